Context: an optimization exercise on an open-source flow, tuned for small area and a short achievable clock period. The choices shown serve that exercise and are no tape-out recipe. Where RTL was checked, it was by simulation tests only, not by an equivalence proof against the original. The runs stand in the order in which they began. Some may have run side by side, so a run need not build on the results above it, and the first need not be the original design. Some runs may be left out. An edit can pass the tests and still lose a function that they never use. For run 1, only the layout was checked, not whether the RTL still works. No activity file was given, so power comes from the tool's default toggle rates.

==> design/flow/run.sh <==
#!/bin/bash
# synth_recipe.tcl (not shown) runs the flow's synth.tcl, then flattens the netlist and writes it again
# the make line also repeats each setting of config.mk as NAME=value (left out here)
make -C /OpenROAD-flow-scripts/flow DESIGN_CONFIG=/design/flow/config.mk WORK_HOME=/design/flow/orfs CLKGATE_MAP_FILE= SYNTH_SCRIPT=/design/flow/synth_recipe.tcl finish
==> design/flow/design.v <==
module mul(
    input         mul_clk,
    input         resetn,
    input         mul_signed,
    input  [31:0] x,
    input  [31:0] y,
    input         de_to_ex_valid,
    input         ex_allowin,
    output [63:0] result
);
    wire [16:0] booth_c;                              
    wire [63:0] booth_part_prod [16:0];               
    wire [16:0] part_prod [63:0];                     
    wire [63:0] x_mul = {{32{x[31]&mul_signed}}, x}; 
    wire [33:0] y_mul = {{ 2{y[31]&mul_signed}}, y};
    genvar j;
    generate
    for(j = 0; j < 17; j = j + 1) begin : booth
        if(j == 0) begin
          booth_2b booth_0(
                            .Y({y_mul[1:0], 1'b0}), 
                            .X(x_mul             ),
                            .P(booth_part_prod[0]), 
                            .C(booth_c[0]        )
                          );
        end else begin
          booth_2b booth(
                            .Y(y_mul[2*j+1:2*j-1]), 
                            .X(x_mul<<(2*j)      ), 
                            .P(booth_part_prod[j]), 
                            .C(booth_c[j]        )
                        );
        end
    end
    endgenerate
    genvar k;
    generate
    for(k = 0; k < 64; k = k + 1)
        begin: switch
            assign part_prod[k] = {
                                        booth_part_prod[16][k],
                                        booth_part_prod[15][k], 
                                        booth_part_prod[14][k], 
                                        booth_part_prod[13][k], 
                                        booth_part_prod[12][k], 
                                        booth_part_prod[11][k], 
                                        booth_part_prod[10][k], 
                                        booth_part_prod[ 9][k], 
                                        booth_part_prod[ 8][k], 
                                        booth_part_prod[ 7][k], 
                                        booth_part_prod[ 6][k], 
                                        booth_part_prod[ 5][k], 
                                        booth_part_prod[ 4][k], 
                                        booth_part_prod[ 3][k], 
                                        booth_part_prod[ 2][k], 
                                        booth_part_prod[ 1][k], 
                                        booth_part_prod[ 0][k]
                                  };
        end
    endgenerate
    reg  [16:0] booth_c_r;               
    reg  [16:0] part_prod_r[63:0];       
    wire [13:0] c[63:0];                 
    wire [63:0] add_src1, add_src2;      
    always @(posedge mul_clk)
    begin
        if(de_to_ex_valid & ex_allowin) begin
                booth_c_r <= booth_c;
        end
    end
    genvar m;
    generate
        for(m = 0; m < 64; m = m + 1) begin : part_prod_trans
            always @(posedge mul_clk)
            begin
                if(de_to_ex_valid & ex_allowin) begin
                    part_prod_r[m] <= part_prod[m];
                end
            end
        end
    endgenerate
    assign c[0] = booth_c_r[13:0];
    assign add_src2[0] = booth_c_r[14];
    genvar i;
    generate
    for(i = 0; i < 64; i = i + 1) 
    begin: wallace
        if(i < 63) begin
            wallace_16 wallace(
                                    .cin    (c[i]          ), 
                                    .data_in(part_prod_r[i]), 
                                    .cout   (c[i+1]        ), 
                                    .C      (add_src2[i+1] ), 
                                    .S      (add_src1[i]   )
                               );
        end else begin
            wallace_16 wallace_63(
                                    .cin    (c[63]          ),
                                    .data_in(part_prod_r[63]), 
                                    .S      (add_src1[63]   )
                                 );
        end
    end
    endgenerate
    assign result = add_src1 + add_src2 + booth_c_r[15] + booth_c_r[16];
endmodule
module booth_2b(
    input [2:0] Y,
    input [63:0] X,
    output [63:0] P,
    output C
);
    assign P = Y==3'b001 ? X      :
               Y==3'b010 ? X      :
               Y==3'b011 ? X<<1   :
               Y==3'b100 ? ~(X<<1):
               Y==3'b101 ? ~X     :
               Y==3'b110 ? ~X     :
                           68'd0;
    assign C = Y==3'b100 || Y==3'b101 || Y==3'b110;
endmodule
module wallace_16(
    input  [13:0] cin,
    input  [16:0] data_in,
    output [13:0] cout,
    output        C,
    output        S
);
    wire B1_2, A1_2, C1_3, B1_3, A1_3, A2_0, C2_1, B2_1, A2_1, B3_1, A3_1, A4_0, B4_0, A5_0;
    function [1:0] Add_1;
        input A, B, CIN;
        begin
          Add_1 = A + B + CIN;
        end
    endfunction
    assign {cout[ 0], B1_2} = Add_1(data_in[ 4], data_in[ 3], data_in[ 2]),
           {cout[ 1], A1_2} = Add_1(data_in[ 7], data_in[ 6], data_in[ 5]),
           {cout[ 2], C1_3} = Add_1(data_in[10], data_in[ 9], data_in[ 8]),
           {cout[ 3], B1_3} = Add_1(data_in[13], data_in[12], data_in[11]),
           {cout[ 4], A1_3} = Add_1(data_in[16], data_in[15], data_in[14]),
           {cout[ 5], A2_0} = Add_1(    cin[ 2],     cin[ 1],     cin[ 0]),
           {cout[ 6], C2_1} = Add_1(data_in[ 0],     cin[ 4],     cin[ 3]),
           {cout[ 7], B2_1} = Add_1(       A1_2,        B1_2, data_in[ 1]),
           {cout[ 8], A2_1} = Add_1(       A1_3,        B1_3,        C1_3),
           {cout[ 9], B3_1} = Add_1(       A2_0,     cin[ 6],     cin[ 5]),
           {cout[10], A3_1} = Add_1(       A2_1,        B2_1,        C2_1),
           {cout[11], B4_0} = Add_1(    cin[ 9],     cin[ 8],     cin[ 7]),
           {cout[12], A4_0} = Add_1(       A3_1,        B3_1,     cin[10]),
           {cout[13], A5_0} = Add_1(       A4_0,        B4_0,     cin[11]),
           {C       , S   } = Add_1(       A5_0,     cin[13],     cin[12]);
endmodule
==> design/flow/config.mk <==
export PLATFORM = sky130hd
export DESIGN_NAME = mul
export DESIGN_NICKNAME = mul
export VERILOG_FILES = /design/flow/design.v
export SDC_FILE = /design/flow/constraint.sdc
export NUM_CORES = 4
export LEC_CHECK = 0
export CAP_MARGIN = 20
export CORE_MARGIN = 2
export CORE_UTILIZATION = 40
export SLEW_MARGIN = 20
==> design/flow/constraint.sdc <==
create_clock -name core_clock -period 12.0 [get_ports {mul_clk}]
set_input_delay 2.4000 -clock core_clock [delete_from_list [all_inputs] [get_ports {mul_clk}]]
set_output_delay 2.4000 -clock core_clock [all_outputs]
set_load 0.01 [all_outputs]
==> results of run 1 <==
## metrics by stage
step                hold WS (ns)  utilization  worst slack [ns]  cells  cell area, um^2
floorplan                   2.61            -              1.69   4959            55300
global placement            2.93        0.423             0.747   6567            58100
CTS                         2.26        0.439            0.0923   6685            60300
finish                      2.33        0.439             0.411   6693            60300
global route                2.32        0.439            0.0531   6686            60300
detailed placement          2.93        0.423             0.837   6568            58100
## logic make-up after synthesis
| kind of cell | synth area share |
|---|---|
| AND/OR/NAND/NOR | 0.0366 |
| buffers and inverters | 0.0786 |
| multiplexers | 0.00256 |
| XOR/XNOR | 0.0919 |
| flip-flops | 0.331 |
| AO/OA/AOI/OAI | 0.149 |
| other | 0.0000679 |
| adder cells (fa/ha/maj) | 0.310 |
## final cells by class
class,count,area (um^2),share of cell area
multi-input combinational,3198,32900,0.545
sequential,609,18300,0.303
inverter,723,2720,0.0450
tap,1794,2240,0.0372
timing repair buffer,245,2010,0.0334
clock buffer,88,1930,0.0319
clock inverter,29,216,0.00359
antenna,7,17.5,0.000290
## worst max-delay path, cell delays in order, from the launching register on
cell	delay, ns
sky130_fd_sc_hd__edfxtp_1	0.55
sky130_fd_sc_hd__fa_1	0.73
sky130_fd_sc_hd__buf_4	0.29
sky130_fd_sc_hd__inv_1	0.06
sky130_fd_sc_hd__buf_4	0.19
sky130_fd_sc_hd__fa_1	0.51
sky130_fd_sc_hd__fa_1	0.59
sky130_fd_sc_hd__fa_1	0.45
sky130_fd_sc_hd__fa_1	0.51
sky130_fd_sc_hd__inv_1	0.05
sky130_fd_sc_hd__fa_1	0.45
sky130_fd_sc_hd__ha_1	0.32
sky130_fd_sc_hd__ha_1	0.46
sky130_fd_sc_hd__and3_1	0.27
sky130_fd_sc_hd__nand3_1	0.46
sky130_fd_sc_hd__a2111oi_2	0.46
sky130_fd_sc_hd__o31ai_2	0.13
sky130_fd_sc_hd__buf_4	0.21
sky130_fd_sc_hd__a21o_1	0.28
sky130_fd_sc_hd__or3_4	0.39
sky130_fd_sc_hd__a21oi_4	0.17
sky130_fd_sc_hd__o22ai_1	0.11
sky130_fd_sc_hd__xnor2_1	0.29
sky130_fd_sc_hd__clkdlybuf4s50_1	0.61
## sequential cells by signal (all words and copies together), names as in the netlist
register / count
part_prod_r: 592
booth_c_r: 17
## placed cells by master (no fill, tap or decap), drive strengths merged, types with 13 or more instances in the layout
master           n
o22a            13
o21bai          14
nor3            23
xor2           509
edfxtp         609
o21ai          518
nor2            95
a21o            42
ha             139
o31ai           18
clkdlybuf4s50   84
nand2          106
a21oi          125
buf            161
nand3           44
fa             770
clkbuf          88
inv            723
mux2i           13
clkinv          25
nor2b           22
and2            64
a221o           19
xnor2           71
a22oi          447
nand4           16
## timing repair
action | in CTS | in global routing
setup endpoints to repair | 0 | 2
gates resized for setup | 0 | 4
buffers inserted | 0 | 0
hold endpoints to repair | 0 | 0
## layer usage
layer / wire length (um) / global-route usage
met1: 72700 / 0.349
met2: 81000 / 0.395
met3: 17000 / 0.0538
met4: 6430 / 0.0900
met5: 81 / 0.00137
## path summary, 6_finish.rpt
path                                         start                           to
hold / removal                                y[7]  part_prod_r[6][3]$_DFFE_PP_
setup / recovery  part_prod_r[0][16]$_SDFFCE_PP0P_                   result[58]
==> flow_summary.ini, run 1 <==
[min_path]
whs_path_depth = 2
timing.hold.worst.class = input pin to flop

[grt]
first_global_vias = 39400
globalRoute.totalOverflow = 0
grtUsageTotal = 0.253
antenna_found_initial = 13
first_pass_grt_wire_length_um = 264000
pin_count_of_the_biggest_net_entering_global_routing = 164

[timing]
max_slew_margin = 0.179
grt_setup_unrepaired = no
final_hold_viol_count = 0
setup_viol = 0
max_clock_freq_mhz = 86.3
fin_tns_setup_ns = 0
timing_worst_slew_pin_value_ns = 1.23
post_route_minimum_period_ns = 11.59
min_period_over_period = 0.966
slew_viol_final = 0

[die]
coreArea_um2 = 137000
initial_utilization = 0.402
io_pins = 133
dieArea_um2 = 141000
chipWidth_um = 376
num_rows = 136
dieHeight_um = 376

[synth]
ys_seq_elements = 609
yosysTopAreaCellShare = 0.331
yosys-top-cells-count = sky130_fd_sc_hd__fa_1 (770), sky130_fd_sc_hd__inv_1 (722), sky130_fd_sc_hd__edfxtp_1 (609)
synth.cell_area_um2 = 55300
synth_edf_count = 609
ys_warn_count = 4
synth.top_cells.by_area = sky130_fd_sc_hd__edfxtp_1 (33%), sky130_fd_sc_hd__fa_1 (28%), sky130_fd_sc_hd__xor2_1 (8.1%)
postSynthAreaPerCell_um2 = 11.1
synth_async_sr_flop_share = 0
syn-instance-count = 4958
synthDistinctLibCells = 78
synth.yosys.seq_area_share = 0.331
yosys.area.top_type = sky130_fd_sc_hd__edfxtp_1
dominantRegCellSynth = sky130_fd_sc_hd__edfxtp_1
synthMostInstantiatedCell = sky130_fd_sc_hd__fa_1

[setup_path]
cp_data_required_time_ns = 9.60
worst-endpoint-arrival_ns = 9.19
worstSetupStartpointType = flop
cp_capture_type = output port
timing_worst_setup_path_type = flop to output port
critPathMaxFanout = 8

[clocking]
clock_sinks = 609
clock_slew_at_the_register_clock_pins_of_the_worst_setup_and_hold_paths_ns = 0.06
numCtsBuffers = 72
clock_tree.buffer_depth = 3
cts.htree.levels = 3
cts.root.buffer_cell = sky130_fd_sc_hd__clkbuf_16
cts-hold-fix-buffers = 0
tritoncts = built

[place]
dp.final_hpwl_um = 124000
quantity_of_i_o_buffers_inserted_on_ports = 131
gp_congestion = 1.02

[drt]
via_per_inst = 5.76
drt_pre_antenna_iters = 6
routed_wire_length_per_instance_um = 26.5
wirelength_um = 177000
vias_post_dr = 38600
drt_first_iter_violations = 4448
remaining_drc_errors = 0
route.antenna.remaining_nets = 0

[job]
maxCapViolations = 0

[outcome]
run_status = no timing/DRC/antenna violations

[cells_and_area]
layout.nets = 5827
final_layout_size_suffix_gt1_frac = 0.0670
areaGrowthSynthToFinish_pct = 9.17
fillers = 12700
Power of run 1 is left out: the tool's default activity adds up to more than one toggle a clock period on the data nets, which glitch-free logic cannot reach.
--- run 2: outline of the changes from run 1 ---
design/flow/design.v: 151 -> 2545 lines; modules unchanged: 0
  mul: edited, 106 -> 2545 lines, shown in part
  removed: booth_2b, wallace_16
==> module mul, changes in run 2, first 41 of 2631 lines <==
@@ -9,98 +9,2537 @@
     output [63:0] result
 );
-    wire [16:0] booth_c;                              
-    wire [63:0] booth_part_prod [16:0];               
-    wire [16:0] part_prod [63:0];                     
-    wire [63:0] x_mul = {{32{x[31]&mul_signed}}, x}; 
-    wire [33:0] y_mul = {{ 2{y[31]&mul_signed}}, y};
-    genvar j;
-    generate
-    for(j = 0; j < 17; j = j + 1) begin : booth
-        if(j == 0) begin
-          booth_2b booth_0(
-                            .Y({y_mul[1:0], 1'b0}), 
-                            .X(x_mul             ),
-                            .P(booth_part_prod[0]), 
-                            .C(booth_c[0]        )
-                          );
-        end else begin
-          booth_2b booth(
-                            .Y(y_mul[2*j+1:2*j-1]), 
-                            .X(x_mul<<(2*j)      ), 
-                            .P(booth_part_prod[j]), 
-                            .C(booth_c[j]        )
-                        );
+    wire en = de_to_ex_valid & ex_allowin;
+    wire n0 = mul_signed & x[31];
+    wire n1 = mul_signed & y[31];
+    wire n2 = y[1] & ~y[0];
+    wire n3 = (y[0] & x[0]) ^ y[1];
+    wire n4 = ((y[0] & x[1]) | (n2 & x[0])) ^ y[1];
+    wire n5 = ((y[0] & x[2]) | (n2 & x[1])) ^ y[1];
+    wire n6 = ((y[0] & x[3]) | (n2 & x[2])) ^ y[1];
+    wire n7 = ((y[0] & x[4]) | (n2 & x[3])) ^ y[1];
+    wire n8 = ((y[0] & x[5]) | (n2 & x[4])) ^ y[1];
+    wire n9 = ((y[0] & x[6]) | (n2 & x[5])) ^ y[1];
+    wire n10 = ((y[0] & x[7]) | (n2 & x[6])) ^ y[1];
+    wire n11 = ((y[0] & x[8]) | (n2 & x[7])) ^ y[1];
+    wire n12 = ((y[0] & x[9]) | (n2 & x[8])) ^ y[1];
+    wire n13 = ((y[0] & x[10]) | (n2 & x[9])) ^ y[1];
+    wire n14 = ((y[0] & x[11]) | (n2 & x[10])) ^ y[1];
==> run 2 against run 1 <==
  * Still clean on timing, DRC and antenna
  * Cell count is 11% lower
  * Global-route usage grew 4.4 points
  * Maximum frequency is 43% higher
  * Utilization down 2.1 points
  * Flip-flop and latch count is 463 lower
  * Die area down 30%
  * Clock-buffer cell count decreased by 71
  * Synthesized area is 30% lower
  * Critical path depth down 12
  * Highest routed layer unchanged
==> flow_summary.ini, run 2 <==
[outcome]
run_status = no timing/DRC/antenna violations

[clocking]
cts-hold-fix-buffers = 0
clock_tree.buffer_depth = 2
cts.root.buffer_cell = sky130_fd_sc_hd__clkbuf_16
tritoncts = built
post_cts_resized = 0
cts.htree.levels = 4
numCtsBuffers = 17
cts_post_setup_buffers_inserted = 0
clock_sinks = 146
clock_slew_at_the_register_clock_pins_of_the_worst_setup_and_hold_paths_ns = 0.07

[drt]
vias_post_dr = 37800
remaining_drc_errors = 0
routed_wire_length_per_instance_um = 25.1
via_per_inst = 6.35
drt_pre_antenna_iters = 9
route.antenna.remaining_nets = 0
wirelength_um = 149000
drt_first_iter_violations = 5047

[die]
dieHeight_um = 314
initial_utilization = 0.404
chipWidth_um = 314
coreArea_um2 = 95200
io_pins = 133
dieArea_um2 = 98500
num_rows = 113

[synth]
synthDistinctLibCells = 73
synth.top_cells.by_area = sky130_fd_sc_hd__fa_1 (25%), sky130_fd_sc_hd__edfxtp_1 (11%), sky130_fd_sc_hd__a21oi_1 (6.5%)
syn-instance-count = 5106
yosys-top-cells-count = sky130_fd_sc_hd__clkbuf_1 (543), sky130_fd_sc_hd__inv_1 (511), sky130_fd_sc_hd__nand2_1 (506)
postSynthAreaPerCell_um2 = 7.52
synthMostInstantiatedCell = sky130_fd_sc_hd__clkbuf_1
yosysTopAreaCellShare = 0.246
ys_seq_elements = 146
yosys.area.top_type = sky130_fd_sc_hd__fa_1
synth.cell_area_um2 = 38400
synth_edf_count = 146
ys_warn_count = 1
synth.yosys.seq_area_share = 0.114
dominantRegCellSynth = sky130_fd_sc_hd__edfxtp_1
synth_async_sr_flop_share = 0

[place]
quantity_of_i_o_buffers_inserted_on_ports = 131
dp.final_hpwl_um = 98300
dp.cells = 5912
instance_area_after_placement_um2 = 39200
gp_congestion = 0.911
pre_cts_ws_ns = 3.99

[timing]
post_route_minimum_period_ns = 8.11
min_period_over_period = 0.676
timing_worst_slew_pin_value_ns = 1.23
max_clock_freq_mhz = 123
grt_setup_unrepaired = no
slew_viol_final = 0
setup_viol = 0
fin_tns_setup_ns = 0
max_slew_margin = 0.180
final_hold_viol_count = 0
fin_ws_ns = 3.89

[setup_path]
cp_capture_type = output port
worstSetupStartpointType = flop
cp_cell_sequence = fa_1 -> ha_1 -> nand3_1 -> nor3b_4 -> nand4_1 -> o2bb2ai_2 -> nor2_1 -> o21ai_2 -> a21oi_2 -> o311ai_1 -> clkdlybuf4s50_1
critPathMaxFanout = 11
cp_data_required_time_ns = 9.60
timing_worst_setup_path_type = flop to output port
worst-endpoint-arrival_ns = 5.71
worst_path_largest_cell_delay_ns = 0.69
cp_num_buf_inv = 1
critPathSlowestCell = sky130_fd_sc_hd__o2bb2ai_2
path_delay_family = compound AO/OA/AOI/OAI gates

[min_path]
timing.hold.worst_endpoint = r140$_DFFE_PP_
whs_path_depth = 2
min-delay-start = y[1]
timing.hold.worst.class = input pin to flop

[grt]
antenna_found_initial = 5
first_global_vias = 34300
grtUsageTotal = 0.297
globalRoute.totalOverflow = 0
pin_count_of_the_biggest_net_entering_global_routing = 128
first_pass_grt_wire_length_um = 223000

[job]
maxCapViolations = 0

[cells_and_area]
area_of_all_placed_cells_without_fillers_um2 = 39800
mostFrequentLayoutCell = sky130_fd_sc_hd__inv_1
layout.nets = 5323
final_layout_size_suffix_gt1_frac = 0.0534
antenna_cells = 0
areaGrowthSynthToFinish_pct = 3.64
stdcell_count = 5944
fillers = 9608
layout_common_cells = sky130_fd_sc_hd__inv_1 (511), sky130_fd_sc_hd__nand2_1 (505), sky130_fd_sc_hd__a21oi_1 (500), sky130_fd_sc_hd__fa_1 (472), sky130_fd_sc_hd__nor2_1 (431)

[pwr]
worst_ir_drop_vdd_mv = 0.196
cellPowerDensity_nw_per_um2 = 237
fin_total_pwr_mw = 9.43
p_leak_nw = 15.5
[run 2: cell count changes in the layout (fill, tap and decap cells not counted), moves of 161 or more]
cell and change:
sky130_fd_sc_hd__nand2_1 +407, sky130_fd_sc_hd__inv_1 -210, sky130_fd_sc_hd__nor2_1 +347, sky130_fd_sc_hd__a22oi_1 -224, sky130_fd_sc_hd__xor2_1 -435, sky130_fd_sc_hd__fa_1 -298, sky130_fd_sc_hd__a21oi_1 +377, sky130_fd_sc_hd__edfxtp_1 -463
sky130_fd_sc_hd__o21ai_0 -161, sky130_fd_sc_hd__o22ai_1 +195
[run 2: logic make-up (layout without fill, tap and decap cells)]
logic type	count (synthesis)	in the layout	synth area share
buffers and inverters	1229	802	0.126
adder cells (fa/ha/maj)	712	712	0.316
flip-flops	146	146	0.114
XOR/XNOR	110	110	0.0251
AND/OR/NAND/NOR	1160	1160	0.127
multiplexers	1	1	0.000261
AO/OA/AOI/OAI	1748	1748	0.291
[run 2: worst max path at each step]
stage | start | endpoint | slack, ns | cells after the start
final | r3$_DFFE_PP_ | result[63] | 3.89 | 11
after global routing | r3$_DFFE_PP_ | result[57] | 3.68 | 11
after CTS | r3$_DFFE_PP_ | result[57] | 3.42 | 11
after detailed placement | y[24] | r93$_DFFE_PP_ | 3.99 | 15
after global placement | r3$_DFFE_PP_ | result[61] | 4.05 | 11
after floorplan | y[1] | r89$_DFFE_PP_ | 5.32 | 13
[run 2: cell type report]
type | count | area [um^2] | share of cell area
Clock buffer | 17 | 425 | 0.0107
Clock inverter | 15 | 226 | 0.00569
Inverter | 514 | 1930 | 0.0485
Multi-Input combinational cell | 3731 | 29300 | 0.735
Sequential cell | 146 | 4380 | 0.110
Tap cell | 1265 | 1580 | 0.0397
Timing Repair Buffer | 256 | 2010 | 0.0505
[run 2: layer usage]
layer | vias to the layer above | part of all wire | track usage
met3 | 379 | 0.13 | 0.0763
li1 | 16600 | - | -
met5 | - | 0.00032 | 0
met2 | 2528 | 0.42 | 0.431
met4 | 8 | 0.041 | 0.115
met1 | 18200 | 0.41 | 0.421
[run 2: power breakdown]
part	internal [mW]	total, mW	switching (mW)
combinational	3.29	7.48	4.19
clock	0.354	0.622	0.268
sequential	1.19	1.32	0.124
[run 2: through the flow]
stage                util  hold slack, ns
floorplan               -            2.73
global placement    0.412            3.03
detailed placement  0.412            3.04
CTS                 0.418            2.49
global route        0.418            2.57
finish              0.418            2.55
==> inputs of run 3 (changes only) <==
--- a/design/flow/config.mk
+++ b/design/flow/config.mk
@@ -6,4 +6,5 @@
 export NUM_CORES = 4
 export LEC_CHECK = 0
+export ABC_AREA = 1
 export CAP_MARGIN = 20
 export CORE_MARGIN = 2
==> run 3 against run 2 <==
  * Wire length is 35% lower
  * Utilization increased by 1.6 points
  * Flip-flop and latch count is the same
  * First-iteration DRC count is 50% lower
  * Via count fell by 36%
  * Synthesized cell count is 34% lower
  * Critical path depth grew 4
  * Maximum frequency rose by 4.4%
  * Die area is 22% lower
  * Global-route usage down 4.3 points
  * Worst hold slack better by 0.060 ns
  * Critical path type is now input pin to flop
==> flow_summary.ini, run 3 <==
[synth]
yosysTopAreaCellShare = 0.315
dominantRegCellSynth = sky130_fd_sc_hd__edfxtp_1
synth.cell_area_um2 = 30000
synthDistinctLibCells = 34
yosys.area.top_type = sky130_fd_sc_hd__fa_1
ys_seq_elements = 146
syn-instance-count = 3368
synth_edf_count = 146
ys_warn_count = 1
synth.yosys.seq_area_share = 0.146
yosys-top-cells-count = sky130_fd_sc_hd__inv_1 (638), sky130_fd_sc_hd__xor2_1 (547), sky130_fd_sc_hd__o22ai_1 (512)
synthMostInstantiatedCell = sky130_fd_sc_hd__inv_1
synth_async_sr_flop_share = 0
postSynthAreaPerCell_um2 = 8.91
synth.top_cells.by_area = sky130_fd_sc_hd__fa_1 (31%), sky130_fd_sc_hd__xor2_1 (16%), sky130_fd_sc_hd__edfxtp_1 (15%)

[setup_path]
critical_path.most_common_cell = sky130_fd_sc_hd__fa_1
critPathMaxFanout = 20
worst_path_largest_cell_delay_ns = 0.72
worst-endpoint-arrival_ns = 8.00
cp_data_required_time_ns = 12.23
cp_cell_sequence = clkdlybuf4s50_1 -> buf_4 -> clkinv_1 -> buf_4 -> nor2_2 -> buf_4 -> inv_1 -> nor2_1 -> fa_1 -> inv_1 -> fa_1 -> fa_1 -> fa_1 -> inv_1 -> fa_1
worstSetupStartpointType = input pin
timing_worst_setup_path_type = input pin to flop
cp_capture_type = flop
critPathSlowestCell = sky130_fd_sc_hd__clkinv_1

[outcome]
run_status = no timing/DRC/antenna violations

[drt]
drt_first_iter_violations = 2519
dr_wl_met2_um = 42800
wirelength_um = 96500
drt_pre_antenna_iters = 6
vias_post_dr = 24100
routed_wire_length_per_instance_um = 22.7
via_per_inst = 5.66
route.met3.wl_um = 10200
remaining_drc_errors = 0
topRoutingLayerUsed = met4
routedLengthMet1_um = 38900
route.antenna.remaining_nets = 0

[place]
gp_congestion = 0.938
dp.final_hpwl_um = 66700
quantity_of_i_o_buffers_inserted_on_ports = 131

[grt]
globalRoute.totalOverflow = 0
grtUsageTotal = 0.254
pin_count_of_the_biggest_net_entering_global_routing = 81
first_pass_grt_wire_length_um = 149000
first_global_vias = 24900
antenna_found_initial = 0

[min_path]
timing.hold.worst.class = input pin to flop
whs_path_depth = 3
min-delay-start = y[1]
timing.hold.worst_endpoint = r140$_DFFE_PP_

[die]
chipWidth_um = 278
num_rows = 100
initial_utilization = 0.404
dieArea_um2 = 77200
dieHeight_um = 278
io_pins = 133
coreArea_um2 = 74300

[timing]
max_slew_margin = 0.267
max_clock_freq_mhz = 129
post_route_minimum_period_ns = 7.77
slew_viol_final = 0
timing_worst_slew_pin_value_ns = 1.10
grt_setup_unrepaired = no
hold-worst-slack_ns = 2.61
fin_tns_setup_ns = 0
setup_viol = 0
final_hold_viol_count = 0
min_period_over_period = 0.647

[clocking]
clock_tree.buffer_depth = 2
cts.htree.levels = 4
cts.root.buffer_cell = sky130_fd_sc_hd__clkbuf_16
clock_slew_at_the_register_clock_pins_of_the_worst_setup_and_hold_paths_ns = 0.07
post_cts_resized = 0
tritoncts = built
clock_sinks = 146
cts-hold-fix-buffers = 0
cts_post_setup_buffers_inserted = 0
numCtsBuffers = 17

[cells_and_area]
fillers = 7335
layout_common_cells = sky130_fd_sc_hd__inv_1 (635), sky130_fd_sc_hd__xor2_1 (547), sky130_fd_sc_hd__o22ai_1 (512), sky130_fd_sc_hd__fa_1 (472), sky130_fd_sc_hd__nand2_1 (274)
final_core_util = 0.435
multiInputGateArea_um2 = 21700
mostFrequentLayoutCell = sky130_fd_sc_hd__inv_1
final_layout_size_suffix_gt1_frac = 0.0505
antenna_cells = 0
areaGrowthSynthToFinish_pct = 7.63
layout.nets = 3930
area_taken_by_flip_flops_and_latches_um2 = 4380

[job]
maxCapViolations = 0
-- run 3: cell count changes after synthesis, sizes merged, moves of 94 or more --
cell and delta:
clkbuf -407, maj3 -124, o22ai +314, o21ai -336, a221oi -140, a22oi -223, nor2 -345, nor2b -94
nand2 -219, xor2 +488, a211oi -112, inv +133, a21oi -435
-- run 3: cell type report --
class                   count  share of cell area
inverters                 649              0.0756
flip-flops and latches    146               0.136
clock buffers              19              0.0134
clock inverters            13             0.00496
repair buffers            217              0.0607
multi-input cells        2242               0.672
well taps                 969              0.0375
-- run 3: stage by stage --
step / setup slack (ns) / instances / cell area (um^2)
6_report: 4.23 / 4255 / 32300
5_1_grt: 4.12 / 4255 / 32300
4_1_cts: 4.35 / 4254 / 32300
3_5_place_dp: 3.81 / 4222 / 31700
3_3_place_gp: 3.88 / 4222 / 31700
2_1_floorplan: 5.65 / 3368 / 30000
-- run 3: cell families after synthesis --
| family | share of synthesized area |
|---|---|
| AO/OA/AOI/OAI | 0.129 |
| XOR/XNOR | 0.162 |
| adder cells (fa/ha/maj) | 0.363 |
| buffers and inverters | 0.135 |
| flip-flops | 0.146 |
| AND/OR/NAND/NOR | 0.0649 |
-- run 3: worst max path at each step --
stage	startpoint	to	cells after the start
CTS	y[3]	r11$_DFFE_PP_	14
global route	y[3]	r23$_DFFE_PP_	14
floorplan	y[3]	r89$_DFFE_PP_	14
detailed placement	y[3]	r23$_DFFE_PP_	14
global placement	y[31]	r69$_DFFE_PP_	15
finish	y[31]	r69$_DFFE_PP_	15
-- run 3: per-layer routing --
metal	vias up	global-route usage
li1	10500	-
met1	11900	0.339
met2	1388	0.392
met3	314	0.0584
met4	0	0.119
met5	-	0
-- run 3: worst max-delay path, delay by kind of cell --
| family | cells | cell delay [ns] |
|---|---|---|
| adder cells (fa/ha/maj) | 5 | 2.29 |
| AND/OR/NAND/NOR | 2 | 0.40 |
| buffers and inverters | 8 | 2.88 |
Power of run 3 is not shown: the default activity estimate is doubtful for this run.
==> inputs of run 4 (changes only) <==
==> design/flow/flow/run.sh (new file) <==
#!/bin/bash
# The standard ORFS layout, with extra make settings:
#  - SYNTH_ARGS=-noabc: no abc -fast before full-adder extraction, so the
#    carry-save tree maps onto full-adder cells without polarity inverters
#  - ABC_AREA=1: area-oriented technology mapping
#  - SETUP_SLACK_MARGIN: repair timing towards a shorter period than the clock
#  - port buffers of a fixed, stronger type
set -euo pipefail
MARGIN=${MARGIN:-6}
bash standard.sh finish \
  SYNTH_ARGS=-noabc \
  ABC_AREA=1 \
  SETUP_SLACK_MARGIN=$MARGIN \
  "BUFFER_PORTS_ARGS=-buffer_cell sky130_fd_sc_hd__buf_4" > make_finish.log 2>&1
==> design/flow/standard.sh (new file) <==
#!/bin/bash
# synth_recipe.tcl (not shown) runs the flow's synth.tcl, then flattens the netlist and writes it again
# the make line also repeats each setting of config.mk as NAME=value (left out here)
make -C /OpenROAD-flow-scripts/flow DESIGN_CONFIG=/design/flow/config.mk WORK_HOME=/design/flow/orfs CLKGATE_MAP_FILE= SYNTH_SCRIPT=/design/flow/synth_recipe.tcl "${@:-finish}"
--- a/design/flow/config.mk
+++ b/design/flow/config.mk
@@ -6,5 +6,4 @@
 export NUM_CORES = 4
 export LEC_CHECK = 0
-export ABC_AREA = 1
 export CAP_MARGIN = 20
 export CORE_MARGIN = 2
removed: design/flow/run.sh
==> run 4 against run 3 <==
  * Maximum frequency rose by 29%
  * Worst hold slack got worse by 0.17 ns
  * Synthesized cell count fell by 12%
  * Clock-buffer cell count fell by 1
  * Critical path depth fell by 5
  * Utilization rose by 1.7 points
  * Setup slack improved by 1.8 ns
  * Non-clock buffer count rose by 37
==> flow_summary.ini, run 4 <==
[timing]
setup_viol = 0
final_hold_viol_count = 0
min_period_over_period = 0.501
grt_setup_unrepaired = yes
fin_tns_setup_ns = 0
max_slew_margin = 0.408
slew_viol_final = 0
fin_ws_ns = 5.99
max_clock_freq_mhz = 166
post_route_minimum_period_ns = 6.01
timing_worst_slew_pin_value_ns = 0.885

[die]
dieArea_um2 = 73400
dieHeight_um = 271
io_pins = 133
num_rows = 97
initial_utilization = 0.406
coreArea_um2 = 70300
chipWidth_um = 271

[clocking]
clock_slew_at_the_register_clock_pins_of_the_worst_setup_and_hold_paths_ns = 0.08
clock_sinks = 146
cts.htree.levels = 4
cts-hold-fix-buffers = 0
numCtsBuffers = 17
cts.root.buffer_cell = sky130_fd_sc_hd__clkbuf_16
tritoncts = built
clock_tree.buffer_depth = 2

[drt]
drt_pre_antenna_iters = 7
via_per_inst = 6.21
drt_first_iter_violations = 2810
vias_post_dr = 24000
wirelength_um = 100000
route.antenna.remaining_nets = 0
routed_wire_length_per_instance_um = 25.9
remaining_drc_errors = 0

[place]
quantity_of_i_o_buffers_inserted_on_ports = 131
gp_congestion = 0.912
dp.final_hpwl_um = 63900
pre_cts_ws_ns = 4.38

[setup_path]
critPathMaxFanout = 16
path_delay_family = adder cells
cp_num_buf_inv = 3
worst_path_largest_cell_delay_ns = 0.65
cp_capture_type = flop
worstSetupStartpointType = input pin
critPathSlowestCell = sky130_fd_sc_hd__o21ai_4
critical_path.most_common_cell = sky130_fd_sc_hd__fa_1
timing_worst_setup_path_type = input pin to flop
cp_data_required_time_ns = 12.20
worst-endpoint-arrival_ns = 6.21
cp_cell_sequence = buf_4 -> clkinvlp_4 -> buf_4 -> o21ai_4 -> o22ai_1 -> xor2_1 -> fa_1 -> fa_1 -> fa_1 -> fa_1

[min_path]
timing.hold.worst.class = input pin to flop

[synth]
synth.top_cells.by_area = sky130_fd_sc_hd__fa_1 (33%), sky130_fd_sc_hd__xor2_1 (17%), sky130_fd_sc_hd__edfxtp_1 (15%)
synth.cell_area_um2 = 28500
ys_warn_count = 1
yosysTopAreaCellShare = 0.332
postSynthAreaPerCell_um2 = 9.60
synth_async_sr_flop_share = 0
synthDistinctLibCells = 34
syn-instance-count = 2970
synthMostInstantiatedCell = sky130_fd_sc_hd__xor2_1
yosys.area.top_type = sky130_fd_sc_hd__fa_1
synth.yosys.seq_area_share = 0.154
synth_edf_count = 146
dominantRegCellSynth = sky130_fd_sc_hd__edfxtp_1
ys_seq_elements = 146
yosys-top-cells-count = sky130_fd_sc_hd__xor2_1 (544), sky130_fd_sc_hd__o22ai_1 (511), sky130_fd_sc_hd__fa_1 (472)

[grt]
first_global_vias = 25200
first_pass_grt_wire_length_um = 151000
pin_count_of_the_biggest_net_entering_global_routing = 82
globalRoute.totalOverflow = 0
antenna_found_initial = 2
grtUsageTotal = 0.270

[cells_and_area]
areaGrowthSynthToFinish_pct = 11.4
layout_common_cells = sky130_fd_sc_hd__xor2_1 (544), sky130_fd_sc_hd__o22ai_1 (510), sky130_fd_sc_hd__fa_1 (470), sky130_fd_sc_hd__nand2_1 (264), sky130_fd_sc_hd__inv_1 (219)
final_layout_size_suffix_gt1_frac = 0.130
mostFrequentLayoutCell = sky130_fd_sc_hd__xor2_1
layout.nets = 3578

[job]
maxCapViolations = 0

[outcome]
run_status = no timing/DRC/antenna violations
## run 4: stage by stage
step	cells	hold slack, ns	cell area, um^2	util
global placement	3776	2.82	29700	0.423
floorplan	2970	2.61	28600	-
finish	3873	2.43	31700	0.452
detailed placement	3776	2.81	29700	0.423
global route	3872	2.44	31700	0.452
CTS	3854	2.41	31200	0.444
## run 4: path summary, 6_finish.rpt
kind              startpoint              to  slack, ns  cells past startpoint
setup / recovery       y[25]   r41$_DFFE_PP_       5.99                     10
hold / removal          y[1]  r140$_DFFE_PP_       2.43                      2
## run 4: repair_timing
item | CTS | global route
setup buffers | 41 | 14
gates resized for setup | 96 | 78
gates cloned | 6 | 4
pin swaps | 14 | 7
setup endpoints to repair | 155 | 87
## run 4: cells by family (layout without fill, tap and decap cells)
group,after synthesis,count (layout),synth area share
AO/OA/AOI/OAI,629,634,0.135
other,0,1,0
XOR/XNOR,550,550,0.169
adder cells (fa/ha/maj),589,589,0.383
flip-flops,146,146,0.154
AND/OR/NAND/NOR,484,486,0.0716
buffers and inverters,572,527,0.0874
## run 4: final cells by class
type / instances / area (um^2)
Fill cell: 6514 / 38500
Sequential cell: 146 / 4380
Clock buffer: 18 / 429
Tap cell: 940 / 1180
Antenna cell: 1 / 2.50
Multi-Input combinational cell: 2259 / 22100
Clock inverter: 13 / 135
Inverter: 242 / 967
Timing Repair Buffer: 254 / 2560
## run 4: per-layer routing
metal | vias up | part of all wire | global-route usage
met1 | 11900 | 0.37 | 0.337
met2 | 1799 | 0.44 | 0.406
met4 | 4 | 0.055 | 0.137
met5 | - | 0.00044 | 0
met3 | 405 | 0.14 | 0.104
li1 | 9885 | - | -
Power of run 4 is not shown: the default activity estimate is doubtful for this run.
==> inputs of run 5 (changes only) <==
--- a/design/flow/design.v
+++ b/design/flow/design.v
@@ -11,5 +11,4 @@
     wire en = de_to_ex_valid & ex_allowin;
     wire n0 = mul_signed & x[31];
-    wire n1 = mul_signed & y[31];
     wire n2 = y[1] & ~y[0];
     wire n3 = (y[0] & x[0]) ^ y[1];
@@ -849,6 +848,6 @@
     wire n837 = n479 ^ n513 ^ n547;
     wire n838 = (n479 & n513) | (n479 & n547) | (n513 & n547);
-    wire n839 = n667 ^ n659 ^ n668;
-    wire n840 = (n667 & n659) | (n667 & n668) | (n659 & n668);
+    wire n839 = n659 ^ n667 ^ n668;
+    wire n840 = (n659 & n667) | (n659 & n668) | (n667 & n668);
     wire n841 = n676 ^ n661 ^ n663;
     wire n842 = (n676 & n661) | (n676 & n663) | (n661 & n663);
@@ -857,6 +856,6 @@
     wire n845 = n446 ^ n480 ^ n514;
     wire n846 = (n446 & n480) | (n446 & n514) | (n480 & n514);
-    wire n847 = n548 ^ n677 ^ n669;
-    wire n848 = (n548 & n677) | (n548 & n669) | (n677 & n669);
+    wire n847 = n548 ^ n669 ^ n677;
+    wire n848 = (n548 & n669) | (n548 & n677) | (n669 & n677);
     wire n849 = n671 ^ n673 ^ n675;
     wire n850 = (n671 & n673) | (n671 & n675) | (n673 & n675);
@@ -875,6 +874,6 @@
     wire n863 = n482 ^ n516 ^ n550;
     wire n864 = (n482 & n516) | (n482 & n550) | (n516 & n550);
-    wire n865 = n693 ^ n687 ^ n689;
-    wire n866 = (n693 & n687) | (n693 & n689) | (n687 & n689);
+    wire n865 = n687 ^ n693 ^ n689;
+    wire n866 = (n687 & n693) | (n687 & n689) | (n693 & n689);
     wire n867 = n691 ^ n694 ^ n696;
     wire n868 = (n691 & n694) | (n691 & n696) | (n694 & n696);
@@ -891,8 +890,8 @@
     wire n879 = n416 ^ n450 ^ n484;
     wire n880 = (n416 & n450) | (n416 & n484) | (n450 & n484);
-    wire n881 = n518 ^ n552 ^ n705;
-    wire n882 = (n518 & n552) | (n518 & n705) | (n552 & n705);
-    wire n883 = n701 ^ n703 ^ n706;
-    wire n884 = (n701 & n703) | (n701 & n706) | (n703 & n706);
+    wire n881 = n518 ^ n552 ^ n701;
+    wire n882 = (n518 & n552) | (n518 & n701) | (n552 & n701);
+    wire n883 = n705 ^ n703 ^ n706;
+    wire n884 = (n705 & n703) | (n705 & n706) | (n703 & n706);
     wire n885 = n281 ^ n315 ^ n349;
     wire n886 = (n281 & n315) | (n281 & n349) | (n315 & n349);
@@ -909,6 +908,6 @@
     wire n897 = n452 ^ n486 ^ n520;
     wire n898 = (n452 & n486) | (n452 & n520) | (n486 & n520);
-    wire n899 = n554 ^ n713 ^ n711;
-    wire n900 = (n554 & n713) | (n554 & n711) | (n713 & n711);
+    wire n899 = n554 ^ n711 ^ n713;
+    wire n900 = (n554 & n711) | (n554 & n713) | (n711 & n713);
     wire n901 = n716 ^ n215 ^ n249;
     wire n902 = (n716 & n215) | (n716 & n249) | (n215 & n249);
@@ -1070,54 +1069,54 @@
     wire n1058 = n807 ^ n638 ^ n802;
     wire n1059 = (n807 & n638) | (n807 & n802) | (n638 & n802);
-    wire n1060 = n804 ^ n809 ^ n811;
-    wire n1061 = (n804 & n809) | (n804 & n811) | (n809 & n811);
+    wire n1060 = n809 ^ n804 ^ n811;
+    wire n1061 = (n809 & n804) | (n809 & n811) | (n804 & n811);
     wire n1062 = n806 ^ n808 ^ n813;
     wire n1063 = (n806 & n808) | (n806 & n813) | (n808 & n813);
     wire n1064 = n646 ^ n815 ^ n810;
     wire n1065 = (n646 & n815) | (n646 & n810) | (n815 & n810);
-    wire n1066 = n812 ^ n817 ^ n819;
-    wire n1067 = (n812 & n817) | (n812 & n819) | (n817 & n819);
+    wire n1066 = n817 ^ n812 ^ n819;
+    wire n1067 = (n817 & n812) | (n817 & n819) | (n812 & n819);
     wire n1068 = n814 ^ n821 ^ n656;
     wire n1069 = (n814 & n821) | (n814 & n656) | (n821 & n656);
     wire n1070 = n816 ^ n823 ^ n818;
     wire n1071 = (n816 & n823) | (n816 & n818) | (n823 & n818);
-    wire n1072 = n820 ^ n825 ^ n827;
-    wire n1073 = (n820 & n825) | (n820 & n827) | (n825 & n827);
+    wire n1072 = n825 ^ n820 ^ n827;
+    wire n1073 = (n825 & n820) | (n825 & n827) | (n820 & n827);
     wire n1074 = n822 ^ n829 ^ n664;
     wire n1075 = (n822 & n829) | (n822 & n664) | (n829 & n664);
     wire n1076 = n824 ^ n826 ^ n831;
     wire n1077 = (n824 & n826) | (n824 & n831) | (n826 & n831);
-    wire n1078 = n828 ^ n833 ^ n835;
-    wire n1079 = (n828 & n833) | (n828 & n835) | (n833 & n835);
+    wire n1078 = n833 ^ n828 ^ n835;
+    wire n1079 = (n833 & n828) | (n833 & n835) | (n828 & n835);
     wire n1080 = n830 ^ n837 ^ n674;
     wire n1081 = (n830 & n837) | (n830 & n674) | (n837 & n674);
-    wire n1082 = n832 ^ n834 ^ n839;
-    wire n1083 = (n832 & n834) | (n832 & n839) | (n834 & n839);
-    wire n1084 = n836 ^ n841 ^ n843;
-    wire n1085 = (n836 & n841) | (n836 & n843) | (n841 & n843);
+    wire n1082 = n839 ^ n832 ^ n834;
+    wire n1083 = (n839 & n832) | (n839 & n834) | (n832 & n834);
+    wire n1084 = n841 ^ n836 ^ n843;
+    wire n1085 = (n841 & n836) | (n841 & n843) | (n836 & n843);
     wire n1086 = n838 ^ n845 ^ n684;
     wire n1087 = (n838 & n845) | (n838 & n684) | (n845 & n684);
     wire n1088 = n840 ^ n847 ^ n842;
     wire n1089 = (n840 & n847) | (n840 & n842) | (n847 & n842);
-    wire n1090 = n844 ^ n849 ^ n851;
-    wire n1091 = (n844 & n849) | (n844 & n851) | (n849 & n851);
+    wire n1090 = n849 ^ n844 ^ n851;
+    wire n1091 = (n849 & n844) | (n849 & n851) | (n844 & n851);
     wire n1092 = n846 ^ n853 ^ n690;
     wire n1093 = (n846 & n853) | (n846 & n690) | (n853 & n690);
-    wire n1094 = n848 ^ n850 ^ n855;
-    wire n1095 = (n848 & n850) | (n848 & n855) | (n850 & n855);
-    wire n1096 = n852 ^ n857 ^ n859;
-    wire n1097 = (n852 & n857) | (n852 & n859) | (n857 & n859);
+    wire n1094 = n848 ^ n855 ^ n850;
+    wire n1095 = (n848 & n855) | (n848 & n850) | (n855 & n850);
+    wire n1096 = n857 ^ n852 ^ n859;
+    wire n1097 = (n857 & n852) | (n857 & n859) | (n852 & n859);
     wire n1098 = n854 ^ n861 ^ n863;
     wire n1099 = (n854 & n861) | (n854 & n863) | (n861 & n863);
     wire n1100 = n698 ^ n856 ^ n858;
     wire n1101 = (n698 & n856) | (n698 & n858) | (n856 & n858);
-    wire n1102 = n860 ^ n865 ^ n867;
-    wire n1103 = (n860 & n865) | (n860 & n867) | (n865 & n867);
+    wire n1102 = n865 ^ n860 ^ n867;
+    wire n1103 = (n865 & n860) | (n865 & n867) | (n860 & n867);
     wire n1104 = n862 ^ n864 ^ n869;
     wire n1105 = (n862 & n864) | (n862 & n869) | (n864 & n869);
     wire n1106 = n871 ^ n702 ^ n866;
     wire n1107 = (n871 & n702) | (n871 & n866) | (n702 & n866);
-    wire n1108 = n873 ^ n868 ^ n875;
-    wire n1109 = (n873 & n868) | (n873 & n875) | (n868 & n875);
+    wire n1108 = n873 ^ n875 ^ n868;
+    wire n1109 = (n873 & n875) | (n873 & n868) | (n875 & n868);
     wire n1110 = n870 ^ n872 ^ n877;
     wire n1111 = (n870 & n872) | (n870 & n877) | (n872 & n877);
@@ -1130,6 +1129,6 @@
     wire n1118 = n885 ^ n887 ^ n889;
     wire n1119 = (n885 & n887) | (n885 & n889) | (n887 & n889);
-    wire n1120 = n882 ^ n884 ^ n891;
-    wire n1121 = (n882 & n884) | (n882 & n891) | (n884 & n891);
+    wire n1120 = n882 ^ n891 ^ n884;
+    wire n1121 = (n882 & n891) | (n882 & n884) | (n891 & n884);
     wire n1122 = n886 ^ n888 ^ n890;
     wire n1123 = (n886 & n888) | (n886 & n890) | (n888 & n890);
@@ -1156,8 +1155,8 @@
     wire n1144 = n916 ^ n919 ^ n921;
     wire n1145 = (n916 & n919) | (n916 & n921) | (n919 & n921);
-    wire n1146 = n524 ^ n558 ^ n924;
-    wire n1147 = (n524 & n558) | (n524 & n924) | (n558 & n924);
-    wire n1148 = n918 ^ n920 ^ n922;
-    wire n1149 = (n918 & n920) | (n918 & n922) | (n920 & n922);
+    wire n1146 = n524 ^ n558 ^ n918;
+    wire n1147 = (n524 & n558) | (n524 & n918) | (n558 & n918);
+    wire n1148 = n924 ^ n920 ^ n922;
+    wire n1149 = (n924 & n920) | (n924 & n922) | (n920 & n922);
     wire n1150 = n925 ^ n927 ^ n929;
     wire n1151 = (n925 & n927) | (n925 & n929) | (n927 & n929);
@@ -1170,6 +1169,6 @@
     wire n1158 = n458 ^ n492 ^ n526;
     wire n1159 = (n458 & n492) | (n458 & n526) | (n492 & n526);
-    wire n1160 = n560 ^ n936 ^ n932;
-    wire n1161 = (n560 & n936) | (n560 & n932) | (n936 & n932);
+    wire n1160 = n560 ^ n932 ^ n936;
+    wire n1161 = (n560 & n932) | (n560 & n936) | (n932 & n936);
     wire n1162 = n934 ^ n937 ^ n939;
     wire n1163 = (n934 & n937) | (n934 & n939) | (n937 & n939);
@@ -1184,6 +1183,6 @@
     wire n1172 = n494 ^ n528 ^ n562;
     wire n1173 = (n494 & n528) | (n494 & n562) | (n528 & n562);
-    wire n1174 = n944 ^ n942 ^ n945;
-    wire n1175 = (n944 & n942) | (n944 & n945) | (n942 & n945);
+    wire n1174 = n942 ^ n944 ^ n945;
+    wire n1175 = (n942 & n944) | (n942 & n945) | (n944 & n945);
     wire n1176 = n947 ^ n359 ^ n393;
     wire n1177 = (n947 & n359) | (n947 & n393) | (n359 & n393);
@@ -1273,32 +1272,32 @@
     wire n1261 = n997 ^ n1002 ^ n999;
     wire n1262 = (n997 & n1002) | (n997 & n999) | (n1002 & n999);
-    wire n1263 = n1001 ^ n1004 ^ n1006;
-    wire n1264 = (n1001 & n1004) | (n1001 & n1006) | (n1004 & n1006);
+    wire n1263 = n1004 ^ n1001 ^ n1006;
+    wire n1264 = (n1004 & n1001) | (n1004 & n1006) | (n1001 & n1006);
     wire n1265 = n1003 ^ n1008 ^ n1005;
     wire n1266 = (n1003 & n1008) | (n1003 & n1005) | (n1008 & n1005);
-    wire n1267 = n1007 ^ n1010 ^ n1012;
-    wire n1268 = (n1007 & n1010) | (n1007 & n1012) | (n1010 & n1012);
+    wire n1267 = n1010 ^ n1007 ^ n1012;
+    wire n1268 = (n1010 & n1007) | (n1010 & n1012) | (n1007 & n1012);
     wire n1269 = n1009 ^ n1011 ^ n1014;
     wire n1270 = (n1009 & n1011) | (n1009 & n1014) | (n1011 & n1014);
-    wire n1271 = n1013 ^ n1016 ^ n1018;
-    wire n1272 = (n1013 & n1016) | (n1013 & n1018) | (n1016 & n1018);
-    wire n1273 = n1015 ^ n1017 ^ n1019;
-    wire n1274 = (n1015 & n1017) | (n1015 & n1019) | (n1017 & n1019);
-    wire n1275 = n1020 ^ n1022 ^ n1024;
-    wire n1276 = (n1020 & n1022) | (n1020 & n1024) | (n1022 & n1024);
-    wire n1277 = n1021 ^ n1023 ^ n1025;
-    wire n1278 = (n1021 & n1023) | (n1021 & n1025) | (n1023 & n1025);
-    wire n1279 = n1026 ^ n1028 ^ n1030;
-    wire n1280 = (n1026 & n1028) | (n1026 & n1030) | (n1028 & n1030);
-    wire n1281 = n1027 ^ n1029 ^ n1032;
-    wire n1282 = (n1027 & n1029) | (n1027 & n1032) | (n1029 & n1032);
+    wire n1271 = n1016 ^ n1013 ^ n1018;
+    wire n1272 = (n1016 & n1013) | (n1016 & n1018) | (n1013 & n1018);
+    wire n1273 = n1015 ^ n1017 ^ n1020;
+    wire n1274 = (n1015 & n1017) | (n1015 & n1020) | (n1017 & n1020);
+    wire n1275 = n1019 ^ n1022 ^ n1024;
+    wire n1276 = (n1019 & n1022) | (n1019 & n1024) | (n1022 & n1024);
+    wire n1277 = n1021 ^ n1026 ^ n1023;
+    wire n1278 = (n1021 & n1026) | (n1021 & n1023) | (n1026 & n1023);
+    wire n1279 = n1025 ^ n1028 ^ n1030;
+    wire n1280 = (n1025 & n1028) | (n1025 & n1030) | (n1028 & n1030);
+    wire n1281 = n1027 ^ n1032 ^ n1029;
+    wire n1282 = (n1027 & n1032) | (n1027 & n1029) | (n1032 & n1029);
     wire n1283 = n1034 ^ n1031 ^ n1036;
     wire n1284 = (n1034 & n1031) | (n1034 & n1036) | (n1031 & n1036);
-    wire n1285 = n1033 ^ n1035 ^ n1038;
-    wire n1286 = (n1033 & n1035) | (n1033 & n1038) | (n1035 & n1038);
+    wire n1285 = n1033 ^ n1038 ^ n1035;
+    wire n1286 = (n1033 & n1038) | (n1033 & n1035) | (n1038 & n1035);
     wire n1287 = n1040 ^ n1037 ^ n1042;
     wire n1288 = (n1040 & n1037) | (n1040 & n1042) | (n1037 & n1042);
-    wire n1289 = n1039 ^ n1041 ^ n1044;
-    wire n1290 = (n1039 & n1041) | (n1039 & n1044) | (n1041 & n1044);
+    wire n1289 = n1039 ^ n1044 ^ n1041;
+    wire n1290 = (n1039 & n1044) | (n1039 & n1041) | (n1044 & n1041);
     wire n1291 = n1046 ^ n1043 ^ n1048;
     wire n1292 = (n1046 & n1043) | (n1046 & n1048) | (n1043 & n1048);
@@ -1307,6 +1306,6 @@
     wire n1295 = n1052 ^ n1049 ^ n1054;
     wire n1296 = (n1052 & n1049) | (n1052 & n1054) | (n1049 & n1054);
-    wire n1297 = n1051 ^ n1053 ^ n1056;
-    wire n1298 = (n1051 & n1053) | (n1051 & n1056) | (n1053 & n1056);
+    wire n1297 = n1051 ^ n1056 ^ n1053;
+    wire n1298 = (n1051 & n1056) | (n1051 & n1053) | (n1056 & n1053);
     wire n1299 = n1058 ^ n1055 ^ n1060;
     wire n1300 = (n1058 & n1055) | (n1058 & n1060) | (n1055 & n1060);
@@ -1343,36 +1342,36 @@
     wire n1331 = n1106 ^ n1103 ^ n1108;
     wire n1332 = (n1106 & n1103) | (n1106 & n1108) | (n1103 & n1108);
-    wire n1333 = n1105 ^ n1110 ^ n1107;
-    wire n1334 = (n1105 & n1110) | (n1105 & n1107) | (n1110 & n1107);
-    wire n1335 = n1112 ^ n1109 ^ n1114;
-    wire n1336 = (n1112 & n1109) | (n1112 & n1114) | (n1109 & n1114);
-    wire n1337 = n1111 ^ n1116 ^ n1118;
-    wire n1338 = (n1111 & n1116) | (n1111 & n1118) | (n1116 & n1118);
+    wire n1333 = n1105 ^ n1110 ^ n1112;
+    wire n1334 = (n1105 & n1110) | (n1105 & n1112) | (n1110 & n1112);
+    wire n1335 = n1107 ^ n1109 ^ n1114;
+    wire n1336 = (n1107 & n1109) | (n1107 & n1114) | (n1109 & n1114);
+    wire n1337 = n1116 ^ n1111 ^ n1118;
+    wire n1338 = (n1116 & n1111) | (n1116 & n1118) | (n1111 & n1118);
     wire n1339 = n1113 ^ n1115 ^ n1120;
     wire n1340 = (n1113 & n1115) | (n1113 & n1120) | (n1115 & n1120);
-    wire n1341 = n1117 ^ n1119 ^ n1122;
-    wire n1342 = (n1117 & n1119) | (n1117 & n1122) | (n1119 & n1122);
-    wire n1343 = n1124 ^ n1121 ^ n1126;
-    wire n1344 = (n1124 & n1121) | (n1124 & n1126) | (n1121 & n1126);
-    wire n1345 = n1123 ^ n1125 ^ n1128;
-    wire n1346 = (n1123 & n1125) | (n1123 & n1128) | (n1125 & n1128);
+    wire n1341 = n1117 ^ n1122 ^ n1119;
+    wire n1342 = (n1117 & n1122) | (n1117 & n1119) | (n1122 & n1119);
+    wire n1343 = n1124 ^ n1126 ^ n1121;
+    wire n1344 = (n1124 & n1126) | (n1124 & n1121) | (n1126 & n1121);
+    wire n1345 = n1123 ^ n1128 ^ n1125;
+    wire n1346 = (n1123 & n1128) | (n1123 & n1125) | (n1128 & n1125);
     wire n1347 = n1130 ^ n1132 ^ n1127;
     wire n1348 = (n1130 & n1132) | (n1130 & n1127) | (n1132 & n1127);
-    wire n1349 = n1129 ^ n1131 ^ n1134;
-    wire n1350 = (n1129 & n1131) | (n1129 & n1134) | (n1131 & n1134);
-    wire n1351 = n1133 ^ n1136 ^ n1138;
-    wire n1352 = (n1133 & n1136) | (n1133 & n1138) | (n1136 & n1138);
-    wire n1353 = n1135 ^ n1140 ^ n1137;
-    wire n1354 = (n1135 & n1140) | (n1135 & n1137) | (n1140 & n1137);
-    wire n1355 = n1139 ^ n1142 ^ n1144;
-    wire n1356 = (n1139 & n1142) | (n1139 & n1144) | (n1142 & n1144);
+    wire n1349 = n1129 ^ n1134 ^ n1131;
+    wire n1350 = (n1129 & n1134) | (n1129 & n1131) | (n1134 & n1131);
+    wire n1351 = n1136 ^ n1138 ^ n1133;
+    wire n1352 = (n1136 & n1138) | (n1136 & n1133) | (n1138 & n1133);
+    wire n1353 = n1135 ^ n1140 ^ n1142;
+    wire n1354 = (n1135 & n1140) | (n1135 & n1142) | (n1140 & n1142);
+    wire n1355 = n1137 ^ n1139 ^ n1144;
+    wire n1356 = (n1137 & n1139) | (n1137 & n1144) | (n1139 & n1144);
     wire n1357 = n1146 ^ n1141 ^ n1143;
     wire n1358 = (n1146 & n1141) | (n1146 & n1143) | (n1141 & n1143);
-    wire n1359 = n1145 ^ n1148 ^ n1150;
-    wire n1360 = (n1145 & n1148) | (n1145 & n1150) | (n1148 & n1150);
+    wire n1359 = n1148 ^ n1145 ^ n1150;
+    wire n1360 = (n1148 & n1145) | (n1148 & n1150) | (n1145 & n1150);
     wire n1361 = n1152 ^ n1147 ^ n1149;
     wire n1362 = (n1152 & n1147) | (n1152 & n1149) | (n1147 & n1149);
-    wire n1363 = n1151 ^ n1154 ^ n1156;
-    wire n1364 = (n1151 & n1154) | (n1151 & n1156) | (n1154 & n1156);
+    wire n1363 = n1154 ^ n1151 ^ n1156;
+    wire n1364 = (n1154 & n1151) | (n1154 & n1156) | (n1151 & n1156);
     wire n1365 = n1153 ^ n1158 ^ n1160;
     wire n1366 = (n1153 & n1158) | (n1153 & n1160) | (n1158 & n1160);
@@ -1381,6 +1380,6 @@
     wire n1369 = n1159 ^ n1164 ^ n1161;
     wire n1370 = (n1159 & n1164) | (n1159 & n1161) | (n1164 & n1161);
-    wire n1371 = n1166 ^ n1163 ^ n1168;
-    wire n1372 = (n1166 & n1163) | (n1166 & n1168) | (n1163 & n1168);
+    wire n1371 = n1166 ^ n1168 ^ n1163;
+    wire n1372 = (n1166 & n1168) | (n1166 & n1163) | (n1168 & n1163);
     wire n1373 = n1165 ^ n1170 ^ n1172;
     wire n1374 = (n1165 & n1170) | (n1165 & n1172) | (n1170 & n1172);
@@ -1389,6 +1388,6 @@
     wire n1377 = n1171 ^ n1173 ^ n1176;
     wire n1378 = (n1171 & n1173) | (n1171 & n1176) | (n1173 & n1176);
-    wire n1379 = n1178 ^ n1175 ^ n1180;
-    wire n1380 = (n1178 & n1175) | (n1178 & n1180) | (n1175 & n1180);
+    wire n1379 = n1178 ^ n1180 ^ n1175;
+    wire n1380 = (n1178 & n1180) | (n1178 & n1175) | (n1180 & n1175);
     wire n1381 = n1177 ^ n1179 ^ n1182;
     wire n1382 = (n1177 & n1179) | (n1177 & n1182) | (n1179 & n1182);
@@ -1399,6 +1398,6 @@
     wire n1387 = n1185 ^ n1187 ^ n1190;
     wire n1388 = (n1185 & n1187) | (n1185 & n1190) | (n1187 & n1190);
-    wire n1389 = n566 ^ n1193 ^ n1189;
-    wire n1390 = (n566 & n1193) | (n566 & n1189) | (n1193 & n1189);
+    wire n1389 = n566 ^ n1189 ^ n1193;
+    wire n1390 = (n566 & n1189) | (n566 & n1193) | (n1189 & n1193);
     wire n1391 = n1191 ^ n1194 ^ n1196;
     wire n1392 = (n1191 & n1194) | (n1191 & n1196) | (n1194 & n1196);
@@ -1409,6 +1408,6 @@
     wire n1397 = n500 ^ n534 ^ n568;
     wire n1398 = (n500 & n534) | (n500 & n568) | (n534 & n568);
-    wire n1399 = n1201 ^ n1199 ^ n1202;
-    wire n1400 = (n1201 & n1199) | (n1201 & n1202) | (n1199 & n1202);
+    wire n1399 = n1199 ^ n1201 ^ n1202;
+    wire n1400 = (n1199 & n1201) | (n1199 & n1202) | (n1201 & n1202);
     wire n1401 = n1204 ^ n467 ^ n501;
     wire n1402 = (n1204 & n467) | (n1204 & n501) | (n467 & n501);
@@ -1448,8 +1447,8 @@
     wire n1436 = n1230 ^ n1233 ^ n1232;
     wire n1437 = (n1230 & n1233) | (n1230 & n1232) | (n1233 & n1232);
-    wire n1438 = n1234 ^ n1236 ^ n1237;
-    wire n1439 = (n1234 & n1236) | (n1234 & n1237) | (n1236 & n1237);
-    wire n1440 = n1238 ^ n1240 ^ n1241;
-    wire n1441 = (n1238 & n1240) | (n1238 & n1241) | (n1240 & n1241);
+    wire n1438 = n1234 ^ n1237 ^ n1236;
+    wire n1439 = (n1234 & n1237) | (n1234 & n1236) | (n1237 & n1236);
+    wire n1440 = n1238 ^ n1241 ^ n1240;
+    wire n1441 = (n1238 & n1241) | (n1238 & n1240) | (n1241 & n1240);
     wire n1442 = n1242 ^ n1245 ^ n1244;
     wire n1443 = (n1242 & n1245) | (n1242 & n1244) | (n1245 & n1244);
@@ -1466,6 +1465,6 @@
     wire n1454 = n1266 ^ n1269 ^ n1268;
     wire n1455 = (n1266 & n1269) | (n1266 & n1268) | (n1269 & n1268);
-    wire n1456 = n1270 ^ n1272 ^ n1273;
-    wire n1457 = (n1270 & n1272) | (n1270 & n1273) | (n1272 & n1273);
+    wire n1456 = n1270 ^ n1273 ^ n1272;
+    wire n1457 = (n1270 & n1273) | (n1270 & n1272) | (n1273 & n1272);
     wire n1458 = n1274 ^ n1276 ^ n1277;
     wire n1459 = (n1274 & n1276) | (n1274 & n1277) | (n1276 & n1277);
@@ -1496,46 +1495,46 @@
     wire n1484 = n1326 ^ n1329 ^ n1328;
     wire n1485 = (n1326 & n1329) | (n1326 & n1328) | (n1329 & n1328);
-    wire n1486 = n1330 ^ n1333 ^ n1332;
-    wire n1487 = (n1330 & n1333) | (n1330 & n1332) | (n1333 & n1332);
+    wire n1486 = n1333 ^ n1330 ^ n1332;
+    wire n1487 = (n1333 & n1330) | (n1333 & n1332) | (n1330 & n1332);
     wire n1488 = n1337 ^ n1334 ^ n1336;
     wire n1489 = (n1337 & n1334) | (n1337 & n1336) | (n1334 & n1336);
     wire n1490 = n1338 ^ n1341 ^ n1340;
     wire n1491 = (n1338 & n1341) | (n1338 & n1340) | (n1341 & n1340);
-    wire n1492 = n1342 ^ n1345 ^ n1344;
-    wire n1493 = (n1342 & n1345) | (n1342 & n1344) | (n1345 & n1344);
+    wire n1492 = n1342 ^ n1345 ^ n1347;
+    wire n1493 = (n1342 & n1345) | (n1342 & n1347) | (n1345 & n1347);
     wire n1494 = n1346 ^ n1349 ^ n1351;
     wire n1495 = (n1346 & n1349) | (n1346 & n1351) | (n1349 & n1351);
-    wire n1496 = n1350 ^ n1352 ^ n1353;
-    wire n1497 = (n1350 & n1352) | (n1350 & n1353) | (n1352 & n1353);
+    wire n1496 = n1350 ^ n1353 ^ n1355;
+    wire n1497 = (n1350 & n1353) | (n1350 & n1355) | (n1353 & n1355);
     wire n1498 = n1354 ^ n1357 ^ n1356;
     wire n1499 = (n1354 & n1357) | (n1354 & n1356) | (n1357 & n1356);
     wire n1500 = n1358 ^ n1361 ^ n1360;
     wire n1501 = (n1358 & n1361) | (n1358 & n1360) | (n1361 & n1360);
-    wire n1502 = n1362 ^ n1365 ^ n1364;
-    wire n1503 = (n1362 & n1365) | (n1362 & n1364) | (n1365 & n1364);
+    wire n1502 = n1365 ^ n1362 ^ n1364;
+    wire n1503 = (n1365 & n1362) | (n1365 & n1364) | (n1362 & n1364);
     wire n1504 = n1369 ^ n1366 ^ n1368;
     wire n1505 = (n1369 & n1366) | (n1369 & n1368) | (n1366 & n1368);
-    wire n1506 = n1370 ^ n1373 ^ n1372;
-    wire n1507 = (n1370 & n1373) | (n1370 & n1372) | (n1373 & n1372);
+    wire n1506 = n1373 ^ n1370 ^ n1372;
+    wire n1507 = (n1373 & n1370) | (n1373 & n1372) | (n1370 & n1372);
     wire n1508 = n1374 ^ n1377 ^ n1376;
     wire n1509 = (n1374 & n1377) | (n1374 & n1376) | (n1377 & n1376);
-    wire n1510 = n1378 ^ n1381 ^ n1380;
-    wire n1511 = (n1378 & n1381) | (n1378 & n1380) | (n1381 & n1380);
-    wire n1512 = n1382 ^ n1385 ^ n1387;
-    wire n1513 = (n1382 & n1385) | (n1382 & n1387) | (n1385 & n1387);
+    wire n1510 = n1378 ^ n1381 ^ n1383;
+    wire n1511 = (n1378 & n1381) | (n1378 & n1383) | (n1381 & n1383);
+    wire n1512 = n1385 ^ n1382 ^ n1387;
+    wire n1513 = (n1385 & n1382) | (n1385 & n1387) | (n1382 & n1387);
     wire n1514 = n1389 ^ n1386 ^ n1388;
     wire n1515 = (n1389 & n1386) | (n1389 & n1388) | (n1386 & n1388);
-    wire n1516 = n1390 ^ n1393 ^ n1392;
-    wire n1517 = (n1390 & n1393) | (n1390 & n1392) | (n1393 & n1392);
+    wire n1516 = n1390 ^ n1393 ^ n1395;
+    wire n1517 = (n1390 & n1393) | (n1390 & n1395) | (n1393 & n1395);
     wire n1518 = n1397 ^ n1394 ^ n1396;
     wire n1519 = (n1397 & n1394) | (n1397 & n1396) | (n1394 & n1396);
-    wire n1520 = n1398 ^ n1401 ^ n1400;
-    wire n1521 = (n1398 & n1401) | (n1398 & n1400) | (n1401 & n1400);
+    wire n1520 = n1398 ^ n1401 ^ n1403;
+    wire n1521 = (n1398 & n1401) | (n1398 & n1403) | (n1401 & n1403);
     wire n1522 = n1402 ^ n1405 ^ n1407;
     wire n1523 = (n1402 & n1405) | (n1402 & n1407) | (n1405 & n1407);
     wire n1524 = n1409 ^ n1411 ^ n1406;
     wire n1525 = (n1409 & n1411) | (n1409 & n1406) | (n1411 & n1406);
-    wire n1526 = n572 ^ n1412 ^ n1410;
-    wire n1527 = (n572 & n1412) | (n572 & n1410) | (n1412 & n1410);
+    wire n1526 = n572 ^ n1410 ^ n1412;
+    wire n1527 = (n572 & n1410) | (n572 & n1412) | (n1410 & n1412);
     wire n1528 = n1415 ^ n539 ^ n573;
     wire n1529 = (n1415 & n539) | (n1415 & n573) | (n539 & n573);
@@ -1571,8 +1570,8 @@
     wire n1559 = n1239 ^ n1437 ^ n1438;
     wire n1560 = (n1239 & n1437) | (n1239 & n1438) | (n1437 & n1438);
-    wire n1561 = n1439 ^ n1243 ^ n1440;
-    wire n1562 = (n1439 & n1243) | (n1439 & n1440) | (n1243 & n1440);
-    wire n1563 = n1441 ^ n1247 ^ n1442;
-    wire n1564 = (n1441 & n1247) | (n1441 & n1442) | (n1247 & n1442);
+    wire n1561 = n1243 ^ n1439 ^ n1440;
+    wire n1562 = (n1243 & n1439) | (n1243 & n1440) | (n1439 & n1440);
+    wire n1563 = n1247 ^ n1441 ^ n1442;
+    wire n1564 = (n1247 & n1441) | (n1247 & n1442) | (n1441 & n1442);
     wire n1565 = n1251 ^ n1443 ^ n1444;
     wire n1566 = (n1251 & n1443) | (n1251 & n1444) | (n1443 & n1444);
@@ -1591,6 +1590,10 @@
     wire n1579 = n1279 ^ n1457 ^ n1458;
     wire n1580 = (n1279 & n1457) | (n1279 & n1458) | (n1457 & n1458);
-    wire n1617 = n1355 ^ n1495 ^ n1496;
-    wire n1618 = (n1355 & n1495) | (n1355 & n1496) | (n1495 & n1496);
+    wire n1581 = n1283 ^ n1459 ^ n1460;
+    wire n1582 = (n1283 & n1459) | (n1283 & n1460) | (n1459 & n1460);
+    wire n1615 = n1348 ^ n1494 ^ n1493;
+    wire n1616 = (n1348 & n1494) | (n1348 & n1493) | (n1494 & n1493);
+    wire n1617 = n1352 ^ n1496 ^ n1495;
+    wire n1618 = (n1352 & n1496) | (n1352 & n1495) | (n1496 & n1495);
     wire n1619 = n1359 ^ n1497 ^ n1498;
     wire n1620 = (n1359 & n1497) | (n1359 & n1498) | (n1497 & n1498);
@@ -1605,20 +1608,20 @@
     wire n1629 = n1379 ^ n1507 ^ n1508;
     wire n1630 = (n1379 & n1507) | (n1379 & n1508) | (n1507 & n1508);
-    wire n1631 = n1383 ^ n1509 ^ n1510;
-    wire n1632 = (n1383 & n1509) | (n1383 & n1510) | (n1509 & n1510);
+    wire n1631 = n1380 ^ n1510 ^ n1509;
+    wire n1632 = (n1380 & n1510) | (n1380 & n1509) | (n1510 & n1509);
     wire n1633 = n1384 ^ n1512 ^ n1511;
     wire n1634 = (n1384 & n1512) | (n1384 & n1511) | (n1512 & n1511);
     wire n1635 = n1391 ^ n1513 ^ n1514;
     wire n1636 = (n1391 & n1513) | (n1391 & n1514) | (n1513 & n1514);
-    wire n1637 = n1395 ^ n1515 ^ n1516;
-    wire n1638 = (n1395 & n1515) | (n1395 & n1516) | (n1515 & n1516);
+    wire n1637 = n1392 ^ n1515 ^ n1516;
+    wire n1638 = (n1392 & n1515) | (n1392 & n1516) | (n1515 & n1516);
     wire n1639 = n1399 ^ n1517 ^ n1518;
     wire n1640 = (n1399 & n1517) | (n1399 & n1518) | (n1517 & n1518);
-    wire n1641 = n1403 ^ n1519 ^ n1520;
-    wire n1642 = (n1403 & n1519) | (n1403 & n1520) | (n1519 & n1520);
+    wire n1641 = n1400 ^ n1519 ^ n1520;
+    wire n1642 = (n1400 & n1519) | (n1400 & n1520) | (n1519 & n1520);
     wire n1643 = n1404 ^ n1522 ^ n1521;
     wire n1644 = (n1404 & n1522) | (n1404 & n1521) | (n1522 & n1521);
-    wire n1645 = n1408 ^ n1523 ^ n1524;
-    wire n1646 = (n1408 & n1523) | (n1408 & n1524) | (n1523 & n1524);
+    wire n1645 = n1408 ^ n1524 ^ n1523;
+    wire n1646 = (n1408 & n1524) | (n1408 & n1523) | (n1524 & n1523);
     wire n1647 = n1413 ^ n1526 ^ n1525;
     wire n1648 = (n1413 & n1526) | (n1413 & n1525) | (n1526 & n1525);
@@ -1653,42 +1656,4 @@
     wire n1677 = n1550 & n1551;
     wire n1678 = n1550 ^ n1551;
-    wire n1679 = n1552 & n1553;
-    wire n1680 = n1552 ^ n1553;
-    wire n1681 = n1554 & n1555;
-    wire n1682 = n1554 ^ n1555;
-    wire n1683 = n1556 & n1557;
-    wire n1684 = n1556 ^ n1557;
-    wire n1685 = n1558 & n1559;
-    wire n1686 = n1558 ^ n1559;
-    wire n1687 = n1560 & n1561;
-    wire n1688 = n1560 ^ n1561;
-    wire n1689 = n1562 & n1563;
-    wire n1690 = n1562 ^ n1563;
-    wire n1691 = n1564 & n1565;
-    wire n1692 = n1564 ^ n1565;
-    wire n1759 = n1632 & n1633;
-    wire n1760 = n1632 ^ n1633;
-    wire n1761 = n1635 & n1634;
-    wire n1762 = n1635 ^ n1634;
-    wire n1763 = n1636 & n1637;
-    wire n1764 = n1636 ^ n1637;
-    wire n1765 = n1638 & n1639;
-    wire n1766 = n1638 ^ n1639;
-    wire n1767 = n1640 & n1641;
-    wire n1768 = n1640 ^ n1641;
-    wire n1769 = n1642 & n1643;
-    wire n1770 = n1642 ^ n1643;
-    wire n1771 = n1645 & n1644;
-    wire n1772 = n1645 ^ n1644;
-    wire n1773 = n1646 & n1647;
-    wire n1774 = n1646 ^ n1647;
-    wire n1775 = n1649 & n1648;
-    wire n1776 = n1649 ^ n1648;
-    wire n1777 = n1650 & n1651;
-    wire n1778 = n1650 ^ n1651;
-    wire n1779 = n1652 & n1653;
-    wire n1780 = n1652 ^ n1653;
-    wire n1781 = n1655 & n1654;
-    wire n1782 = n1655 ^ n1654;
     wire n1783 = n4 & n1657;
     wire n1784 = n4 & n1658;
@@ -1703,18 +1668,4 @@
     wire n1793 = n1677 | (n1678 & n1675);
     wire n1794 = n1678 & n1676;
-    wire n1795 = n1681 | (n1682 & n1679);
-    wire n1796 = n1682 & n1680;
-    wire n1797 = n1685 | (n1686 & n1683);
-    wire n1798 = n1686 & n1684;
-    wire n1837 = n1765 | (n1766 & n1763);
-    wire n1838 = n1766 & n1764;
-    wire n1839 = n1769 | (n1770 & n1767);
-    wire n1840 = n1770 & n1768;
-    wire n1841 = n1773 | (n1774 & n1771);
-    wire n1842 = n1774 & n1772;
-    wire n1843 = n1777 | (n1778 & n1775);
-    wire n1844 = n1778 & n1776;
-    wire n1845 = n1781 | (n1782 & n1779);
-    wire n1846 = n1782 & n1780;
     wire n1847 = n1659 | (n1660 & n1783);
     wire n1848 = n1660 & n1784;
@@ -1729,8 +1680,4 @@
     wire n1857 = n1793 | (n1794 & n1791);
     wire n1858 = n1794 & n1792;
-    wire n1907 = n1779 | (n1780 & n1843);
-    wire n1908 = n1780 & n1844;
-    wire n1909 = n1845 | (n1846 & n1843);
-    wire n1910 = n1846 & n1844;
     wire n1911 = n1663 | (n1664 & n1849);
     wire n1912 = n1664 & n1850;
@@ -1742,5 +1689,4 @@
     wire n1918 = n1854 & n1850;
     wire n1975 = n1671 | (n1672 & n1917);
-    wire n1976 = n1672 & n1918;
     wire n1977 = n1791 | (n1792 & n1917);
     wire n1978 = n1792 & n1918;
@@ -1754,5 +1700,7 @@
     wire n2172 = n1668 ^ n1913;
     wire n2173 = n1670 ^ n1915;
-    wire n2174 = n1672 ^ n1917;
+    wire n2175 = n1674 ^ n1975;
+    wire n2176 = n1676 ^ n1977;
+    wire n2177 = n1678 ^ n1979;
     reg r0;
     reg r1;
@@ -1893,222 +1841,211 @@
     reg r136;
     reg r137;
-    reg r138;
-    reg r139;
-    reg r140;
-    reg r141;
-    reg r142;
-    reg r143;
-    reg r144;
-    reg r145;
-    reg r146;
-    reg r147;
-    reg r148;
     always @(posedge mul_clk) begin
         if (en) begin
-            r0 <= n1459;
-            r1 <= n1283;
-            r2 <= n1460;
-            r3 <= n1287;
-            r4 <= n1461;
-            r5 <= n1462;
-            r6 <= n1291;
-            r7 <= n1463;
-            r8 <= n1464;
-            r9 <= n1295;
-            r10 <= n1465;
-            r11 <= n1466;
-            r12 <= n1299;
-            r13 <= n1467;
-            r14 <= n1468;
-            r15 <= n1303;
-            r16 <= n1469;
-            r17 <= n1470;
-            r18 <= n1307;
-            r19 <= n1471;
-            r20 <= n1472;
-            r21 <= n1311;
-            r22 <= n1473;
-            r23 <= n1474;
-            r24 <= n1315;
-            r25 <= n1475;
-            r26 <= n1476;
-            r27 <= n1319;
-            r28 <= n1477;
-            r29 <= n1478;
-            r30 <= n1323;
-            r31 <= n1479;
-            r32 <= n1480;
-            r33 <= n1327;
-            r34 <= n1481;
-            r35 <= n1482;
-            r36 <= n1331;
-            r37 <= n1483;
-            r38 <= n1484;
-            r39 <= n1335;
-            r40 <= n1485;
-            r41 <= n1486;
-            r42 <= n1339;
-            r43 <= n1487;
-            r44 <= n1488;
-            r45 <= n1343;
-            r46 <= n1489;
-            r47 <= n1490;
-            r48 <= n1347;
+            r0 <= mul_signed;
+            r1 <= y[31];
+            r2 <= n1287;
+            r3 <= n1461;
+            r4 <= n1462;
+            r5 <= n1291;
+            r6 <= n1463;
+            r7 <= n1464;
+            r8 <= n1295;
+            r9 <= n1465;
+            r10 <= n1466;
+            r11 <= n1299;
+            r12 <= n1467;
+            r13 <= n1468;
+            r14 <= n1303;
+            r15 <= n1469;
+            r16 <= n1470;
+            r17 <= n1307;
+            r18 <= n1471;
+            r19 <= n1472;
+            r20 <= n1311;
+            r21 <= n1473;
+            r22 <= n1474;
+            r23 <= n1315;
+            r24 <= n1475;
+            r25 <= n1476;
+            r26 <= n1319;
+            r27 <= n1477;
+            r28 <= n1478;
+            r29 <= n1323;
+            r30 <= n1479;
+            r31 <= n1480;
+            r32 <= n1327;
+            r33 <= n1481;
+            r34 <= n1482;
+            r35 <= n1331;
+            r36 <= n1483;
+            r37 <= n1484;
+            r38 <= n1335;
+            r39 <= n1485;
+            r40 <= n1486;
+            r41 <= n1339;
+            r42 <= n1487;
+            r43 <= n1488;
+            r44 <= n1343;
+            r45 <= n1489;
+            r46 <= n1490;
+            r47 <= n1344;
+            r48 <= n1492;
             r49 <= n1491;
-            r50 <= n1492;
-            r51 <= n1348;
-            r52 <= n1494;
-            r53 <= n1493;
-            r54 <= n1566;
-            r55 <= n1567;
-            r56 <= n1568;
-            r57 <= n1569;
-            r58 <= n1570;
-            r59 <= n1571;
-            r60 <= n1572;
-            r61 <= n1573;
-            r62 <= n1574;
-            r63 <= n1575;
-            r64 <= n1576;
-            r65 <= n1577;
-            r66 <= n1578;
-            r67 <= n1579;
-            r68 <= n1580;
-            r69 <= n1617;
-            r70 <= n1618;
-            r71 <= n1619;
-            r72 <= n1620;
-            r73 <= n1621;
-            r74 <= n1622;
-            r75 <= n1623;
-            r76 <= n1624;
-            r77 <= n1625;
-            r78 <= n1626;
-            r79 <= n1627;
-            r80 <= n1628;
-            r81 <= n1629;
-            r82 <= n1630;
-            r83 <= n1631;
-            r84 <= n1689;
-            r85 <= n1690;
-            r86 <= n1687;
-            r87 <= n1688;
-            r88 <= n1691;
-            r89 <= n1692;
-            r90 <= n1761;
-            r91 <= n1762;
-            r92 <= n1759;
-            r93 <= n1760;
-            r94 <= n1683;
-            r95 <= n1684;
-            r96 <= n1795;
-            r97 <= n1796;
-            r98 <= n1797;
-            r99 <= n1798;
-            r100 <= n1763;
-            r101 <= n1764;
-            r102 <= n1837;
-            r103 <= n1838;
-            r104 <= n1771;
-            r105 <= n1772;
-            r106 <= n1839;
-            r107 <= n1840;
-            r108 <= n1841;
-            r109 <= n1842;
-            r110 <= n1679;
-            r111 <= n1680;
-            r112 <= n1857;
-            r113 <= n1858;
-            r114 <= n1775;
-            r115 <= n1776;
-            r116 <= n1843;
-            r117 <= n1844;
-            r118 <= n1907;
-            r119 <= n1908;
-            r120 <= n1909;
-            r121 <= n1910;
-            r122 <= n1917;
-            r123 <= n1918;
-            r124 <= n1767;
-            r125 <= n1768;
-            r126 <= n1674;
-            r127 <= n1975;
-            r128 <= n1676;
-            r129 <= n1977;
-            r130 <= n1678;
-            r131 <= n1979;
-            r132 <= n1682;
-            r133 <= n1686;
-            r134 <= n1766;
-            r135 <= n1770;
-            r136 <= n1774;
-            r137 <= n1778;
-            r138 <= n1780;
-            r139 <= n1782;
-            r140 <= n1658;
-            r141 <= n2167;
-            r142 <= n2168;
-            r143 <= n2169;
-            r144 <= n2170;
-            r145 <= n2171;
-            r146 <= n2172;
-            r147 <= n2173;
-            r148 <= n2174;
+            r50 <= n1552;
+            r51 <= n1553;
+            r52 <= n1554;
+            r53 <= n1555;
+            r54 <= n1556;
+            r55 <= n1557;
+            r56 <= n1558;
+            r57 <= n1559;
+            r58 <= n1560;
+            r59 <= n1561;
+            r60 <= n1562;
+            r61 <= n1563;
+            r62 <= n1564;
+            r63 <= n1565;
+            r64 <= n1566;
+            r65 <= n1567;
+            r66 <= n1568;
+            r67 <= n1569;
+            r68 <= n1570;
+            r69 <= n1571;
+            r70 <= n1572;
+            r71 <= n1573;
+            r72 <= n1574;
+            r73 <= n1575;
+            r74 <= n1576;
+            r75 <= n1577;
+            r76 <= n1578;
+            r77 <= n1579;
+            r78 <= n1580;
+            r79 <= n1581;
+            r80 <= n1582;
+            r81 <= n1615;
+            r82 <= n1617;
+            r83 <= n1616;
+            r84 <= n1619;
+            r85 <= n1618;
+            r86 <= n1620;
+            r87 <= n1621;
+            r88 <= n1622;
+            r89 <= n1623;
+            r90 <= n1624;
+            r91 <= n1625;
+            r92 <= n1626;
+            r93 <= n1627;
+            r94 <= n1628;
+            r95 <= n1629;
+            r96 <= n1630;
+            r97 <= n1631;
+            r98 <= n1633;
+            r99 <= n1632;
+            r100 <= n1635;
+            r101 <= n1634;
+            r102 <= n1636;
+            r103 <= n1637;
+            r104 <= n1638;
+            r105 <= n1639;
+            r106 <= n1640;
+            r107 <= n1641;
+            r108 <= n1642;
+            r109 <= n1643;
+            r110 <= n1645;
+            r111 <= n1644;
+            r112 <= n1647;
+            r113 <= n1646;
+            r114 <= n1649;
+            r115 <= n1648;
+            r116 <= n1651;
+            r117 <= n1650;
+            r118 <= n1653;
+            r119 <= n1652;
+            r120 <= n1655;
+            r121 <= n1654;
+            r122 <= n1857;
+            r123 <= n1858;
+            r124 <= n1672;
+            r125 <= n1918;
+            r126 <= n1917;
+            r127 <= n1658;
+            r128 <= n2167;
+            r129 <= n2168;
+            r130 <= n2169;
+            r131 <= n2170;
+            r132 <= n2171;
+            r133 <= n2172;
+            r134 <= n2173;
+            r135 <= n2175;
+            r136 <= n2176;
+            r137 <= n2177;
         end
     end
-    wire n1581 = r0 ^ r1 ^ r2;
-    wire n1582 = (r0 & r1) | (r0 & r2) | (r1 & r2);
-    wire n1583 = r3 ^ r4 ^ r5;
-    wire n1584 = (r3 & r4) | (r3 & r5) | (r4 & r5);
-    wire n1585 = r6 ^ r7 ^ r8;
-    wire n1586 = (r6 & r7) | (r6 & r8) | (r7 & r8);
-    wire n1587 = r9 ^ r10 ^ r11;
-    wire n1588 = (r9 & r10) | (r9 & r11) | (r10 & r11);
-    wire n1589 = r12 ^ r13 ^ r14;
-    wire n1590 = (r12 & r13) | (r12 & r14) | (r13 & r14);
-    wire n1591 = r15 ^ r16 ^ r17;
-    wire n1592 = (r15 & r16) | (r15 & r17) | (r16 & r17);
-    wire n1593 = r18 ^ r19 ^ r20;
-    wire n1594 = (r18 & r19) | (r18 & r20) | (r19 & r20);
-    wire n1595 = r21 ^ r22 ^ r23;
-    wire n1596 = (r21 & r22) | (r21 & r23) | (r22 & r23);
-    wire n1597 = r24 ^ r25 ^ r26;
-    wire n1598 = (r24 & r25) | (r24 & r26) | (r25 & r26);
-    wire n1599 = r27 ^ r28 ^ r29;
-    wire n1600 = (r27 & r28) | (r27 & r29) | (r28 & r29);
-    wire n1601 = r30 ^ r31 ^ r32;
-    wire n1602 = (r30 & r31) | (r30 & r32) | (r31 & r32);
-    wire n1603 = r33 ^ r34 ^ r35;
-    wire n1604 = (r33 & r34) | (r33 & r35) | (r34 & r35);
-    wire n1605 = r36 ^ r37 ^ r38;
-    wire n1606 = (r36 & r37) | (r36 & r38) | (r37 & r38);
-    wire n1607 = r39 ^ r40 ^ r41;
-    wire n1608 = (r39 & r40) | (r39 & r41) | (r40 & r41);
-    wire n1609 = r42 ^ r43 ^ r44;
-    wire n1610 = (r42 & r43) | (r42 & r44) | (r43 & r44);
-    wire n1611 = r45 ^ r46 ^ r47;
-    wire n1612 = (r45 & r46) | (r45 & r47) | (r46 & r47);
-    wire n1613 = r48 ^ r49 ^ r50;
-    wire n1614 = (r48 & r49) | (r48 & r50) | (r49 & r50);
-    wire n1615 = r51 ^ r52 ^ r53;
-    wire n1616 = (r51 & r52) | (r51 & r53) | (r52 & r53);
-    wire n1693 = r54 & r55;
-    wire n1694 = r54 ^ r55;
-    wire n1695 = r56 & r57;
-    wire n1696 = r56 ^ r57;
-    wire n1697 = r58 & r59;
-    wire n1698 = r58 ^ r59;
-    wire n1699 = r60 & r61;
-    wire n1700 = r60 ^ r61;
-    wire n1701 = r62 & r63;
-    wire n1702 = r62 ^ r63;
-    wire n1703 = r64 & r65;
-    wire n1704 = r64 ^ r65;
-    wire n1705 = r66 & r67;
-    wire n1706 = r66 ^ r67;
-    wire n1707 = r68 & n1581;
-    wire n1708 = r68 ^ n1581;
-    wire n1709 = n1582 & n1583;
-    wire n1710 = n1582 ^ n1583;
+    wire n1 = r0 & r1;
+    wire n1583 = r2 ^ r3 ^ r4;
+    wire n1584 = (r2 & r3) | (r2 & r4) | (r3 & r4);
+    wire n1585 = r5 ^ r6 ^ r7;
+    wire n1586 = (r5 & r6) | (r5 & r7) | (r6 & r7);
+    wire n1587 = r8 ^ r9 ^ r10;
+    wire n1588 = (r8 & r9) | (r8 & r10) | (r9 & r10);
+    wire n1589 = r11 ^ r12 ^ r13;
+    wire n1590 = (r11 & r12) | (r11 & r13) | (r12 & r13);
+    wire n1591 = r14 ^ r15 ^ r16;
+    wire n1592 = (r14 & r15) | (r14 & r16) | (r15 & r16);
+    wire n1593 = r17 ^ r18 ^ r19;
+    wire n1594 = (r17 & r18) | (r17 & r19) | (r18 & r19);
+    wire n1595 = r20 ^ r21 ^ r22;
+    wire n1596 = (r20 & r21) | (r20 & r22) | (r21 & r22);
+    wire n1597 = r23 ^ r24 ^ r25;
+    wire n1598 = (r23 & r24) | (r23 & r25) | (r24 & r25);
+    wire n1599 = r26 ^ r27 ^ r28;
+    wire n1600 = (r26 & r27) | (r26 & r28) | (r27 & r28);
+    wire n1601 = r29 ^ r30 ^ r31;
+    wire n1602 = (r29 & r30) | (r29 & r31) | (r30 & r31);
+    wire n1603 = r32 ^ r33 ^ r34;
+    wire n1604 = (r32 & r33) | (r32 & r34) | (r33 & r34);
+    wire n1605 = r35 ^ r36 ^ r37;
+    wire n1606 = (r35 & r36) | (r35 & r37) | (r36 & r37);
+    wire n1607 = r38 ^ r39 ^ r40;
+    wire n1608 = (r38 & r39) | (r38 & r40) | (r39 & r40);
+    wire n1609 = r41 ^ r42 ^ r43;
+    wire n1610 = (r41 & r42) | (r41 & r43) | (r42 & r43);
+    wire n1611 = r44 ^ r45 ^ r46;
+    wire n1612 = (r44 & r45) | (r44 & r46) | (r45 & r46);
+    wire n1613 = r47 ^ r48 ^ r49;
+    wire n1614 = (r47 & r48) | (r47 & r49) | (r48 & r49);
+    wire n1679 = r50 & r51;
+    wire n1680 = r50 ^ r51;
+    wire n1681 = r52 & r53;
+    wire n1682 = r52 ^ r53;
+    wire n1683 = r54 & r55;
+    wire n1684 = r54 ^ r55;
+    wire n1685 = r56 & r57;
+    wire n1686 = r56 ^ r57;
+    wire n1687 = r58 & r59;
+    wire n1688 = r58 ^ r59;
+    wire n1689 = r60 & r61;
+    wire n1690 = r60 ^ r61;
+    wire n1691 = r62 & r63;
+    wire n1692 = r62 ^ r63;
+    wire n1693 = r64 & r65;
+    wire n1694 = r64 ^ r65;
+    wire n1695 = r66 & r67;
+    wire n1696 = r66 ^ r67;
+    wire n1697 = r68 & r69;
+    wire n1698 = r68 ^ r69;
+    wire n1699 = r70 & r71;
+    wire n1700 = r70 ^ r71;
+    wire n1701 = r72 & r73;
+    wire n1702 = r72 ^ r73;
+    wire n1703 = r74 & r75;
+    wire n1704 = r74 ^ r75;
+    wire n1705 = r76 & r77;
+    wire n1706 = r76 ^ r77;
+    wire n1707 = r78 & r79;
+    wire n1708 = r78 ^ r79;
+    wire n1709 = r80 & n1583;
+    wire n1710 = r80 ^ n1583;
     wire n1711 = n1584 & n1585;
     wire n1712 = n1584 ^ n1585;
@@ -2141,26 +2078,54 @@
     wire n1739 = n1612 & n1613;
     wire n1740 = n1612 ^ n1613;
-    wire n1741 = n1614 & n1615;
-    wire n1742 = n1614 ^ n1615;
-    wire n1743 = r69 & n1616;
-    wire n1744 = r69 ^ n1616;
-    wire n1745 = r70 & r71;
-    wire n1746 = r70 ^ r71;
-    wire n1747 = r72 & r73;
-    wire n1748 = r72 ^ r73;
-    wire n1749 = r74 & r75;
-    wire n1750 = r74 ^ r75;
-    wire n1751 = r76 & r77;
-    wire n1752 = r76 ^ r77;
-    wire n1753 = r78 & r79;
-    wire n1754 = r78 ^ r79;
-    wire n1755 = r80 & r81;
-    wire n1756 = r80 ^ r81;
-    wire n1757 = r82 & r83;
-    wire n1758 = r82 ^ r83;
-    wire n1799 = r84 | (r85 & r86);
-    wire n1800 = r85 & r87;
-    wire n1801 = n1693 | (n1694 & r88);
-    wire n1802 = n1694 & r89;
+    wire n1741 = n1614 & r81;
+    wire n1742 = n1614 ^ r81;
+    wire n1743 = r82 & r83;
+    wire n1744 = r82 ^ r83;
+    wire n1745 = r84 & r85;
+    wire n1746 = r84 ^ r85;
+    wire n1747 = r86 & r87;
+    wire n1748 = r86 ^ r87;
+    wire n1749 = r88 & r89;
+    wire n1750 = r88 ^ r89;
+    wire n1751 = r90 & r91;
+    wire n1752 = r90 ^ r91;
+    wire n1753 = r92 & r93;
+    wire n1754 = r92 ^ r93;
+    wire n1755 = r94 & r95;
+    wire n1756 = r94 ^ r95;
+    wire n1757 = r96 & r97;
+    wire n1758 = r96 ^ r97;
+    wire n1759 = r98 & r99;
+    wire n1760 = r98 ^ r99;
+    wire n1761 = r100 & r101;
+    wire n1762 = r100 ^ r101;
+    wire n1763 = r102 & r103;
+    wire n1764 = r102 ^ r103;
+    wire n1765 = r104 & r105;
+    wire n1766 = r104 ^ r105;
+    wire n1767 = r106 & r107;
+    wire n1768 = r106 ^ r107;
+    wire n1769 = r108 & r109;
+    wire n1770 = r108 ^ r109;
+    wire n1771 = r110 & r111;
+    wire n1772 = r110 ^ r111;
+    wire n1773 = r112 & r113;
+    wire n1774 = r112 ^ r113;
+    wire n1775 = r114 & r115;
+    wire n1776 = r114 ^ r115;
+    wire n1777 = r116 & r117;
+    wire n1778 = r116 ^ r117;
+    wire n1779 = r118 & r119;
+    wire n1780 = r118 ^ r119;
+    wire n1781 = r120 & r121;
+    wire n1782 = r120 ^ r121;
+    wire n1795 = n1681 | (n1682 & n1679);
+    wire n1796 = n1682 & n1680;
+    wire n1797 = n1685 | (n1686 & n1683);
+    wire n1798 = n1686 & n1684;
+    wire n1799 = n1689 | (n1690 & n1687);
+    wire n1800 = n1690 & n1688;
+    wire n1801 = n1693 | (n1694 & n1691);
+    wire n1802 = n1694 & n1692;
     wire n1803 = n1697 | (n1698 & n1695);
     wire n1804 = n1698 & n1696;
@@ -2195,12 +2160,22 @@
     wire n1833 = n1757 | (n1758 & n1755);
     wire n1834 = n1758 & n1756;
-    wire n1835 = r90 | (r91 & r92);
-    wire n1836 = r91 & r93;
-    wire n1859 = r94 | (r95 & r96);
-    wire n1860 = r95 & r97;
-    wire n1861 = r98 | (r99 & r96);
-    wire n1862 = r99 & r97;
-    wire n1863 = r88 | (r89 & n1799);
-    wire n1864 = r89 & n1800;
+    wire n1835 = n1761 | (n1762 & n1759);
+    wire n1836 = n1762 & n1760;
+    wire n1837 = n1765 | (n1766 & n1763);
+    wire n1838 = n1766 & n1764;
+    wire n1839 = n1769 | (n1770 & n1767);
+    wire n1840 = n1770 & n1768;
+    wire n1841 = n1773 | (n1774 & n1771);
+    wire n1842 = n1774 & n1772;
+    wire n1843 = n1777 | (n1778 & n1775);
+    wire n1844 = n1778 & n1776;
+    wire n1845 = n1781 | (n1782 & n1779);
+    wire n1846 = n1782 & n1780;
+    wire n1859 = n1683 | (n1684 & n1795);
+    wire n1860 = n1684 & n1796;
+    wire n1861 = n1797 | (n1798 & n1795);
+    wire n1862 = n1798 & n1796;
+    wire n1863 = n1691 | (n1692 & n1799);
+    wire n1864 = n1692 & n1800;
     wire n1865 = n1801 | (n1802 & n1799);
     wire n1866 = n1802 & n1800;
@@ -2237,20 +2212,24 @@
     wire n1897 = n1833 | (n1834 & n1831);
     wire n1898 = n1834 & n1832;
-    wire n1899 = r100 | (r101 & n1835);
-    wire n1900 = r101 & n1836;
-    wire n1901 = r102 | (r103 & n1835);
-    wire n1902 = r103 & n1836;
-    wire n1903 = r104 | (r105 & r106);
-    wire n1904 = r105 & r107;
-    wire n1905 = r108 | (r109 & r106);
-    wire n1906 = r109 & r107;
-    wire n1919 = r110 | (r111 & r112);
-    wire n1920 = r111 & r113;
-    wire n1921 = r96 | (r97 & r112);
-    wire n1922 = r97 & r113;
-    wire n1923 = n1859 | (n1860 & r112);
-    wire n1924 = n1860 & r113;
-    wire n1925 = n1861 | (n1862 & r112);
-    wire n1926 = n1862 & r113;
+    wire n1899 = n1763 | (n1764 & n1835);
+    wire n1900 = n1764 & n1836;
+    wire n1901 = n1837 | (n1838 & n1835);
+    wire n1902 = n1838 & n1836;
+    wire n1903 = n1771 | (n1772 & n1839);
+    wire n1904 = n1772 & n1840;
+    wire n1905 = n1841 | (n1842 & n1839);
+    wire n1906 = n1842 & n1840;
+    wire n1907 = n1779 | (n1780 & n1843);
+    wire n1908 = n1780 & n1844;
+    wire n1909 = n1845 | (n1846 & n1843);
+    wire n1910 = n1846 & n1844;
+    wire n1919 = n1679 | (n1680 & r122);
+    wire n1920 = n1680 & r123;
+    wire n1921 = n1795 | (n1796 & r122);
+    wire n1922 = n1796 & r123;
+    wire n1923 = n1859 | (n1860 & r122);
+    wire n1924 = n1860 & r123;
+    wire n1925 = n1861 | (n1862 & r122);
+    wire n1926 = n1862 & r123;
     wire n1927 = n1695 | (n1696 & n1865);
     wire n1928 = n1696 & n1866;
@@ -2285,6 +2264,6 @@
     wire n1957 = n1893 | (n1894 & n1889);
     wire n1958 = n1894 & n1890;
-    wire n1959 = r92 | (r93 & n1897);
-    wire n1960 = r93 & n1898;
+    wire n1959 = n1759 | (n1760 & n1897);
+    wire n1960 = n1760 & n1898;
     wire n1961 = n1835 | (n1836 & n1897);
     wire n1962 = n1836 & n1898;
@@ -2293,22 +2272,23 @@
     wire n1965 = n1901 | (n1902 & n1897);
     wire n1966 = n1902 & n1898;
-    wire n1967 = r114 | (r115 & n1905);
-    wire n1968 = r115 & n1906;
-    wire n1969 = r116 | (r117 & n1905);
-    wire n1970 = r117 & n1906;
-    wire n1971 = r118 | (r119 & n1905);
-    wire n1972 = r119 & n1906;
-    wire n1973 = r120 | (r121 & n1905);
-    wire n1974 = r121 & n1906;
-    wire n1981 = r112 | (r113 & r122);
-    wire n1982 = r113 & r123;
-    wire n1983 = n1919 | (n1920 & r122);
-    wire n1984 = n1920 & r123;
-    wire n1985 = n1921 | (n1922 & r122);
-    wire n1986 = n1922 & r123;
-    wire n1987 = n1923 | (n1924 & r122);
-    wire n1988 = n1924 & r123;
-    wire n1989 = n1925 | (n1926 & r122);
-    wire n1990 = n1926 & r123;
+    wire n1967 = n1775 | (n1776 & n1905);
+    wire n1968 = n1776 & n1906;
+    wire n1969 = n1843 | (n1844 & n1905);
+    wire n1970 = n1844 & n1906;
+    wire n1971 = n1907 | (n1908 & n1905);
+    wire n1972 = n1908 & n1906;
+    wire n1973 = n1909 | (n1910 & n1905);
+    wire n1974 = n1910 & n1906;
+    wire n1976 = r124 & r125;
+    wire n1981 = r122 | (r123 & r126);
+    wire n1982 = r123 & r125;
+    wire n1983 = n1919 | (n1920 & r126);
+    wire n1984 = n1920 & r125;
+    wire n1985 = n1921 | (n1922 & r126);
+    wire n1986 = n1922 & r125;
+    wire n1987 = n1923 | (n1924 & r126);
+    wire n1988 = n1924 & r125;
+    wire n1989 = n1925 | (n1926 & r126);
+    wire n1990 = n1926 & r125;
     wire n1991 = n1703 | (n1704 & n1933);
     wire n1992 = n1704 & n1934;
@@ -2343,8 +2323,8 @@
     wire n2021 = n1957 | (n1958 & n1949);
     wire n2022 = n1958 & n1950;
-    wire n2023 = r124 | (r125 & n1965);
-    wire n2024 = r125 & n1966;
-    wire n2025 = r106 | (r107 & n1965);
-    wire n2026 = r107 & n1966;
+    wire n2023 = n1767 | (n1768 & n1965);
+    wire n2024 = n1768 & n1966;
+    wire n2025 = n1839 | (n1840 & n1965);
+    wire n2026 = n1840 & n1966;
     wire n2027 = n1903 | (n1904 & n1965);
     wire n2028 = n1904 & n1966;
@@ -2359,6 +2339,6 @@
     wire n2037 = n1973 | (n1974 & n1965);
     wire n2038 = n1974 & n1966;
-    wire n2039 = r86 | (r87 & n1989);
-    wire n2040 = r87 & n1990;
+    wire n2039 = n1687 | (n1688 & n1989);
+    wire n2040 = n1688 & n1990;
     wire n2041 = n1799 | (n1800 & n1989);
     wire n2042 = n1800 & n1990;
@@ -2487,14 +2467,12 @@
     wire n2165 = n2101 | (n2102 & n2069);
     wire n2166 = n2102 & n2070;
-    wire n2175 = r126 ^ r127;
-    wire n2176 = r128 ^ r129;
-    wire n2177 = r130 ^ r131;
-    wire n2178 = r111 ^ n1981;
-    wire n2179 = r132 ^ n1983;
-    wire n2180 = r95 ^ n1985;
-    wire n2181 = r133 ^ n1987;
-    wire n2182 = r87 ^ n1989;
-    wire n2183 = r85 ^ n2039;
-    wire n2184 = r89 ^ n2041;
+    wire n2174 = r124 ^ r126;
+    wire n2178 = n1680 ^ n1981;
+    wire n2179 = n1682 ^ n1983;
+    wire n2180 = n1684 ^ n1985;
+    wire n2181 = n1686 ^ n1987;
+    wire n2182 = n1688 ^ n1989;
+    wire n2183 = n1690 ^ n2039;
+    wire n2184 = n1692 ^ n2041;
     wire n2185 = n1694 ^ n2043;
     wire n2186 = n1696 ^ n2045;
@@ -2530,16 +2508,16 @@
     wire n2216 = n1756 ^ n2137;
     wire n2217 = n1758 ^ n2139;
-    wire n2218 = r93 ^ n2141;
-    wire n2219 = r91 ^ n2143;
-    wire n2220 = r101 ^ n2145;
-    wire n2221 = r134 ^ n2147;
-    wire n2222 = r125 ^ n2149;
-    wire n2223 = r135 ^ n2151;
-    wire n2224 = r105 ^ n2153;
-    wire n2225 = r136 ^ n2155;
-    wire n2226 = r115 ^ n2157;
-    wire n2227 = r137 ^ n2159;
-    wire n2228 = r138 ^ n2161;
-    wire n2229 = r139 ^ n2163;
-    assign result = {n2229, n2228, n2227, n2226, n2225, n2224, n2223, n2222, n2221, n2220, n2219, n2218, n2217, n2216, n2215, n2214, n2213, n2212, n2211, n2210, n2209, n2208, n2207, n2206, n2205, n2204, n2203, n2202, n2201, n2200, n2199, n2198, n2197, n2196, n2195, n2194, n2193, n2192, n2191, n2190, n2189, n2188, n2187, n2186, n2185, n2184, n2183, n2182, n2181, n2180, n2179, n2178, n2177, n2176, n2175, r148, r147, r146, r145, r144, r143, r142, r141, r140};
+    wire n2218 = n1760 ^ n2141;
+    wire n2219 = n1762 ^ n2143;
+    wire n2220 = n1764 ^ n2145;
+    wire n2221 = n1766 ^ n2147;
+    wire n2222 = n1768 ^ n2149;
+    wire n2223 = n1770 ^ n2151;
+    wire n2224 = n1772 ^ n2153;
+    wire n2225 = n1774 ^ n2155;
+    wire n2226 = n1776 ^ n2157;
+    wire n2227 = n1778 ^ n2159;
+    wire n2228 = n1780 ^ n2161;
+    wire n2229 = n1782 ^ n2163;
+    assign result = {n2229, n2228, n2227, n2226, n2225, n2224, n2223, n2222, n2221, n2220, n2219, n2218, n2217, n2216, n2215, n2214, n2213, n2212, n2211, n2210, n2209, n2208, n2207, n2206, n2205, n2204, n2203, n2202, n2201, n2200, n2199, n2198, n2197, n2196, n2195, n2194, n2193, n2192, n2191, n2190, n2189, n2188, n2187, n2186, n2185, n2184, n2183, n2182, n2181, n2180, n2179, n2178, r137, r136, r135, n2174, r134, r133, r132, r131, r130, r129, r128, r127};
 endmodule
--- a/design/flow/flow/run.sh
+++ b/design/flow/flow/run.sh
@@ -7,8 +7,9 @@
 #  - port buffers of a fixed, stronger type
 set -euo pipefail
-MARGIN=${MARGIN:-6}
+MARGIN=${MARGIN:-6.2}
 bash standard.sh finish \
   SYNTH_ARGS=-noabc \
   ABC_AREA=1 \
   SETUP_SLACK_MARGIN=$MARGIN \
+  CORE_UTILIZATION=55 \
   "BUFFER_PORTS_ARGS=-buffer_cell sky130_fd_sc_hd__buf_4" > make_finish.log 2>&1
==> run 5 against run 4 <==
  * Still clean
  * Global-route usage increased by 10 points
  * Via count increased by 0.60%
  * Synthesized area decreased by 1.1%
  * Maximum frequency increased by 3.8%
  * Critical endpoint is now r81$_DFFE_PP_
==> flow_summary.ini, run 5 <==
[clocking]
clock_tree.buffer_depth = 2
cts.htree.levels = 4
clock_slew_at_the_register_clock_pins_of_the_worst_setup_and_hold_paths_ns = 0.06
cts.root.buffer_cell = sky130_fd_sc_hd__clkbuf_16
cts-hold-fix-buffers = 0
tritoncts = built
clock_sinks = 135
numCtsBuffers = 17

[die]
chipWidth_um = 230
num_rows = 82
coreArea_um2 = 50400
dieArea_um2 = 53100
io_pins = 133
dieHeight_um = 230
initial_utilization = 0.560

[setup_path]
cp_data_required_time_ns = 12.23
cp_cell_sequence = buf_16 -> inv_4 -> o21ai_4 -> buf_12 -> o22ai_1 -> xor2_1 -> ha_1 -> fa_2 -> fa_2 -> fa_1 -> fa_2 -> fa_1
worstSetupStartpointType = input pin
critPathSlowestCell = sky130_fd_sc_hd__fa_2
timing_worst_setup_path_type = input pin to flop
cp_capture_type = flop
critical_path.most_common_cell = sky130_fd_sc_hd__fa_2
worst_path_largest_cell_delay_ns = 0.60
timing.critical_path.from = y[13]
crit_end = r81$_DFFE_PP_
critPathMaxFanout = 18
worst-endpoint-arrival_ns = 6.01

[synth]
synth.cell_area_um2 = 28200
ys_warn_count = 1
yosys-top-cells-count = sky130_fd_sc_hd__xor2_1 (541), sky130_fd_sc_hd__o22ai_1 (511), sky130_fd_sc_hd__fa_1 (472)
synth_async_sr_flop_share = 0
synthDistinctLibCells = 37
ys_seq_elements = 135
postSynthAreaPerCell_um2 = 9.44
synth.top_cells.by_area = sky130_fd_sc_hd__fa_1 (34%), sky130_fd_sc_hd__xor2_1 (17%), sky130_fd_sc_hd__edfxtp_1 (14%)
dominantRegCellSynth = sky130_fd_sc_hd__edfxtp_1
syn-instance-count = 2985
synth_edf_count = 135
yosys.area.top_type = sky130_fd_sc_hd__fa_1
yosysTopAreaCellShare = 0.335
synthMostInstantiatedCell = sky130_fd_sc_hd__xor2_1
synth.yosys.seq_area_share = 0.144

[grt]
pin_count_of_the_biggest_net_entering_global_routing = 68
grtUsageTotal = 0.372
globalRoute.totalOverflow = 0
first_pass_grt_wire_length_um = 148000
antenna_found_initial = 0
first_global_vias = 24900

[cells_and_area]
mostFrequentLayoutCell = sky130_fd_sc_hd__xor2_1
antenna_cells = 0
areaGrowthSynthToFinish_pct = 13.2
final_layout_size_suffix_gt1_frac = 0.171
stdcell_count = 3622
layout.nets = 3595
layout_common_cells = sky130_fd_sc_hd__xor2_1 (539), sky130_fd_sc_hd__o22ai_1 (496), sky130_fd_sc_hd__fa_1 (426), sky130_fd_sc_hd__nand2_1 (290), sky130_fd_sc_hd__inv_1 (194)
fillers = 4149
final_core_util = 0.633

[pwr]
cellPowerDensity_nw_per_um2 = 311
p_leak_nw = 13.4
fin_total_pwr_mw = 9.92
worst_ir_drop_vdd_mv = 0.202

[place]
dp.cells = 3518
quantity_of_i_o_buffers_inserted_on_ports = 131
pre_cts_ws_ns = 4.67
gp_congestion = 0.895
dp.final_hpwl_um = 63500

[drt]
drt_pre_antenna_iters = 6
remaining_drc_errors = 0
wirelength_um = 102000
via_per_inst = 6.68
routed_wire_length_per_instance_um = 28.1
drt_first_iter_violations = 3303
route.antenna.remaining_nets = 0
vias_post_dr = 24200

[timing]
final_hold_viol_count = 0
grt_setup_unrepaired = yes
max_clock_freq_mhz = 173
post_route_minimum_period_ns = 5.79
min_period_over_period = 0.482
timing_worst_slew_pin_value_ns = 0.874
fin_tns_setup_ns = 0
slew_viol_final = 0
fin_ws_ns = 6.21
setup_viol = 0
max_slew_margin = 0.418

[outcome]
run_status = no timing/DRC/antenna violations

[min_path]
timing.hold.worst.class = input pin to flop
min-delay-start = de_to_ex_valid

[job]
maxCapViolations = 0
==> run 5: cell families (layout without fill, tap and decap cells) <==
family | after synthesis | in the layout | share of synthesized area
DFF | 135 | 135 | 0.144
and+or+nand+nor | 526 | 529 | 0.0775
xor gates and xnor gates | 545 | 545 | 0.169
adders and majority gates | 588 | 588 | 0.387
buffers and inverters | 575 | 534 | 0.0890
AOI/OAI and AO/OA | 616 | 619 | 0.134
==> run 5: worst min path at each step <==
| stage | endpoint | cells after the start | slack, ns |
|---|---|---|---|
| global route | r12$_DFFE_PP_ | 3 | 2.32 |
| floorplan | r127$_DFFE_PP_ | 1 | 2.61 |
| global placement | r8$_DFFE_PP_ | 3 | 2.81 |
| detailed placement | r10$_DFFE_PP_ | 3 | 2.81 |
| finish | r12$_DFFE_PP_ | 3 | 2.31 |
| CTS | r8$_DFFE_PP_ | 3 | 2.29 |
==> run 5: routing by layer <==
layer,track usage,part of all wire,vias up
li1,-,-,9907
met1,0.499,0.37,12100
met2,0.547,0.43,1781
met3,0.106,0.13,402
met4,0.199,0.064,0
met5,0,0,-
==> run 5: through the flow <==
step	instance area (um^2)	hold WS (ns)
5_1_grt	31900	2.32
3_5_place_dp	29400	2.81
3_3_place_gp	29400	2.81
6_report	31900	2.31
4_1_cts	30900	2.29
2_1_floorplan	29300	2.61
==> run 5: area by class of cell <==
cell class / count / area [um^2] / share of cell area
clock buffers: 17 / 425 / 0.0133
clock inverters: 14 / 135 / 0.00423
inverters: 246 / 1050 / 0.0329
multi-input cells: 2281 / 22600 / 0.709
flip-flops and latches: 135 / 4050 / 0.127
well taps: 672 / 841 / 0.0263
repair buffers: 256 / 2790 / 0.0874
repair inverters: 1 / 8.76 / 0.000274
==> run 5: what timing repair did <==
item                                    in CTS  in global routing
setup buffers                               25                 26
endpoints found under the setup margin     143                 91
gates resized for setup                    120                 91
cloned                                       5                 17
pin swaps                                   15                 18
==> run 5: worst max-delay path: cells and delay by family <==
kind                     cells  cell delay [ns]
buffers and inverters        3             0.50
XOR/XNOR                     1             0.18
AO/OA/AOI/OAI                2             0.38
adder cells (fa/ha/maj)      6             2.51
==> run 5: where the power goes <==
group	switching, mW	internal [mW]	leakage (nW)
Sequential	0.0935	1.20	1.26
Combinational	4.59	3.51	11.8
Clock	0.223	0.300	0.276
==> inputs of run 6 (changes only) <==
--- a/design/flow/flow/run.sh
+++ b/design/flow/flow/run.sh
@@ -5,5 +5,5 @@
 #  - ABC_AREA=1: area-oriented technology mapping
 #  - SETUP_SLACK_MARGIN: repair timing towards a shorter period than the clock
-#  - port buffers of a fixed, stronger type
+#  - port buffers of a fixed, stronger type; clock tree from clkbuf_8
 set -euo pipefail
 MARGIN=${MARGIN:-6.2}
@@ -13,3 +13,4 @@
   SETUP_SLACK_MARGIN=$MARGIN \
   CORE_UTILIZATION=55 \
+  CTS_BUF_LIST=sky130_fd_sc_hd__clkbuf_8 \
   "BUFFER_PORTS_ARGS=-buffer_cell sky130_fd_sc_hd__buf_4" > make_finish.log 2>&1
==> run 6 against run 5 <==
  * Clock-buffer cell count is the same
  * Maximum frequency hardly changed
  * Largest cell class unchanged
  * Synthesized cell count stayed put
  * Synthesized area is the same
  * Global-route usage down 0.38 points
  * Non-clock buffer count is 16 lower
  * First-iteration DRC count fell by 14%
  * Sequential share of layout area grew 0.21 points
==> flow_summary.ini, run 6 <==
[cells_and_area]
mostFrequentLayoutCell = sky130_fd_sc_hd__xor2_1
layout.nets = 3579
antenna_cells = 0
areaGrowthSynthToFinish_pct = 11.4
layout_common_cells = sky130_fd_sc_hd__xor2_1 (538), sky130_fd_sc_hd__o22ai_1 (495), sky130_fd_sc_hd__fa_1 (426), sky130_fd_sc_hd__nand2_1 (286), sky130_fd_sc_hd__inv_1 (195)
final_layout_size_suffix_gt1_frac = 0.170
stdcell_count = 3606

[timing]
grt_setup_unrepaired = yes
fin_tns_setup_ns = 0
setup_viol = 0
post_route_minimum_period_ns = 5.79
timing_worst_slew_pin_value_ns = 0.965
max_slew_margin = 0.357
final_hold_viol_count = 0
slew_viol_final = 0
max_clock_freq_mhz = 173
min_period_over_period = 0.482

[die]
num_rows = 82
initial_utilization = 0.560
io_pins = 133
chipWidth_um = 230
dieArea_um2 = 53100
coreArea_um2 = 50400
dieHeight_um = 230

[synth]
postSynthAreaPerCell_um2 = 9.44
ys_warn_count = 1
synth.top_cells.by_area = sky130_fd_sc_hd__fa_1 (34%), sky130_fd_sc_hd__xor2_1 (17%), sky130_fd_sc_hd__edfxtp_1 (14%)
yosysTopAreaCellShare = 0.335
synthDistinctLibCells = 37
synth.cell_area_um2 = 28200
dominantRegCellSynth = sky130_fd_sc_hd__edfxtp_1
yosys-top-cells-count = sky130_fd_sc_hd__xor2_1 (541), sky130_fd_sc_hd__o22ai_1 (511), sky130_fd_sc_hd__fa_1 (472)
synthMostInstantiatedCell = sky130_fd_sc_hd__xor2_1
synth_edf_count = 135
synth_async_sr_flop_share = 0
synth.yosys.seq_area_share = 0.144
syn-instance-count = 2985
yosys.area.top_type = sky130_fd_sc_hd__fa_1
ys_seq_elements = 135

[place]
dp.cells = 3518
gp_congestion = 0.895
quantity_of_i_o_buffers_inserted_on_ports = 131
dp.final_hpwl_um = 63500

[clocking]
tritoncts = built
clock_slew_at_the_register_clock_pins_of_the_worst_setup_and_hold_paths_ns = 0.08
clock_tree.buffer_depth = 2
clock_sinks = 135
numCtsBuffers = 17
cts.root.buffer_cell = sky130_fd_sc_hd__clkbuf_8
cts.htree.levels = 4

[grt]
grtUsageTotal = 0.368
antenna_found_initial = 1
first_pass_grt_wire_length_um = 147000
globalRoute.totalOverflow = 0
first_global_vias = 24800
pin_count_of_the_biggest_net_entering_global_routing = 68

[drt]
drt_pre_antenna_iters = 8
drt_first_iter_violations = 2857
routed_wire_length_per_instance_um = 27.5
wirelength_um = 99100
route.antenna.remaining_nets = 0
remaining_drc_errors = 0
via_per_inst = 6.62
vias_post_dr = 23900

[setup_path]
cp_data_required_time_ns = 12.31
timing_worst_setup_path_type = input pin to flop
worst-endpoint-arrival_ns = 6.10
cp_capture_type = flop
critPathMaxFanout = 24
worstSetupStartpointType = input pin

[outcome]
run_status = no timing/DRC/antenna violations

[min_path]
timing.hold.worst.class = input pin to flop

[job]
maxCapViolations = 0
-- run 6: cell types whose count changed in the layout (fill, tap and decap cells not counted), moves of 4 or more --
cell,before,now
sky130_fd_sc_hd__buf_12,21,16
sky130_fd_sc_hd__clkbuf_16,31,7
sky130_fd_sc_hd__clkbuf_8,1,18
sky130_fd_sc_hd__nand2_1,290,286
sky130_fd_sc_hd__nand2_2,19,24
-- run 6: worst max-delay path: stages --
cell                      delay [ns]
sky130_fd_sc_hd__buf_4          0.15
sky130_fd_sc_hd__inv_1          0.36
sky130_fd_sc_hd__buf_4          0.42
sky130_fd_sc_hd__o22ai_1        0.16
sky130_fd_sc_hd__xor2_1         0.18
sky130_fd_sc_hd__fa_1           0.64
sky130_fd_sc_hd__fa_1           0.47
sky130_fd_sc_hd__fa_2           0.37
sky130_fd_sc_hd__fa_1           0.53
sky130_fd_sc_hd__fa_1           0.42
-- run 6: what timing repair did --
action | 4_1_cts | 5_1_grt
hold buffers | 0 | 0
setup buffers | 14 | 29
pin swaps | 9 | 18
cloned | 3 | 11
resized for setup | 90 | 108
endpoints found under the setup margin | 141 | 85
-- run 6: area by class of cell --
| class | count | area (um^2) |
|---|---|---|
| inverters | 246 | 1020 |
| well taps | 672 | 841 |
| repair buffers | 240 | 2470 |
| clock buffers | 17 | 234 |
| flip-flops and latches | 135 | 4050 |
| multi-input cells | 2282 | 22700 |
| clock inverters | 14 | 135 |
| fillers | 4215 | 19000 |
-- run 6: final timing paths --
path	start	to	slack [ns]	depth (start not counted)
max	x[1]	r77$_DFFE_PP_	6.21	10
min	de_to_ex_valid	r12$_DFFE_PP_	2.23	3
-- run 6: routing by layer --
metal / GRT usage / vias up / routed length, um
li1: - / 9865 / -
met4: 0.195 / 0 / 6190
met5: 0 / - / 0
met2: 0.547 / 1703 / 42600
met3: 0.0968 / 386 / 12500
met1: 0.494 / 11900 / 37800
-- run 6: through the flow --
step	util	setup WS [ns]	instance area, um^2	hold WS, ns
after detailed placement	0.584	4.67	29400	2.81
after global placement	0.584	4.75	29400	2.81
after CTS	0.604	6.12	30400	2.20
final	0.623	6.21	31400	2.23
after global routing	0.623	6.18	31400	2.24
after floorplan	-	6.15	29300	2.61
-- run 6: cell families (layout without fill, tap and decap cells) --
logic type	Yosys count	in the layout	synth area share
AOI/OAI and AO/OA	616	618	0.134
xor gates and xnor gates	545	545	0.169
adders and majority gates	588	588	0.387
buffers and inverters	575	517	0.0890
DFF	135	135	0.144
and+or+nand+nor	526	531	0.0775
Power of run 6 is not shown: the default activity estimate is doubtful for this run.
==> inputs of run 7 (changes only) <==
==> design/flow/run.sh (new file) <==
#!/bin/bash
# synth_recipe.tcl (not shown) runs the flow's synth.tcl, then flattens the netlist and writes it again
# the make line also repeats each setting of config.mk as NAME=value (left out here)
make -C /OpenROAD-flow-scripts/flow DESIGN_CONFIG=/design/flow/config.mk WORK_HOME=/design/flow/orfs CLKGATE_MAP_FILE= SYNTH_SCRIPT=/design/flow/synth_recipe.tcl finish
--- a/design/flow/config.mk
+++ b/design/flow/config.mk
@@ -6,6 +6,9 @@
 export NUM_CORES = 4
 export LEC_CHECK = 0
+export ABC_AREA = 1
 export CAP_MARGIN = 20
 export CORE_MARGIN = 2
-export CORE_UTILIZATION = 40
+export CORE_UTILIZATION = 55
+export CTS_BUF_LIST = sky130_fd_sc_hd__clkbuf_8
+export SETUP_SLACK_MARGIN = 5
 export SLEW_MARGIN = 20
removed: design/flow/flow/run.sh
removed: design/flow/standard.sh
==> run 7 against run 6 <==
  * Still clean on timing, DRC and antenna
  * Global-route usage is 1.6 points lower
  * Cell count grew 11%
  * Sequential share of layout area down 0.13 points
  * Final area rose by 1.0%
  * Maximum frequency shrank 17%
  * Highest routed layer unchanged
==> flow_summary.ini, run 7 <==
[outcome]
run_status = no timing/DRC/antenna violations

[die]
initial_utilization = 0.554
dieArea_um2 = 55700
chipWidth_um = 236
num_rows = 85
coreArea_um2 = 53500
io_pins = 133
dieHeight_um = 236

[timing]
min_period_over_period = 0.584
post_route_minimum_period_ns = 7.01
setup_viol = 0
fin_ws_ns = 4.99
grt_setup_unrepaired = yes
max_clock_freq_mhz = 143
fin_tns_setup_ns = 0
final_hold_viol_count = 0
timing_worst_slew_pin_value_ns = 0.954
slew_viol_final = 0
max_slew_margin = 0.362

[synth]
post_synthesis_compound_gate_area_fraction = 0.128
syn-instance-count = 3361
synth.cell_area_um2 = 29600
synth.yosys.seq_area_share = 0.137
synth.top_cells.by_area = sky130_fd_sc_hd__fa_1 (32%), sky130_fd_sc_hd__xor2_1 (16%), sky130_fd_sc_hd__edfxtp_1 (14%)
synth_edf_count = 135
yosysTopAreaCellShare = 0.319
postSynthAreaPerCell_um2 = 8.81
yosys-top-cells-count = sky130_fd_sc_hd__inv_1 (619), sky130_fd_sc_hd__xor2_1 (539), sky130_fd_sc_hd__o22ai_1 (511)
synthXorXnorAreaFrac = 0.161
synthDistinctLibCells = 37
dominantRegCellSynth = sky130_fd_sc_hd__edfxtp_1
synth_top_family_by_area = adder cells
synth-simple-area-share = 0.0725
ys_warn_count = 1
synth_async_sr_flop_share = 0
ys_seq_elements = 135
yosys.area.top_type = sky130_fd_sc_hd__fa_1
yosys-mux-area-fraction = 0
synthMostInstantiatedCell = sky130_fd_sc_hd__inv_1
synthAdderAreaFrac = 0.368

[cells_and_area]
area_of_all_placed_cells_without_fillers_um2 = 31700
final_layout_size_suffix_gt1_frac = 0.0600
areaGrowthSynthToFinish_pct = 7.09
layout.nets = 3943
mostFrequentLayoutCell = sky130_fd_sc_hd__inv_1
layout_common_cells = sky130_fd_sc_hd__inv_1 (615), sky130_fd_sc_hd__xor2_1 (539), sky130_fd_sc_hd__o22ai_1 (511), sky130_fd_sc_hd__fa_1 (472), sky130_fd_sc_hd__nand2_1 (304)

[drt]
routed_wire_length_per_instance_um = 24.0
via_per_inst = 6.14
drt_first_iter_violations = 2582
vias_post_dr = 24500
wirelength_um = 96100
remaining_drc_errors = 0
route.antenna.remaining_nets = 0
drt_pre_antenna_iters = 5

[grt]
antenna_found_initial = 1
globalRoute.totalOverflow = 0
pin_count_of_the_biggest_net_entering_global_routing = 64
grtUsageTotal = 0.351
first_global_vias = 25800
first_pass_grt_wire_length_um = 148000

[clocking]
tritoncts = built
clock_sinks = 135
cts.root.buffer_cell = sky130_fd_sc_hd__clkbuf_8
cts.htree.levels = 4
clock_slew_at_the_register_clock_pins_of_the_worst_setup_and_hold_paths_ns = 0.09
clock_tree.buffer_depth = 2
cts-hold-fix-buffers = 0
numCtsBuffers = 17

[setup_path]
worst-endpoint-arrival_ns = 7.34
timing.critical_path.from = y[25]
cp_data_required_time_ns = 12.33
critPathSlowestCell = sky130_fd_sc_hd__nand2_2
worst_path_largest_cell_delay_ns = 0.52
critical_path.most_common_cell = sky130_fd_sc_hd__fa_1
cp_capture_type = flop
worstSetupStartpointType = input pin
cp_cell_sequence = clkdlybuf4s50_1 -> buf_4 -> nor2_1 -> inv_1 -> nand2_2 -> o22ai_1 -> xor2_1 -> fa_1 -> fa_1 -> inv_1 -> fa_1 -> inv_1 -> fa_1 -> inv_1 -> fa_1
critPathMaxFanout = 33
timing_worst_setup_path_type = input pin to flop

[place]
instance_area_after_placement_um2 = 31000
gp_congestion = 0.917
pre_cts_ws_ns = 3.55
dp.final_hpwl_um = 66600
quantity_of_i_o_buffers_inserted_on_ports = 131

[pwr]
p_leak_nw = 14.7
cellPowerDensity_nw_per_um2 = 300
worst_ir_drop_vdd_mv = 0.300

[min_path]
whs_path_depth = 3
min-delay-start = y[1]
timing.hold.worst.class = input pin to flop

[job]
maxCapViolations = 0
==> run 7: changes by cell type in the layout (fill, tap and decap cells not counted), sizes merged, moves of 4 or more <==
cell,previous run,this run
clkbuf,25,17
clkinv,14,9
inv,228,630
a211oi,5,1
o211ai,0,7
clkdlybuf4s50,0,130
a21oi,60,51
nand2,330,322
clkinvlp,16,3
nor2,103,94
buf,232,108
==> run 7: where the power goes <==
| part | switching [mW] | total, mW | internal (mW) |
|---|---|---|---|
| Combinational | 4.44 | 7.76 | 3.32 |
| Clock | 0.224 | 0.476 | 0.252 |
| Sequential | 0.0895 | 1.29 | 1.20 |
| Total | 4.75 | 9.53 | 4.78 |
==> run 7: layout make-up <==
class | count | area [um^2]
clock inverter | 15 | 238
antenna | 1 | 2.50
tap | 696 | 871
fill | 4700 | 21800
inverter | 632 | 2400
timing repair buffer | 238 | 2160
multi-input combinational | 2263 | 21800
sequential | 135 | 4050
clock buffer | 17 | 234
==> run 7: cells by family (layout without fill, tap and decap cells) <==
family | Yosys count | after routing
adders and majority gates | 587 | 587
and+or+nand+nor | 514 | 514
buffers and inverters | 963 | 902
xor gates and xnor gates | 546 | 546
other | 0 | 1
DFF | 135 | 135
AOI/OAI and AO/OA | 616 | 616
==> run 7: what timing repair did <==
action,in CTS,in global routing
setup endpoints to repair,81,32
gates resized for setup,11,20
setup buffers,9,7
pin swaps,4,3
==> run 7: final timing paths <==
check / to / slack (ns)
min: r127$_DFFE_PP_ / 2.57
max: r81$_DFFE_PP_ / 4.99
==> run 7: worst max-delay path, delay by kind of cell <==
| kind | cells | cell delay (ns) |
|---|---|---|
| XOR/XNOR | 1 | 0.22 |
| AO/OA/AOI/OAI | 1 | 0.42 |
| buffers and inverters | 6 | 1.18 |
| adder cells (fa/ha/maj) | 5 | 2.40 |
| AND/OR/NAND/NOR | 2 | 0.71 |
==> run 7: routing by layer <==
metal / wire length, um / global-route usage
met2: 42700 / 0.539
met3: 10100 / 0.0806
met1: 37500 / 0.462
met5: 0 / 0
met4: 5800 / 0.194
==> run 7: per-stage QoR <==
stage	cells	util	hold WS, ns	total power [mW]
2_1_floorplan	3361	-	2.67	6.92
3_3_place_gp	3948	0.580	3.12	8.94
3_5_place_dp	3948	0.580	3.16	9.07
4_1_cts	3989	0.591	2.51	9.63
5_1_grt	3997	0.593	2.56	10.6
6_report	3997	0.593	2.57	9.53

afterwards: timing with drivers on the ports:
No port has a modelled driver above. Below, the same layouts with a new extraction and two added sets of constraints. Step 1 assumes that a clkbuf_16 drives the clock port and a buf_2 every other input. Step 2 also shifts input and output timing later by t, the mid clock arrival at the registers, as if the neighbouring blocks saw the same clock. Three values: no drivers, after step 1, after step 2; two values: the first two.
run | t, ns | setup WS [ns] | clock arrival spread, ns | slew at the worst register clock pin (ns)
run 1 | 0.699 | 0.410 / 0.336 / 1.035 | 0.031 / 0.031 | 0.06 / 0.06
run 2 | 0.568 | 3.892 / 3.825 / 3.723 | 0.019 / 0.019 | 0.08 / 0.08
run 3 | 0.557 | 4.234 / 4.275 / 3.718 | 0.014 / 0.013 | 0.07 / 0.07
run 4 | 0.542 | 5.993 / 5.918 / 5.376 | 0.022 / 0.022 | 0.08 / 0.08
run 5 | 0.550 | 6.212 / 6.062 / 5.512 | 0.010 / 0.010 | 0.06 / 0.06
run 6 | 0.625 | 6.215 / 6.132 / 5.508 | 0.018 / 0.017 | 0.09 / 0.09
run 7 | 0.637 | 4.988 / 5.020 / 4.384 | 0.015 / 0.015 | 0.09 / 0.09
After both steps setup and hold are still met in every run listed. The setup slack of run 6, which loses most, moves by -0.083 ns with the drivers and by -0.707 ns with both steps.
